What follows belongs to an exercise in optimizing a design on an open flow for a short achievable clock period; a production flow would make more cautious choices.
Function was checked by simulation only, so behaviour that the tests miss may differ from the original.
Order is by start time. A run may have started before the one above it ended, and the first run may already hold edits.
Some runs may be left out. An edit can pass the tests and still lose a function that they never use.

[flow/config.mk]
export PLATFORM = sky130hd
export DESIGN_NAME = processador
export DESIGN_NICKNAME = processador
export VERILOG_FILES = /design/flow/design.v
export SDC_FILE = /design/flow/constraint.sdc
export NUM_CORES = 8
export LEC_CHECK = 0
export CAP_MARGIN = 40
export CORE_MARGIN = 2
export CORE_UTILIZATION = 30
export SLEW_MARGIN = 20
[flow/constraint.sdc]
create_clock -name core_clock -period 230.0 [get_ports {clk}]
set_input_delay 46.0000 -clock core_clock [delete_from_list [all_inputs] [get_ports {clk}]]
set_output_delay 46.0000 -clock core_clock [all_outputs]
set_load 0.01 [all_outputs]
[flow/design.v]
module ALU (Resultado, slt, zero, codigo_entrada, operador1, operador2, shift);
	output reg [63:0] Resultado;
	output reg slt, zero;
	reg[31:0] HIdiv;
	reg[31:0] LOdiv;
	input [3:0] codigo_entrada;
	input [31:0] operador1;
	input [31:0] operador2;
	input [4:0] shift;
	always @(*)
	begin
		Resultado = 64'b0;
		slt = 0;
		zero = 0;
		HIdiv = 32'b0;
		LOdiv = 32'b0;
		case(codigo_entrada)
			4'b0001: Resultado = operador1 + operador2;
			4'b0010:
				begin
				Resultado= operador1 - operador2;
				if ($signed(Resultado) < 0) slt = 1;
				zero = Resultado == 0 ? 1:0 ;
				end
			4'b0011: Resultado = operador1 * operador2;
			4'b0100: 
				begin
				if (operador2 == 32'b0) begin
					HIdiv = operador1;
					LOdiv = 32'hFFFFFFFF;
				end else begin
					HIdiv = operador1 % operador2;
					LOdiv = operador1 / operador2;
				end
				Resultado = {HIdiv, LOdiv};
				end
			4'b0101: Resultado = operador1 << shift;
			4'b0110: Resultado = operador1 >> shift;
			4'b0111: Resultado = operador1 & operador2;
			4'b1000: Resultado = operador1 | operador2;
			4'b1001: Resultado = operador1 ^ operador2;
			4'b1010: Resultado = ~(operador1 | operador2);
			4'b1011: Resultado = ~operador1;
			default: Resultado = 64'b0;
		endcase
	end
endmodule
module Add_B (entrada_AddPC, entrada_Imediato, saida_addB);
	input [31:0] entrada_AddPC, entrada_Imediato;
	output wire [31:0] saida_addB;
	assign saida_addB = entrada_AddPC + entrada_Imediato;
endmodule 
module Add_PC (entrada_PC, saida_addPC);
	input [31:0] entrada_PC;
	output wire [31:0] saida_addPC;
	assign saida_addPC = entrada_PC + 1;
endmodule 
module Program_counter (breakk, entrada_PC, saida_PC, clk, reset, in, out, switchIO);
	input breakk, clk, reset, in, out;
	input switchIO;
	input [31:0] entrada_PC;
	output reg [31:0] saida_PC;
	reg paradaIO;
	wire paradaIO_prox;
	assign paradaIO_prox = switchIO ? 1'b0 : ((in | out) ? 1'b1 : paradaIO);
	always @(posedge clk)
	begin
		if (reset)
			begin
			saida_PC <= 32'd1;
			paradaIO <= 1'b0;
			end
		else
			begin
			paradaIO <= paradaIO_prox;
			if (paradaIO_prox == 1'b0 && breakk == 1'b0) saida_PC <= entrada_PC;
			end
	end
endmodule 
module banco_Registradores (Reg_leitura1, Reg_leitura2, Reg_escrita, Dados_entrada, Dados_escrita, Dados_leitura1,
Dados_leitura2, RS, EscreveReg, WriteHILO, In, ResultadoHILO, clk, reset, Out);
parameter RA = 5'b11111;
parameter HI = 5'b11110;
parameter LO = 5'b11101;
parameter RE = 5'b11100;
parameter ZERO = 5'b11010;
input [4:0] Reg_leitura1;
input [4:0] Reg_leitura2;
input [31:0] Dados_escrita;
input [31:0] Dados_entrada;
input clk, reset;
input EscreveReg, WriteHILO, Out, In;
input [63:0] ResultadoHILO;
input [4:0] Reg_escrita;
output wire [31:0] Dados_leitura1;
output wire [31:0] Dados_leitura2;
output reg [31:0] RS;
reg [31:0] registradores_banco [31:0];
assign Dados_leitura1 = registradores_banco[Reg_leitura1];  
assign Dados_leitura2 = registradores_banco[Reg_leitura2];
genvar k;
generate
	for (k = 0; k < 32; k = k + 1) begin : g_reg
		always @ (posedge clk)
		begin
			if (reset)
				registradores_banco[k] <= 32'b0;
			else if (In && k == RE)
				registradores_banco[k] <= Dados_entrada;
			else if (EscreveReg && Reg_escrita == k)
				registradores_banco[k] <= Dados_escrita;
			else if (WriteHILO && k == HI)
				registradores_banco[k] <= ResultadoHILO[63:32];
			else if (WriteHILO && k == LO)
				registradores_banco[k] <= ResultadoHILO[31:0];
			else if (k == ZERO)
				registradores_banco[k] <= 32'b0;
		end
	end
endgenerate
always @ (posedge clk)
begin
	if (reset) RS <= 32'b0;
	else if (Out) RS <= Dados_escrita;
end
endmodule 
module binParaBCD(
	input [25:0] bin,
	output reg [3:0] dezmilhao,
	output reg [3:0] milhao,
	output reg [3:0] cemmil,
	output reg [3:0] dezmil,
	output reg [3:0] mil,
	output reg [3:0] cem,
	output reg [3:0] dez,
	output reg [3:0] um
);
	integer i;
	always @(bin)
	begin
			dezmilhao = 4'd0;
			milhao = 4'd0;
			cemmil = 4'd0;
			dezmil = 4'd0;
			mil = 4'd0;
			cem = 4'd0;
			dez = 4'd0;
			um = 4'd0;
			for (i = 25; i >= 0; i = i-1)
			begin
				if (dezmilhao >= 5) dezmilhao = dezmilhao + 3;
				if (milhao >= 5) milhao = milhao + 3;
				if (cemmil >= 5) cemmil = cemmil + 3;
				if (dezmil >= 5) dezmil = dezmil + 3;
				if (mil >= 5) mil = mil+3;
				if (cem >= 5) cem = cem+3;
				if (dez >= 5) dez = dez+3;
				if (um >= 5) um = um+3;
				dezmilhao = dezmilhao << 1;
				dezmilhao[0] = milhao[3];
				milhao = milhao << 1;
				milhao[0] = cemmil[3];
				cemmil = cemmil << 1;
				cemmil[0] = dezmil [3];
				dezmil = dezmil << 1;
				dezmil[0] = mil[3];
				mil = mil << 1;
				mil[0] = cem[3];
				cem = cem << 1;
				cem[0] = dez[3];
				dez = dez << 1;
				dez[0] = um[3];
				um = um << 1;
				um[0] = bin[i];
			end
	end
endmodule 
module branch_logic (Zero_ula, BifNot, Branch, saida_para_muxf);
input Zero_ula, BifNot, Branch;
output reg saida_para_muxf;
	always @(*)
	begin
	saida_para_muxf = (Zero_ula & Branch) | (~Zero_ula & BifNot);
	end
endmodule 
module concatenador (entrada_AddPC, entrada_jump, saida_endJump);
	input [31:0] entrada_AddPC;
	input [25:0] entrada_jump;
	output wire [31:0] saida_endJump;
	assign saida_endJump = { entrada_AddPC [31:26] , entrada_jump };
endmodule 
module decodificadorDisplay (A,B,C,D, a,b,c,d,e,f,g);
	input A, B, C, D;
	output a,b,c,d,e,f,g;
	reg[6:0]segmentos;
	always @(*)
    	if ({A,B,C,D} == 4'b0000)
        	begin
        	segmentos = 7'b0000001;
        	end
    	else if ({A,B,C,D} == 4'b0001)
        	begin
        	segmentos = 7'b1001111;
        	end
    	else if ({A,B,C,D} == 4'b0010)
        	begin
        	segmentos = 7'b0010010;
        	end
    	else if ({A,B,C,D} == 4'b0011)
        	begin
        	segmentos = 7'b0000110;
        	end
    	else if ({A,B,C,D} == 4'b0100)
        	begin
        	segmentos = 7'b1001100;
        	end
    	else if ({A,B,C,D} == 4'b0101)
        	begin
        	segmentos = 7'b0100100;
        	end	 
    	else if ({A,B,C,D} == 4'b0110)
        	begin
        	segmentos = 7'b1100000;
        	end	 
    	else if ({A,B,C,D} == 4'b0111)
        	begin
        	segmentos = 7'b0001111;
        	end	 
    	else if ({A,B,C,D} == 4'b1000)
        	begin
        	segmentos = 7'b0000000;
        	end
    	else if ({A,B,C,D} == 4'b1001)
        	begin
        	segmentos = 7'b0000100;
        	end	 
    	else
        	segmentos = 7'b1111111;
    	assign {a,b,c,d,e,f,g} = segmentos;
endmodule 
module entrada (switches_fpga, In, saida_RE);
input [9:0] switches_fpga;
input In;
output reg [31:0] saida_RE;
always @(*)
begin
saida_RE = 32'b0;
if(In) saida_RE = switches_fpga;
end
endmodule 
module extensor_sinal (sin_entrada, sin_saida);
input [15:0] sin_entrada;
output wire [31:0] sin_saida;
assign sin_saida = sin_entrada[15] == 0 ? {16'b0000000000000000, sin_entrada}: {16'b1111111111111111, sin_entrada};
endmodule 
module filtroSwitchIO (clk, reset, switch, saida);
	input clk, reset, switch;
	output reg saida;
	reg [1:0] controle;
	always @( posedge clk )
	begin
		if (reset)
		begin
			saida <= 1'd0;
			controle <= 2'd0;
		end
		else if(switch == 1'd1 && (controle == 2'd0 || controle == 2'd1)) 
		begin 
			saida <= 1'd1;	
			controle <= controle + 2'd1;
		end
		else if (switch == 1'd1 && controle == 2'd2) 
		begin 
			saida <= 1'd0;	
		end
		else
		begin
			saida <= 1'd0;
			controle<=1'd0;
		end
	end
endmodule
module muxa (Instrucao0_25, Dados_leitura1, JumpR, saida_muxa);
	input [25:0] Instrucao0_25;
	input [31:0] Dados_leitura1;
	input JumpR;
	output reg [25:0] saida_muxa;
	always @ (*)
	begin
		if (JumpR) saida_muxa = Dados_leitura1[25:0];
		else saida_muxa = Instrucao0_25;
	end
endmodule 
module muxb (Instrucao21_25, JumpR, saida_muxb);
	input [4:0] Instrucao21_25;
	parameter ra = 5'b11111;
	input JumpR;
	output reg [4:0] saida_muxb;
	always @ (*)
	begin
		if (JumpR) saida_muxb = ra;
		else saida_muxb = Instrucao21_25;
	end
endmodule 
module muxc (Instrucao16_20, Instrucao11_15, RegDst, saida_muxc);
	parameter ra = 5'b11111;  
	input [4:0] Instrucao16_20;
	input [4:0] Instrucao11_15;
	input [1:0] RegDst;
	output reg [4:0] saida_muxc;
	always @ (*)
	begin
		saida_muxc = 5'b0;
		if (RegDst == 2'b00) saida_muxc = Instrucao16_20;
		if (RegDst == 2'b01) saida_muxc = Instrucao11_15;
		if (RegDst == 2'b10) saida_muxc = ra;
	end
endmodule 
module muxd (PC, Dados_escrita, WriteRa, saida_muxd);
input [31:0] PC;
input [31:0] Dados_escrita;
input WriteRa;
output reg [31:0] saida_muxd;
always @(*)
begin
	if (WriteRa) saida_muxd = PC;
	else saida_muxd = Dados_escrita;
end
endmodule 
module muxe (OrigALU, Dados_leitura2, imediato, saida_muxe);
input OrigALU;
input [31:0] Dados_leitura2;
input [31:0] imediato;
output reg [31:0] saida_muxe;
always @(*)
begin
	if (OrigALU) saida_muxe = imediato;
	else saida_muxe = Dados_leitura2;
end
endmodule
module muxf (entradaOR, PCplus4, PCplusBranch, saida_muxf );
input [31:0] PCplus4;
input [31:0] PCplusBranch;
input entradaOR;
output reg [31:0] saida_muxf;
always @(*)
begin
	if (entradaOR) saida_muxf = PCplusBranch;
	else saida_muxf = PCplus4;
end
endmodule
module muxg (entrada_muxf, entrada_jump, Jump, saida_muxg);
	input [31:0]entrada_muxf;
	input [31:0]entrada_jump;
	input Jump;
	output reg [31:0]saida_muxg;
	always @(*)
	begin
		if (Jump) saida_muxg = entrada_jump;
		else saida_muxg = entrada_muxf;
	end
endmodule 
module muxk (Dados_leitura, Slt_resultado, Resultado_ula, Slt, MemparaReg, saida_muxk);
	input [31:0] Dados_leitura;
	input Slt_resultado, Slt, MemparaReg;
	input [31:0] Resultado_ula;
	output reg [31:0] saida_muxk;
	always @(*)
	begin
		if (Slt) saida_muxk = Slt_resultado;
		else if (MemparaReg) saida_muxk = Dados_leitura;
		else saida_muxk = Resultado_ula;
	end
endmodule 
module unidade_Controle(Opcode, WriteHILO, EscreveReg, OrigALU, LeMem, EscreveMem, MemparaReg,
WriteRa, BifNot, Slt, Jump, JumpR, Out, In, Break, Branch, RegDst, controleALU);
	input [5:0] Opcode;
	output reg WriteHILO, EscreveReg, OrigALU, LeMem, EscreveMem, MemparaReg,
	WriteRa, BifNot, Slt, Jump, JumpR, Out, In, Break, Branch;
	output reg [1:0] RegDst;
	output reg [3:0] controleALU;
	always @(*)
	begin
		WriteHILO = 0;
		EscreveReg = 0;
		OrigALU = 0;
		LeMem = 0;
		EscreveMem = 0;
		MemparaReg = 0;
		WriteRa = 0;
		BifNot = 0;
		Slt = 0;
		Jump = 0;
		JumpR = 0;
		Out = 0;
		In = 0;
		Break = 0;
		Branch = 0;
		RegDst = 2'b00;
		controleALU = 4'b0000;
		case(Opcode)
			6'b000001:
				begin
					WriteHILO = 0;
					EscreveReg = 1;
					OrigALU = 0;
					LeMem = 0;
					EscreveMem = 0;
					MemparaReg = 0;
					WriteRa = 0;
					BifNot = 0;
					Slt = 0;
					Jump = 0;
					JumpR = 0;
					Out = 0;
					In = 0;
					Break = 0;
					Branch = 0;
					RegDst = 2'b01;
					controleALU = 4'b0001;
				end
			6'b000010 :
				begin
					RegDst = 2'b00;
					WriteHILO = 0;
					EscreveReg = 1;
					OrigALU = 1;
					LeMem = 0;
					EscreveMem = 0;
					MemparaReg = 0;
					WriteRa = 0;
					BifNot = 0;
					Slt = 0;
					Jump = 0;
					JumpR = 0;
					Out = 0;
					In = 0;
					Break = 0;
					Branch = 0;
					controleALU = 4'b0001;
				end
				6'b000011 :
				begin
					RegDst = 2'b01;
					WriteHILO = 0;
					EscreveReg = 1;
					OrigALU = 0;
					LeMem = 0;
					EscreveMem = 0;
					MemparaReg = 0;
					WriteRa = 0;
					BifNot = 0;
					Slt = 0;
					Jump = 0;
					JumpR = 0;
					Out = 0;
					In = 0;
					Break = 0;
					Branch = 0;
					controleALU = 4'b0010;
				end
				6'b000100 :
				begin
					RegDst = 2'b00;
					WriteHILO = 0;
					EscreveReg = 1;
					OrigALU = 1;
					LeMem = 0;
					EscreveMem = 0;
					MemparaReg = 0;
					WriteRa = 0;
					BifNot = 0;
					Slt = 0;
					Jump = 0;
					JumpR = 0;
					Out = 0;
					In = 0;
					Break = 0;
					Branch = 0;
					controleALU = 4'b0010;
				end
				6'b000101 :
				begin
					RegDst = 2'b01;
					WriteHILO = 1;
					EscreveReg = 0;
					OrigALU = 0;
					LeMem = 0;
					EscreveMem = 0;
					MemparaReg = 0;
					WriteRa = 0;
					BifNot = 0;
					Slt = 0;
					Jump = 0;
					JumpR = 0;
					Out = 0;
					In = 0;
					Break = 0;
					Branch = 0;	
					controleALU = 4'b0011;
				end
				6'b000111 :
				begin
					RegDst = 2'b01;
					WriteHILO = 1;
					EscreveReg = 0;
					OrigALU = 0;
					LeMem = 0;
					EscreveMem = 0;
					MemparaReg = 0;
					WriteRa = 0;
					BifNot = 0;
					Slt = 0;
					Jump = 0;
					JumpR = 0;
					Out = 0;
					In = 0;
					Break = 0;
					Branch = 0;	
					controleALU = 4'b0100;
				end
				6'b001000 :
				begin
					RegDst = 2'b00;
					WriteHILO = 0;
					EscreveReg = 1;
					OrigALU = 1;
					LeMem = 1;
					EscreveMem = 0;
					MemparaReg = 1;
					WriteRa = 0;
					BifNot = 0;
					Slt = 0;
					Jump = 0;
					JumpR = 0;
					Out = 0;
					In = 0;
					Break = 0;
					Branch = 0;
					controleALU = 4'b0001;	
				end
				6'b001001 :
				begin
					RegDst = 2'b00;
					WriteHILO = 0;
					EscreveReg = 0;
					OrigALU = 1;
					LeMem = 0;
					EscreveMem = 1;
					MemparaReg = 0;
					WriteRa = 0;
					BifNot = 0;
					Slt = 0;
					Jump = 0;
					JumpR = 0;
					Out = 0;
					In = 0;
					Break = 0;
					Branch = 0;
					controleALU = 4'b0001;	
				end
				6'b001011 :
				begin
					RegDst = 2'b01;
					WriteHILO = 0;
					EscreveReg = 1;
					OrigALU = 0;
					LeMem = 0;
					EscreveMem = 0;
					MemparaReg = 0;
					WriteRa = 0;
					BifNot = 0;
					Slt = 0;
					Jump = 0;
					JumpR = 0;
					Out = 0;
					In = 0;
					Break = 0;
					Branch = 0;
					controleALU = 4'b0110;	
				end
				6'b001100 :
				begin
					RegDst = 2'b01;
					WriteHILO = 0;
					EscreveReg = 1;
					OrigALU = 0;
					LeMem = 0;
					EscreveMem = 0;
					MemparaReg = 0;
					WriteRa = 0;
					BifNot = 0;
					Slt = 0;
					Jump = 0;
					JumpR = 0;
					Out = 0;
					In = 0;
					Break = 0;
					Branch = 0;
					controleALU = 4'b0101;	
				end
				6'b001101 :
				begin
					RegDst = 2'b01;
					WriteHILO = 0;
					EscreveReg = 1;
					OrigALU = 0;
					LeMem = 0;
					EscreveMem = 0;
					MemparaReg = 0;
					WriteRa = 0;
					BifNot = 0;
					Slt = 0;
					Jump = 0;
					JumpR = 0;
					Out = 0;
					In = 0;
					Break = 0;
					Branch = 0;
					controleALU = 4'b0111;		
				end
				6'b001110 :
				begin
					RegDst = 2'b00;
					WriteHILO = 0;
					EscreveReg = 1;
					OrigALU = 1;
					LeMem = 0;
					EscreveMem = 0;
					MemparaReg = 0;
					WriteRa = 0;
					BifNot = 0;
					Slt = 0;
					Jump = 0;
					JumpR = 0;
					Out = 0;
					In = 0;
					Break = 0;
					Branch = 0;
					controleALU = 4'b0111;		
				end
				6'b001111 :
				begin
					RegDst = 2'b01;
					WriteHILO = 0;
					EscreveReg = 1;
					OrigALU = 0;
					LeMem = 0;
					EscreveMem = 0;
					MemparaReg = 0;
					WriteRa = 0;
					BifNot = 0;
					Slt = 0;
					Jump = 0;
					JumpR = 0;
					Out = 0;
					In = 0;
					Break = 0;
					Branch = 0;
					controleALU = 4'b1000;		
				end
				6'b010000 :
				begin
					RegDst = 2'b00;
					WriteHILO = 0;
					EscreveReg = 1;
					OrigALU = 1;
					LeMem = 0;
					EscreveMem = 0;
					MemparaReg = 0;
					WriteRa = 0;
					BifNot = 0;
					Slt = 0;
					Jump = 0;
					JumpR = 0;
					Out = 0;
					In = 0;
					Break = 0;
					Branch = 0;
					controleALU = 4'b1000;		
				end
				6'b010001 :
				begin
					RegDst = 2'b01;
					WriteHILO = 0;
					EscreveReg = 1;
					OrigALU = 0;
					LeMem = 0;
					EscreveMem = 0;
					MemparaReg = 0;
					WriteRa = 0;
					BifNot = 0;
					Slt = 0;
					Jump = 0;
					JumpR = 0;
					Out = 0;
					In = 0;
					Break = 0;
					Branch = 0;
					controleALU = 4'b1001;		
				end
				6'b010010 :
				begin
					RegDst = 2'b00;
					WriteHILO = 0;
					EscreveReg = 1;
					OrigALU = 1;
					LeMem = 0;
					EscreveMem = 0;
					MemparaReg = 0;
					WriteRa = 0;
					BifNot = 0;
					Slt = 0;
					Jump = 0;
					JumpR = 0;
					Out = 0;
					In = 0;
					Break = 0;
					Branch = 0;
					controleALU = 4'b1001;		
				end
				6'b010011 :
				begin
					RegDst = 2'b01;
					WriteHILO = 0;
					EscreveReg = 1;
					OrigALU = 0;
					LeMem = 0;
					EscreveMem = 0;
					MemparaReg = 0;
					WriteRa = 0;
					BifNot = 0;
					Slt = 0;
					Jump = 0;
					JumpR = 0;
					Out = 0;
					In = 0;
					Break = 0;
					Branch = 0;
					controleALU = 4'b1010;		
				end
				6'b010100 :
				begin
					RegDst = 2'b01;
					WriteHILO = 0;
					EscreveReg = 1;
					OrigALU = 0;
					LeMem = 0;
					EscreveMem = 0;
					MemparaReg = 0;
					WriteRa = 0;
					BifNot = 0;
					Slt = 1;
					Jump = 0;
					JumpR = 0;
					Out = 0;
					In = 0;
					Break = 0;
					Branch = 0;
					controleALU = 4'b0010;		
				end
				6'b010101 :
				begin
					RegDst = 2'b00;
					WriteHILO = 0;
					EscreveReg = 1;
					OrigALU = 1;
					LeMem = 0;
					EscreveMem = 0;
					MemparaReg = 0;
					WriteRa = 0;
					BifNot = 0;
					Slt = 1;
					Jump = 0;
					JumpR = 0;
					Out = 0;
					In = 0;
					Break = 0;
					Branch = 0;
					controleALU = 4'b0010;		
				end
				6'b010110 :
				begin
					RegDst = 2'b01;
					WriteHILO = 0;
					EscreveReg = 1;
					OrigALU = 0;
					LeMem = 0;
					EscreveMem = 0;
					MemparaReg = 0;
					WriteRa = 0;
					BifNot = 0;
					Slt = 0;
					Jump = 0;
					JumpR = 0;
					Out = 0;
					In = 0;
					Break = 0;
					Branch = 0;
					controleALU = 4'b1011;	
				end
				6'b010111:
				begin
					RegDst = 2'b00;
					WriteHILO = 0;
					EscreveReg = 0;
					OrigALU = 0;
					LeMem = 0;
					EscreveMem = 0;
					MemparaReg = 0;
					WriteRa = 0;
					BifNot = 0;
					Slt = 0;
					Jump = 1;
					JumpR = 0;
					Out = 0;
					In = 0;
					Break = 0;
					Branch = 0;
					controleALU = 4'b0000;	
				end
				6'b011000:
				begin
					RegDst = 2'b00;
					WriteHILO = 0;
					EscreveReg = 0;
					OrigALU = 0;
					LeMem = 0;
					EscreveMem = 0;
					MemparaReg = 0;
					WriteRa = 0;
					BifNot = 0;
					Slt = 0;
					Jump = 1;
					JumpR = 1;
					Out = 0;
					In = 0;
					Break = 0;
					Branch = 0;
					controleALU = 4'b0000;	
				end
				6'b011001:
				begin
					RegDst = 2'b00;
					WriteHILO = 0;
					EscreveReg = 0;
					OrigALU = 0;
					LeMem = 0;
					EscreveMem = 0;
					MemparaReg = 0;
					WriteRa = 0;
					BifNot = 0;
					Slt = 0;
					Jump = 0;
					JumpR = 0;
					Out = 0;
					In = 0;
					Break = 0;
					Branch = 1;
					controleALU = 4'b0010;
				end
				6'b011010:
				begin
					RegDst = 2'b00;
					WriteHILO = 0;
					EscreveReg = 0;
					OrigALU = 0;
					LeMem = 0;
					EscreveMem = 0;
					MemparaReg = 0;
					WriteRa = 0;
					BifNot = 1;
					Slt = 0;
					Jump = 0;
					JumpR = 0;
					Out = 0;
					In = 0;
					Break = 0;
					Branch = 0;
					controleALU = 4'b0010;	
				end
				6'b011011:
				begin
					RegDst = 2'b10;
					WriteHILO = 0;
					EscreveReg = 1;
					OrigALU = 0;
					LeMem = 0;
					EscreveMem = 0;
					MemparaReg = 0;
					WriteRa = 1;
					BifNot = 0;
					Slt = 0;
					Jump = 1;
					JumpR = 0;
					Out = 0;
					In = 0;
					Break = 0;
					Branch = 0;
					controleALU = 4'b0000;	
				end
				6'b011100:
				begin
					RegDst = 2'b00;
					WriteHILO = 0;
					EscreveReg = 0;
					OrigALU = 0;
					LeMem = 0;
					EscreveMem = 0;
					MemparaReg = 0;
					WriteRa = 0;
					BifNot = 0;
					Slt = 0;
					Jump = 0;
					JumpR = 0;
					Out = 0;
					In = 0;
					Break = 1;
					Branch = 0;
					controleALU = 4'b0000;	
				end
				6'b011101:
				begin
					RegDst = 2'b01;
					WriteHILO = 0;
					EscreveReg = 0;
					OrigALU = 0;
					LeMem = 0;
					EscreveMem = 0;
					MemparaReg = 0;
					WriteRa = 0;
					BifNot = 0;
					Slt = 0;
					Jump = 0;
					JumpR = 0;
					Out = 1;
					In = 0;
					Break = 0;
					Branch = 0;
					controleALU = 4'b0001;	
				end
				6'b011110:
				begin
					RegDst = 2'b00;
					WriteHILO = 0;
					EscreveReg = 0;
					OrigALU = 0;
					LeMem = 0;
					EscreveMem = 0;
					MemparaReg = 0;
					WriteRa = 0;
					BifNot = 0;
					Slt = 0;
					Jump = 0;
					JumpR = 0;
					Out = 0;
					In = 1;
					Break = 0;
					Branch = 0;
					controleALU = 4'b0000;	
				end	
				default:
				begin
					WriteHILO = 0;
					EscreveReg = 0;
					OrigALU = 0;
					LeMem = 0;
					EscreveMem = 0;
					MemparaReg = 0;
					WriteRa = 0;
					BifNot = 0;
					Slt = 0;
					Jump = 0;
					JumpR = 0;
					Out = 0;
					In = 0;
					Break = 0;
					Branch = 0;
					controleALU = 4'b0000;
					RegDst = 2'b10;			
				end
		endcase
	end
endmodule 
module processador (clk, Reset, Chaves, switch, display1, display2, display3, display4, display5, display6, display7, display8, saida_Display, 
saidaPC, Instrucao, EscreveMem, Dados_escrita_mem, Dados_leitura_mem, Resultado_ULA);
	input clk, Reset, switch;
	input [9:0] Chaves;
	output wire [31:0] saida_Display, saidaPC;
	input [31:0] Instrucao;
	output wire EscreveMem;
	output wire [31:0] Dados_escrita_mem;
	input [31:0] Dados_leitura_mem;
	output wire [6:0] display1, display2, display3, display4, display5, display6, display7, display8;
	wire WriteHILOwire, EscreveRegwire, OrigALUwire,
	LeMemwire, EscreveMemwire, MemparaRegwire, WriteRawire, BifNotwire, Sltwire,
	Jumpwire, JumpRwire, Outwire, Inwire, Breakwire, Branchwire;
	wire [1:0] RegDstwire;
	wire[3:0] controleALU;
	output wire [63:0] Resultado_ULA;
	wire [31:0] Saida_addPC, saida_moduloEntrada, saida_leitura2, saida_leitura1,
	saida_Concatenador, saida_AddB, saida_MemData, saida_Muxg, saida_Muxf,
	saida_Extensor, saida_Muxe, saida_Muxk, saida_Muxd;
	wire [4:0] saida_Muxc;
	wire [25:0] saida_Muxa;
	wire [4:0] saida_Muxb;
	wire [3:0] display1b, display2b, display3b, display4b, display5b, display6b, display7b, display8b;
	wire slt_ula, zero_ula, saida_branch_logic, switchIO;
	unidade_Controle UndControle(
			.Opcode(Instrucao[31:26]),
			.WriteHILO(WriteHILOwire),
			.EscreveReg(EscreveRegwire),
			.OrigALU(OrigALUwire),
			.LeMem(LeMemwire),
			.EscreveMem(EscreveMemwire),
			.MemparaReg(MemparaRegwire),
			.WriteRa(WriteRawire),
			.BifNot(BifNotwire),
			.Slt(Sltwire),
			.Jump(Jumpwire),
			.JumpR(JumpRwire),
			.Out(Outwire),
			.In(Inwire),
			.Break(Breakwire),
			.Branch(Branchwire),
			.RegDst(RegDstwire),
			.controleALU(controleALU)
	);
	Program_counter pc(
			.breakk(Breakwire),
			.entrada_PC(saida_Muxg),
			.saida_PC(saidaPC),
			.clk(clk),
			.reset(Reset),
			.in(Inwire),
			.out(Outwire),
			.switchIO(switchIO)
	);
	filtroSwitchIO filtro(
		.clk(clk),
		.reset(Reset),
		.switch(switch),
		.saida(switchIO)
	);
	Add_PC addPC (
		.entrada_PC(saidaPC),
		.saida_addPC(Saida_addPC)
	);
	muxa MuxA(
		.Instrucao0_25(Instrucao[25:0]),
		.Dados_leitura1(saida_leitura1),
		.JumpR(JumpRwire),
		.saida_muxa(saida_Muxa)
	);
	muxb MuxB(
		.Instrucao21_25(Instrucao[25:21]),
		.JumpR(JumpRwire),
		.saida_muxb(saida_Muxb)
	);
	muxc MuxC (
		.Instrucao16_20(Instrucao[20:16]),
		.Instrucao11_15(Instrucao[15:11]),
		.RegDst(RegDstwire),
		.saida_muxc(saida_Muxc)
	);
	muxd MuxD(
		.PC(saidaPC),
		.Dados_escrita(saida_Muxk),
		.WriteRa(WriteRawire),
		.saida_muxd(saida_Muxd)
	);
	banco_Registradores bancoR(
		.Reg_leitura1(saida_Muxb),
		.Reg_leitura2(Instrucao[20:16]),
		.Reg_escrita(saida_Muxc),
		.Dados_entrada(saida_moduloEntrada),
		.Dados_escrita(saida_Muxd),
		.Dados_leitura1(saida_leitura1),
		.Dados_leitura2(saida_leitura2),
		.RS(saida_Display),
		.EscreveReg(EscreveRegwire),  
		.WriteHILO(WriteHILOwire),
		.In(Inwire),
		.ResultadoHILO(Resultado_ULA),
		.clk(clk),
		.reset(Reset),
		.Out(Outwire)
	);
	binParaBCD decod(
		.bin(saida_Display[25:0]),
		.dezmilhao(display8b),
		.milhao(display7b),
		.cemmil(display6b),
		.dezmil(display5b),
		.mil(display4b),
		.cem(display3b),
		.dez(display2b),
		.um(display1b)
	);
	decodificadorDisplay decodSaida8(
		.A(display8b[3]),
		.B(display8b[2]),
		.C(display8b[1]),
		.D(display8b[0]),
		.a(display8[6]),
		.b(display8[5]),
		.c(display8[4]),
		.d(display8[3]),
		.e(display8[2]),
		.f(display8[1]),
		.g(display8[0])
	);
	decodificadorDisplay decodSaida7(
		.A(display7b[3]),
		.B(display7b[2]),
		.C(display7b[1]),
		.D(display7b[0]),
		.a(display7[6]),
		.b(display7[5]),
		.c(display7[4]),
		.d(display7[3]),
		.e(display7[2]),
		.f(display7[1]),
		.g(display7[0])
	);
	decodificadorDisplay decodSaida6(
		.A(display6b[3]),
		.B(display6b[2]),
		.C(display6b[1]),
		.D(display6b[0]),
		.a(display6[6]),
		.b(display6[5]),
		.c(display6[4]),
		.d(display6[3]),
		.e(display6[2]),
		.f(display6[1]),
		.g(display6[0])
	);
	decodificadorDisplay decodSaida5(
		.A(display5b[3]),
		.B(display5b[2]),
		.C(display5b[1]),
		.D(display5b[0]),
		.a(display5[6]),
		.b(display5[5]),
		.c(display5[4]),
		.d(display5[3]),
		.e(display5[2]),
		.f(display5[1]),
		.g(display5[0])
	);
	decodificadorDisplay decodSaida4(
		.A(display4b[3]),
		.B(display4b[2]),
		.C(display4b[1]),
		.D(display4b[0]),
		.a(display4[6]),
		.b(display4[5]),
		.c(display4[4]),
		.d(display4[3]),
		.e(display4[2]),
		.f(display4[1]),
		.g(display4[0])
	);
	decodificadorDisplay decodSaida3(
		.A(display3b[3]),
		.B(display3b[2]),
		.C(display3b[1]),
		.D(display3b[0]),
		.a(display3[6]),
		.b(display3[5]),
		.c(display3[4]),
		.d(display3[3]),
		.e(display3[2]),
		.f(display3[1]),
		.g(display3[0])
	);
	decodificadorDisplay decodSaida2(
		.A(display2b[3]),
		.B(display2b[2]),
		.C(display2b[1]),
		.D(display2b[0]),
		.a(display2[6]),
		.b(display2[5]),
		.c(display2[4]),
		.d(display2[3]),
		.e(display2[2]),
		.f(display2[1]),
		.g(display2[0])
	);
	decodificadorDisplay decodSaida1(
		.A(display1b[3]),
		.B(display1b[2]),
		.C(display1b[1]),
		.D(display1b[0]),
		.a(display1[6]),
		.b(display1[5]),
		.c(display1[4]),
		.d(display1[3]),
		.e(display1[2]),
		.f(display1[1]),
		.g(display1[0])
	);
	entrada Entrada (
		.switches_fpga(Chaves),
		.In(Inwire),
		.saida_RE(saida_moduloEntrada)
	);
	extensor_sinal Extensor(
		.sin_entrada(Instrucao[15:0]),
		.sin_saida(saida_Extensor)
	);
	concatenador Concat(
		.entrada_AddPC(Saida_addPC),
		.entrada_jump(saida_Muxa),
		.saida_endJump(saida_Concatenador)
	);
	muxe Muxe ( 
		.OrigALU(OrigALUwire),
		.Dados_leitura2(saida_leitura2),
		.imediato(saida_Extensor),
		.saida_muxe(saida_Muxe)
	);
	ALU Alu ( 
		.Resultado(Resultado_ULA),
		.slt(slt_ula),
		.zero(zero_ula),
		.codigo_entrada(controleALU),
		.operador1(saida_leitura1),
		.operador2(saida_Muxe),
		.shift(Instrucao[10:6])
	);
	Add_B Add_b(
		.entrada_AddPC(Saida_addPC),
		.entrada_Imediato(saida_Extensor),
		.saida_addB(saida_AddB)
	);
	assign EscreveMem = EscreveMemwire;
	assign Dados_escrita_mem = saida_leitura2;
	assign saida_MemData = Dados_leitura_mem;
	muxk Muxk(
		.Dados_leitura(saida_MemData),
		.Slt_resultado(slt_ula),
		.Resultado_ula(Resultado_ULA[31:0]),
		.Slt(Sltwire),
		.MemparaReg(MemparaRegwire),
		.saida_muxk(saida_Muxk)
	);
	branch_logic Branch(
		.Zero_ula(zero_ula),
		.BifNot(BifNotwire),
		.Branch(Branchwire),
		.saida_para_muxf(saida_branch_logic)
	);
	muxf Muxf(
		.entradaOR(saida_branch_logic),
		.PCplus4(Saida_addPC),
		.PCplusBranch(saida_AddB),
		.saida_muxf(saida_Muxf)
	);
	muxg Muxg(
		.entrada_muxf(saida_Muxf),
		.entrada_jump(saida_Concatenador),
		.Jump(Jumpwire),
		.saida_muxg(saida_Muxg)
	);
endmodule 
[flow/run.sh]
#!/bin/bash
# synth_recipe.tcl (not shown) runs the flow's synth.tcl, then flattens the netlist and writes it again
# the make line also repeats each setting of config.mk as NAME=value (left out here)
make -C /OpenROAD-flow-scripts/flow DESIGN_CONFIG=/design/flow/config.mk WORK_HOME=/design/flow/orfs CLKGATE_MAP_FILE= SYNTH_SCRIPT=/design/flow/synth_recipe.tcl finish
==> metrics.md, run 1 <==
| Metric | Value |
|---|---|
| Prevailing post-synth register cell | dfxtp_1 |
| Wire length of the first global-routing pass | around 1100000 um |
| # DRC | 0 |
| Critical path's top delay family | compound AO/OA/AOI/OAI gates |
| CTS Hold Bufs | 0 |
| Worst skew pair latency | 0.85 ns |
| CP endpoint | Resultado_ULA[45] |
| Area of the multi-input gates | 103000 um2 |
| CP most frequent cell | o21a_1 |
| Syn_area_per_cell | approximately 7.8 um2 |
| Status | no timing/DRC/antenna violations |
| Clock Sinks | 1092 |
| Synth async-reset ratio | 0% |
| Final setup margin | 9.54 ns |
| Clk slew on worst S/H paths | around 0.070 ns |
| Vias | 144000 |
| Sequential cell area | 21900 um2 |
| Fin nets | 19200 |
| CTS tree | done |
| Fin crit share | 95.9% |
| Crit path launch | Instrucao[16] |
| Slew headroom | 26.9% |
| Tmin final | 220.46 ns |
| Worst slew pin tran | ~1.1 ns |
| Worst path slowest cell | nor2_1 |
| Mapped cell area | approximately 130000 um2 |
| Antenna-violating nets left | 0 |
| Post-synthesis sequential area ratio | 16.4% |
| EDFF count, synth | 0 |
| Crit path depth | approximately 630 |
| Hold Violations, Final | 0 |
| Die Area | 449000 um2 |
| Post-route cell area | roughly 150000 um2 |
| Overflow after GRT | 0 |
| CTS root buf | clkbuf_16 |
| Vias in the first global route | 133000 |
| Clock Skew | 0.103 ns |
| Max Clk Rate | between 0.004 and 0.005 GHz |
| # H-tree levels | 3 |
| Netlist cell types | 137 |
| Critical path type | input port to primary output |
| Share of layout cells above drive strength 1 | about a tenth |
| Slew Viols, Final | 0 |
| Worst hold start | filtro.controle[0] |
| Crit path DAT | 174.46 ns |
| Critical path fanouts, max | 47 |
| Core Footprint | about 440000 um2 |
| Worst Path Buf+Inv | 31 |
| Worst setup EP type | primary output |
| Post-DR wirelength/cell | around 33 um |
| Fill cells | 46500 |
| Wirelength, routed | 768000 um |
| Vias per std cell | 6.23 |
| Worst Path Required | approximately 180 ns |
| Maximum number of pins on one net before global-route repair | 200 |
| Initial antenna violation count | between 90 and 100 |
| Post-synthesis instance total | 17100 |
| Most common cell in the netlist | nor2_1 |
| Hold Slack | around 0.50 ns |
| Worst Hold Class | flip-flop to flip-flop |
| Cells taking the most area after synthesis | dfxtp_1 16%, fa_1 14%, ha_1 11% |
| Commonest cells post-synth | 2433 x nor2_1, 1541 x inv_1, 1337 x nand2_1 |
| Worst r2r dst | bancoR.registradores_banco[11][0] |
| Final setup fails | 0 |
| Ports | 294 |
| Area Growth Syn to Fin | 13.0% |
| Critical path launch point type | input port |
| Placed Area | 146000 um2 |
| End of the worst hold path | filtro.controle[0] |
| Placer congestion estimate | 1.12 |
| Area leader, netlist | dfxtp_1 |
| Setup slack, reg-to-reg | 101.53 ns |
| Max-Cap Viols | 0 |
| Final HPWL DP | 566000 um |
| TritonCTS buffer count | 110 |
| Die Y | 670 um |
| Worst Reg-to-Reg Cells | 635 |
| DR iter-0 viols | between 20000 and 25000 |
| Hold path cells | 2 |
| PortBufs | 293 |
| CP peak stage delay | 0.78 ns |
| Clk buf depth | 3 |
| Yosys warning count | 18 |
| # rows | about 240 |
| Starting density of the core | 30.2% |
| FF-to-FF Start | bancoR.registradores_banco[30][28] |
| GRT Total Usage | between 30 and 40% |
| Yosys top cell area share | 16.4% |
| Iteration count of the initial detailed-routing pass | 30 |
| DP Worst Slack | 6.07 ns |
| Yosys reg bits | 1092 |
| Chip width | between 600 and 700 um |
==> kinds of logic after synthesis <==
family | Yosys count | share of synthesized area (%)
AOI/OAI and AO/OA | 4794 | 25.9
adders and majority gates | 2040 | 24.2
xor gates and xnor gates | 279 | 1.90
buffers and inverters | 2760 | 7.95
and+or+nand+nor | 5572 | 18.6
muxes | 609 | 5.02
DFF | 1092 | 16.4
==> state kept, by name, summed over array words and instances, names as in the netlist <==
register / flops
bancoR.RS: 32
pc.saida_PC: 32
filtro.saida: 1
filtro.controle: 2
pc.paradaIO: 1
bancoR.registradores_banco: 1024
==> through the flow <==
stage                     util [%]  setup TNS [ns]  std cells
after floorplan                  -               0      17100
after global placement        32.7               0      22700
after detailed placement      32.9               0      22800
after CTS                     33.8               0      23000
after global routing          34.0          -0.149      23000
final                         34.1               0      23100
==> placed cells by master (no fill, tap or decap), types with 540 or more instances in the layout <==
cell,synthesis,routed
a211oi_1,1066,1058
a21oi_1,626,591
a22oi_1,595,595
buf_4,57,556
dfxtp_1,1092,1092
fa_1,900,900
ha_1,1140,1140
inv_1,1541,1524
nand2_1,1337,1331
nor2_1,2433,2333
o21ai_0,567,540
==> what timing repair did <==
item                                    in CTS  in global routing
setup buffers                                0                 32
endpoints found under the setup margin       0                 34
resized for setup                            0                 84
endpoints found under the hold margin        0                  0
==> layout make-up <==
cell class                      count  area share (%)
Inverter                         1583            3.95
Sequential cell                  1092            14.5
Clock buffer                      147            2.08
Antenna cell                      100           0.166
Multi-Input combinational cell  13300            68.3
Timing Repair Buffer              950            5.66
Clock inverter                     56           0.462
Tap cell                         5904            4.91
==> per-layer routing <==
| metal | wire length (um) | up-vias | track usage (%) |
|---|---|---|---|
| met4 | 78900 | 54 | 25.7 |
| met3 | 107000 | 3251 | 13.8 |
| met5 | 713 | - | 0.840 |
| met1 | 287000 | 69200 | 39.8 |
| met2 | 295000 | 10700 | 45.6 |
| li1 | - | 60800 | - |
Power of run 1 is not shown: the default activity estimate is doubtful for this run.
## Run 2: large edit since run 1, in outline
flow/design.v: 1267 -> 8904 lines; modules unchanged: 3
  datapath: new, 4522 lines, shown in part
  sel: new, 6 lines
  addw: new, 6 lines
  subw: new, 6 lines
  carryw: new, 7 lines
  recip: new, 3472 lines, not shown
  recip_seed: new, 18 lines
  booth16: new, 12 lines
  booth8: new, 12 lines
  processador: edited, 283 -> 133 lines
  removed: ALU, Add_B, Add_PC, Program_counter, banco_Registradores, branch_logic, concatenador, entrada, extensor_sinal, filtroSwitchIO, muxa, muxb, muxc, muxd, muxe, muxf, muxg, muxk
==> module datapath as of run 2, first 62 of 4522 lines <==
module datapath (rs, rt, sh, imm, OrigALU, ctl, R, MS1, MS3,
	pvA, paA, pvB, rA1, rA3, rB1, rB3, res, b, zero, slt);
	input [4:0] rs, rt, sh;
	input [31:0] imm;
	input OrigALU;
	input [3:0] ctl;
	input [32*32-1:0] R;
	input [32*68-1:0] MS1;
	input [32*70-1:0] MS3;
	input pvA, pvB;
	input [4:0] paA;
	input [67:0] rA1, rB1;
	input [69:0] rA3, rB3;
	output reg [63:0] res;
	output [31:0] b;
	output zero, slt;
	integer k;
	genvar g, h;
	wire [32*11-1:0] dsg;
	wire [32*44-1:0] dmg;
	generate
		for (g = 0; g < 32; g = g + 1) begin : g_dig
			wire [33:0] ext = {1'b0, R[32*g +: 32], 1'b0};
			for (h = 0; h < 11; h = h + 1) begin : g_d
				booth8 bd (.v(ext[3*h +: 4]), .s(dsg[11*g+h]), .mg(dmg[44*g+4*h +: 4]));
			end
		end
	endgenerate
	wire [31:0] drs = 32'b1 << rs;
	wire hitA = pvA && (paA == rt);
	wire hitB = pvB && (rt == 5'd30);
	wire [31:0] drt = 32'b1 << rt;
	wire [33:0] drm = {hitB, hitA, drt & {32{~(hitA | hitB)}}};
	wire [31:0] a;
	wire [10:0] asg;
	wire [43:0] amg;
	wire [70:0] M1, M3;
	generate
		for (g = 0; g < 32; g = g + 1) begin : g_sa
			wire [31:0] xa, xb;
			for (h = 0; h < 32; h = h + 1) begin : g_r
				assign xa[h] = R[32*h + g];
			end
			sel #(.N(32)) sa (.d(drs), .x(xa), .y(a[g]));
			sel #(.N(32)) sb (.d(drt), .x(xa), .y(b[g]));
		end
		for (g = 0; g < 11; g = g + 1) begin : g_ss
			wire [31:0] xs;
			for (h = 0; h < 32; h = h + 1) begin : g_r
				assign xs[h] = dsg[11*h + g];
			end
			sel #(.N(32)) ss (.d(drs), .x(xs), .y(asg[g]));
		end
		for (g = 0; g < 44; g = g + 1) begin : g_sm
			wire [31:0] xm;
			for (h = 0; h < 32; h = h + 1) begin : g_r
				assign xm[h] = dmg[44*h + g];
			end
			sel #(.N(32)) sm (.d(drs), .x(xm), .y(amg[g]));
		end
		for (g = 0; g < 71; g = g + 1) begin : g_sM
			wire [33:0] x1, x3;
==> module sel as of run 2 <==
module sel (d, x, y);
  parameter N = 32;
  input [N-1:0] d, x;
  output y;
  assign y = |(d & x);
endmodule
==> module addw as of run 2 <==
module addw (a, b, s);
  parameter W = 32;
  input [W-1:0] a, b;
  output [W-1:0] s;
  assign s = a + b;
endmodule
==> module subw as of run 2 <==
module subw (a, b, s);
  parameter W = 32;
  input [W-1:0] a, b;
  output [W-1:0] s;
  assign s = a - b;
endmodule
==> module carryw as of run 2 <==
module carryw (a, b, c);
  parameter W = 32;
  input [W-1:0] a, b;
  output c;
  wire [W:0] t = {1'b0, a} + {1'b0, b};
  assign c = t[W];
endmodule
==> module recip_seed as of run 2 <==
module recip_seed (idx, y0);
  input [9:0] idx;
  output [12:0] y0;
  wire [1023:0] oh = 1024'b1 << idx;
  assign y0[0] = |(oh & 1024'hfffffe0001ffc01fe03f03e0f83c3c3c3871c71c718c7319cce6666666cc993649b6db6d25a5a5294ad4ab552aaaaaaaaaa955ab56b5ad2da49649364c999998ce738e38f1f0f81fc003ffffc007f03e1e3c738ce6666cdb25b4b5a955aaaa954ad692d936666738e1e0fe00000fe0f1c7333364b4a55aa954a4b264671c3f00);
  assign y0[1] = |(oh & 1024'h555554aaaaaa95554aaa554aad56a956ad5a95a95ad6a5ad694b4b4b4b692da492db6db64936c9b26c9932664cccccccccce663398c631ce38e78e3870e1e1e0f07c0fc0fe00ffe00003ffffc0000ffe01fc0f83e1e1e3c71c738c67339999b3264db64b6d2d2d6a54aa555555554aa56a5a5a4926c9933198c73c78781fc000);
  assign y0[2] = |(oh & 1024'h3333326666664cccd999332664cd9b3264c9b364c9b26c9b24d926d926db649249b6db6d24925b6925b496d2da5a5a5a5a5ad296b5ad6b5a95ad5a952a54ab55aad55aaa5555aaaaaaa955556aaaaaab5556aad54ab54a95a95ad6b5a52d2d25b496db6db649b64c99336666666673398c639c71c70e1c3e1f07c07f801fffff);
  assign y0[3] = |(oh & 1024'hf0f0e1e1e1e3c3c3878f0e1e3c3870e1c3870e3c78e1c78e3c71e38e1c71c71c78e38e31c71c718e38c71ce39c639c639c6318e739ce7398c63398ce63398cc66333999cccc66666667333326666666cccd99b3266cd9b364c9b26c93649b6c924db6db6d2492da4b692d2d2d2d296b5ad6b52b52a54a954aad552aaab55555);
  assign y0[4] = |(oh & 1024'hff01fe01fe03fc07f80fe01fc07f01fc07f01fc07e03f81fc0fe07e03f03f03f81f81f03f03f07e07c0fc1f83e07c1f83e0f81f07c1f0783e0f87c1e0f87c3e1f0f8783c3c1e1e1e1f0f0f1e1e1e1e3c3c7870e1e3c78f1c3871e38f1c78e38e3c71c71ce38e39c718e31ce31ce718c6318ce7319cc673399ccce666733333);
  assign y0[5] = |(oh & 1024'hfffe0001fffc0007ffe0003fff0003fff0003ffe0007ffc001ffe000fff0007ff800fff000ffe003ffc007fe003ff801ff800ffc00ff801ff803fe007fc01ff007f803fc01fe01ff00ff01fe01fe03fc07f01fe03f80fc07f01f80fc07e07e03f03f03e07e07c0f81f03e0fc1f07c1f07c1f0f83c1f0f87c3c1e1e0f0f0f);
  assign y0[6] = |(oh & 1024'h1fffffffc0000001fffffff0000000ffffffe0000003fffffe000000ffffff800000fffffe000003ffffe000007ffff800003ffff800007fffe00003ffff00007fffc0001ffff0000fffe0001fffc000fffe0007ffc000fff8003ffe001fff000ffe001ffc007ff001ffc00ffc00ffc00ff803ff007fc03fe01ff00ff);
  assign y0[7] = |(oh & 1024'h3ffffffffffffff00000000000001ffffffffffffe0000000000007ffffffffffe00000000001ffffffffff80000000007ffffffffe000000000ffffffffc00000000fffffffe00000003ffffffe0000003ffffff8000001ffffff000001fffffc00000fffffc00003ffffc00007ffff00003fffe0000ffff);
  assign y0[8] = |(oh & 1024'hffffffffffffffffffffffffffe000000000000000000000001fffffffffffffffffffff80000000000000000001fffffffffffffffffc0000000000000001ffffffffffffffe00000000000007ffffffffffff000000000003ffffffffffc0000000003fffffffff000000001ffffffff);
  assign y0[9] = |(oh & 1024'h1fffffffffffffffffffffffffffffffffffffffffffff80000000000000000000000000000000000003ffffffffffffffffffffffffffffffe00000000000000000000000000ffffffffffffffffffffffc0000000000000000000fffffffffffffffff);
  assign y0[10] = |(oh & 1024'h7fffffffffffffffffffffffffffffffffffffffffffffffffffffffffffffffffffe0000000000000000000000000000000000000000000000003ffffffffffffffffffffffffffffffffffff);
  assign y0[11] = |(oh & 1024'h1fffffffffffffffffffffffffffffffffffffffffffffffffffffffffffffffffffffffffffffffffffff);
  assign y0[12] = |(oh & 1024'hffffffffffffffffffffffffffffffffffffffffffffffffffffffffffffffffffffffffffffffffffffffffffffffffffffffffffffffffffffffffffffffffffffffffffffffffffffffffffffffffffffffffffffffffffffffffffffffffffffffffffffffffffffffffffffffffffffffffffffffffffffffffffffffff);
endmodule
==> module booth16 as of run 2 <==
module booth16 (v, s, mg);
  input [4:0] v;
  output s;
  output [7:0] mg;
  wire [3:0] u = {1'b0, v[3:1]} + {3'b0, v[0]};       
  wire [3:0] mag = v[4] ? 4'd8 - u : u;
  assign s = v[4] & (u != 4'd8);
  genvar k;
  for (k = 1; k <= 8; k = k + 1) begin : g_m
    assign mg[k-1] = (mag == k);
  end
endmodule
==> module booth8 as of run 2 <==
module booth8 (v, s, mg);
  input [3:0] v;
  output s;
  output [3:0] mg;
  wire [2:0] u = {1'b0, v[2:1]} + {2'b0, v[0]};       
  wire [2:0] mag = v[3] ? 3'd4 - u : u;
  assign s = v[3] & (u != 3'd4);
  genvar k;
  for (k = 1; k <= 4; k = k + 1) begin : g_m
    assign mg[k-1] = (mag == k);
  end
endmodule
==> module processador as of run 2 <==
module processador (clk, Reset, Chaves, switch, display1, display2, display3, display4, display5, display6, display7, display8, saida_Display,
saidaPC, Instrucao, EscreveMem, Dados_escrita_mem, Dados_leitura_mem, Resultado_ULA);
	input clk, Reset, switch;
	input [9:0] Chaves;
	output wire [31:0] saida_Display, saidaPC;
	input [31:0] Instrucao;
	output wire EscreveMem;
	output wire [31:0] Dados_escrita_mem;
	input [31:0] Dados_leitura_mem;
	output wire [6:0] display1, display2, display3, display4, display5, display6, display7, display8;
	output wire [63:0] Resultado_ULA;
	integer k;
	wire WriteHILO, EscreveReg, OrigALU, LeMem, EscreveMemC, MemparaReg, WriteRa, BifNot, Slt,
	     Jump, JumpR, Out, In, Break, Branch;
	wire [1:0] RegDst;
	wire [3:0] controleALU;
	unidade_Controle UndControle(
		.Opcode(Instrucao[31:26]), .WriteHILO(WriteHILO), .EscreveReg(EscreveReg),
		.OrigALU(OrigALU), .LeMem(LeMem), .EscreveMem(EscreveMemC), .MemparaReg(MemparaReg),
		.WriteRa(WriteRa), .BifNot(BifNot), .Slt(Slt), .Jump(Jump), .JumpR(JumpR),
		.Out(Out), .In(In), .Break(Break), .Branch(Branch), .RegDst(RegDst),
		.controleALU(controleALU));
	wire [4:0] rs = Instrucao[25:21];
	wire [4:0] rt = Instrucao[20:16];
	wire [4:0] rd = Instrucao[15:11];
	wire [4:0] sh = Instrucao[10:6];
	wire [31:0] imm = {{16{Instrucao[15]}}, Instrucao[15:0]};
	reg [32*32-1:0] R;             
	reg [32*68-1:0] MS1;           
	reg [32*70-1:0] MS3;           
	reg pvA, pvB;                  
	reg [4:0] paA;                 
	reg [31:0] pxA, pxB;           
	reg [31:0] PC;
	reg paradaIO;
	reg [31:0] RS;
	wire [67:0] rA1, rB1;
	wire [69:0] rA3, rB3;
	recip recA (.x(pxA), .M1(rA1), .M3(rA3));
	recip recB (.x(pxB), .M1(rB1), .M3(rB3));
	wire [31:0] b;
	wire zero, slt;
	datapath dp (.rs(rs), .rt(rt), .sh(sh), .imm(imm), .OrigALU(OrigALU), .ctl(controleALU),
		.R(R), .MS1(MS1), .MS3(MS3),
		.pvA(pvA), .paA(paA), .pvB(pvB),
		.rA1(rA1), .rA3(rA3), .rB1(rB1), .rB3(rB3),
		.res(Resultado_ULA), .b(b), .zero(zero), .slt(slt));
	wire [31:0] wd = WriteRa ? PC : Slt ? {31'b0, slt} : MemparaReg ? Dados_leitura_mem : Resultado_ULA[31:0];
	wire [4:0] regdst = (RegDst == 2'b00) ? rt : (RegDst == 2'b01) ? rd : (RegDst == 2'b10) ? 5'd31 : 5'd0;
	wire weA = In | EscreveReg | WriteHILO;
	wire [4:0] waA = In ? 5'd28 : EscreveReg ? regdst : 5'd29;
	wire [31:0] wdA = In ? {22'b0, Chaves} : EscreveReg ? wd : Resultado_ULA[31:0];
	wire weB = WriteHILO & ~In & ~EscreveReg;
	wire [31:0] wdB = Resultado_ULA[63:32];
	always @(posedge clk) begin
		for (k = 0; k < 32; k = k + 1) begin
			if (Reset) R[32*k +: 32] <= 32'b0;
			else if (weA && waA == k) R[32*k +: 32] <= wdA;
			else if (weB && k == 30) R[32*k +: 32] <= wdB;
			else if (k == 26) R[32*k +: 32] <= 32'b0;
			if (Reset) begin
				MS1[68*k +: 68] <= 68'b0; MS3[70*k +: 70] <= 70'b0;
			end else if (pvA && paA == k) begin
				MS1[68*k +: 68] <= rA1; MS3[70*k +: 70] <= rA3;
			end else if (pvB && k == 30) begin
				MS1[68*k +: 68] <= rB1; MS3[70*k +: 70] <= rB3;
			end
		end
		if (Reset) begin
			pvA <= 1'b0; pvB <= 1'b0; paA <= 5'b0; pxA <= 32'b0; pxB <= 32'b0;
		end else begin
			pvA <= weA; paA <= waA; pxA <= wdA;
			pvB <= weB; pxB <= wdB;
		end
	end
	always @(posedge clk) begin
		if (Reset) RS <= 32'b0;
		else if (Out) RS <= wd;
	end
	assign saida_Display = RS;
	reg switchIO;
	reg [1:0] controle;
	always @(posedge clk) begin
		if (Reset) begin
			switchIO <= 1'b0;
			controle <= 2'd0;
		end else if (switch && (controle == 2'd0 || controle == 2'd1)) begin
			switchIO <= 1'b1;
			controle <= controle + 2'd1;
		end else if (switch && controle == 2'd2) begin
			switchIO <= 1'b0;
		end else begin
			switchIO <= 1'b0;
			controle <= 2'd0;
		end
	end
	wire [31:0] pc1 = PC + 32'd1;
	wire taken = (Branch & zero) | (BifNot & ~zero);
	wire [25:0] jtgt = JumpR ? R[32*31 +: 26] : Instrucao[25:0];
	wire [31:0] pcn = Jump ? {pc1[31:26], jtgt} : taken ? pc1 + imm : pc1;
	wire paradaIO_prox = switchIO ? 1'b0 : ((In | Out) ? 1'b1 : paradaIO);
	always @(posedge clk) begin
		if (Reset) begin
			PC <= 32'd1;
			paradaIO <= 1'b0;
		end else begin
			paradaIO <= paradaIO_prox;
			if (!paradaIO_prox && !Break) PC <= pcn;
		end
	end
	assign saidaPC = PC;
	assign EscreveMem = EscreveMemC;
	assign Dados_escrita_mem = b;
	wire [3:0] display1b, display2b, display3b, display4b, display5b, display6b, display7b, display8b;
	binParaBCD decod (.bin(RS[25:0]), .dezmilhao(display8b), .milhao(display7b), .cemmil(display6b),
		.dezmil(display5b), .mil(display4b), .cem(display3b), .dez(display2b), .um(display1b));
	decodificadorDisplay d8 (.A(display8b[3]), .B(display8b[2]), .C(display8b[1]), .D(display8b[0]),
		.a(display8[6]), .b(display8[5]), .c(display8[4]), .d(display8[3]), .e(display8[2]), .f(display8[1]), .g(display8[0]));
	decodificadorDisplay d7 (.A(display7b[3]), .B(display7b[2]), .C(display7b[1]), .D(display7b[0]),
		.a(display7[6]), .b(display7[5]), .c(display7[4]), .d(display7[3]), .e(display7[2]), .f(display7[1]), .g(display7[0]));
	decodificadorDisplay d6 (.A(display6b[3]), .B(display6b[2]), .C(display6b[1]), .D(display6b[0]),
		.a(display6[6]), .b(display6[5]), .c(display6[4]), .d(display6[3]), .e(display6[2]), .f(display6[1]), .g(display6[0]));
	decodificadorDisplay d5 (.A(display5b[3]), .B(display5b[2]), .C(display5b[1]), .D(display5b[0]),
		.a(display5[6]), .b(display5[5]), .c(display5[4]), .d(display5[3]), .e(display5[2]), .f(display5[1]), .g(display5[0]));
	decodificadorDisplay d4 (.A(display4b[3]), .B(display4b[2]), .C(display4b[1]), .D(display4b[0]),
		.a(display4[6]), .b(display4[5]), .c(display4[4]), .d(display4[3]), .e(display4[2]), .f(display4[1]), .g(display4[0]));
	decodificadorDisplay d3 (.A(display3b[3]), .B(display3b[2]), .C(display3b[1]), .D(display3b[0]),
		.a(display3[6]), .b(display3[5]), .c(display3[4]), .d(display3[3]), .e(display3[2]), .f(display3[1]), .g(display3[0]));
	decodificadorDisplay d2 (.A(display2b[3]), .B(display2b[2]), .C(display2b[1]), .D(display2b[0]),
		.a(display2[6]), .b(display2[5]), .c(display2[4]), .d(display2[3]), .e(display2[2]), .f(display2[1]), .g(display2[0]));
	decodificadorDisplay d1 (.A(display1b[3]), .B(display1b[2]), .C(display1b[1]), .D(display1b[0]),
		.a(display1[6]), .b(display1[5]), .c(display1[4]), .d(display1[3]), .e(display1[2]), .f(display1[1]), .g(display1[0]));
endmodule
removed: flow/run.sh
==> flow/flow/run.sh (new file) <==
#!/bin/bash
set -euo pipefail
bash standard.sh synth > synth.log 2>&1
bash standard.sh SETUP_SLACK_MARGIN=130 finish > layout.log 2>&1
==> flow/standard.sh (new file) <==
#!/bin/bash
# synth_recipe.tcl (not shown) runs the flow's synth.tcl, then flattens the netlist and writes it again
# the make line also repeats each setting of config.mk as NAME=value (left out here)
make -C /OpenROAD-flow-scripts/flow DESIGN_CONFIG=/design/flow/config.mk WORK_HOME=/design/flow/orfs CLKGATE_MAP_FILE= SYNTH_SCRIPT=/design/flow/synth_recipe.tcl "${@:-finish}"
--- a/flow/config.mk
+++ b/flow/config.mk
@@ -5,7 +5,11 @@
 export SDC_FILE = /design/flow/constraint.sdc
 export NUM_CORES = 8
 export LEC_CHECK = 0
+export ABC_CLOCK_PERIOD_IN_PS = 1000
 export CAP_MARGIN = 40
 export CORE_MARGIN = 2
 export CORE_UTILIZATION = 30
+export PLACE_DENSITY = 0.38
 export SLEW_MARGIN = 20
+export SYNTH_HIERARCHICAL = 1
+export SYNTH_MINIMUM_KEEP_SIZE = 0
==> run 2 against run 1 <==
  * Synthesized cell count increased to 4.6 times the previous value
  * Area after synthesis grew to 4.5 times the previous value
  * First-iteration DRC count rose to 4.2 times the previous value
  * Non-clock buffer count up 4006
  * Routed wire length grew to 5.5 times the previous value
  * Design area grew to 4.6 times the previous value
  * Utilization is 0.84 points higher
  * Now fails the layout checks on max-slew violations
  * Worst setup slack better by 110 ns
  * Count of clock-buffer cells in the layout grew 889
  * Cell count grew to 4.6 times the previous value
  * Via count rose to 4.6 times the previous value
==> metrics.md, run 2 <==
| Metric | Value |
|---|---|
| Status | failed layout checks |
| Layout Check Failures | max-slew violations |
| Overflow after GRT | 0 |
| Ports | 294 |
| Commonest non-fill, non-tap cell in the layout | nand2_1 |
| Worst path slowest cell | or4_4 |
| # DRC | 0 |
| Max-Cap Viols | 0 |
| Fin util | 34.9% |
| CTS root buf | clkbuf_16 |
| GRT Total Usage | roughly 40% |
| Starting density of the core | 30.1% |
| Worst Path Required | 184.00 ns |
| Mapped cell area | 595000 um2 |
| Antenna-violating nets left | 0 |
| Post-DR wirelength/cell | 39.8 um |
| Worst slew pin tran | roughly 1.7 ns |
| Fill cells | 209000 |
| Clock Sinks | 5579 |
| Clk slew on worst S/H paths | ~0.050 ns |
| Final setup fails | 0 |
| GR Util met2 | between 50% and 60% |
| Hold Violations, Final | 0 |
| Final setup margin | 123.64 ns |
| Initial antenna violation count | between 500 and 600 |
| Area of the multi-input gates | 454000 um2 |
| Wire length of the first global-routing pass | 5580000 um |
| Met1 GRT Util | 48.7% |
| Fin crit share | 46.2% |
| Chip width | 1410 um |
| Sequential cell area | roughly 110000 um2 |
| Worst skew pair latency | about 1.4 ns |
| # H-tree levels | 6 |
| Post-synthesis instance total | 78700 |
| Syn_area_per_cell | 7.57 um2 |
| Die Area | around 2000000 um2 |
| Critical path type | input port to primary output |
| Core Footprint | 1980000 um2 |
| Slew Viols, Final | between 40 and 50 |
| Clk buf depth | 5 |
| Maximum number of pins on one net before global-route repair | roughly 190 |
| Crit path DAT | 60.36 ns |
| Max Clk Rate | 0.00940 GHz |
| Vias in the first global route | between 600k and 700k |
| CTS tree | done |
| TritonCTS buffer count | slightly above 700 |
| CP most frequent cell | fa_1 |
| Area Growth Syn to Fin | 16.1% |
| CP peak stage delay | 0.89 ns |
| GR peak layer | met2 |
| Final HPWL DP | around 2900000 um |
| Commonest non-fill, non-tap cells in the layout | 13500 x nand2_1, 8134 x a21oi_1, 6193 x a22oi_1 |
| Top Registers | MS3: 2240 flops, MS1: 2176 flops, R: 1024 flops |
| Yosys warning count | 12 |
| Met3 Track Usage GR | 12.4% |
| Vias per std cell | approximately 6.3 |
| Worst Hold Class | flip-flop to flip-flop |
| Critical path fanouts, max | 51 |
| Max FFs per register | around 2200 |
| Largest register by flop count | MS3 |
| Vias | 660000 |
| Wirelength, routed | 4200000 um |
| Placer congestion estimate | approximately 1.1 |
| PortBufs | 293 |
| RSZ-0062 raised after global routing | yes |
| Fin nets | 83000 |
| Critical path launch point type | input port |
| DR iter-0 viols | a little over 90000 |
| Tmin final | between 100 and 150 ns |
| Clock Skew | 0.216 ns |
| Worst setup EP type | primary output |
| CTS Hold Bufs | 0 |
| Setup slack, reg-to-reg | around 170 ns |
| DP Worst Slack | 119.93 ns |
| Die Y | 1410 um |
| Iteration count of the initial detailed-routing pass | 15 |
| Slew headroom | -10.1% |
| Share of layout cells above drive strength 1 | 14.4% |
| Sum Neg Setup Slack | 0 ns |
| # rows | roughly 520 |
| Hold Slack | 0.452 ns |
[run 2: final timing paths]
check | from | to | depth (start not counted)
max | Instrucao[21] | Resultado_ULA[62] | 47
min | MS3[2034] | MS3[2034] | 2
max reg2reg | pxA[24] | R[985] | 169
min reg2reg | MS3[2034] | MS3[2034] | 2
[run 2: through the flow]
| stage | area [um2] | std cells |
|---|---|---|
| finish | 691000 | 106000 |
| detailed placement | 639000 | 102000 |
| global route | 690000 | 105000 |
| global placement | 632000 | 101000 |
| floorplan | 599000 | 78800 |
| CTS | 682000 | 104000 |
[run 2: cell type report]
class / count / area share (%)
diodes: 1284 / 0.465
clock buffers: 1036 / 2.96
clock inverters: 211 / 0.442
inverters: 3797 / 2.08
multi-input cells: 62200 / 65.7
flip-flops and latches: 5579 / 16.2
well taps: 26500 / 4.79
repair buffers: 4956 / 7.39
[run 2: timing repair]
item / in CTS / in global routing
setup endpoints to repair: 64 / 64
resized for setup: 2095 / 575
gates cloned: 121 / 22
pin swaps: 583 / 368
setup buffers: 807 / 188
[run 2: layer usage]
layer / share of wire [%] / routed length, um
met4: 9.0 / 379000
met1: 39 / 1630000
met3: 10 / 427000
met5: 0.071 / 2980
met2: 42 / 1760000
[run 2: worst max-delay path, delay by kind of cell]
| family | cells | cell delay [ns] |
|---|---|---|
| fa+ha+maj | 12 | 5.57 |
| buf+inv | 15 | 2.82 |
| simple gates | 7 | 2.37 |
| compound gates | 10 | 2.37 |
| xor+xnor | 3 | 0.65 |
Power of run 2 is not shown: default switching activity piles up to over one toggle a cycle in this logic, so the estimate is an artifact.
==> inputs of run 3 (changes only) <==
--- a/flow/config.mk
+++ b/flow/config.mk
@@ -7,9 +7,10 @@
 export LEC_CHECK = 0
 export ABC_CLOCK_PERIOD_IN_PS = 1000
 export CAP_MARGIN = 40
+export CELL_PAD_IN_SITES_DETAIL_PLACEMENT = 1
 export CORE_MARGIN = 2
-export CORE_UTILIZATION = 30
-export PLACE_DENSITY = 0.38
+export CORE_UTILIZATION = 25
+export PLACE_DENSITY = 0.34
 export SLEW_MARGIN = 20
 export SYNTH_HIERARCHICAL = 1
 export SYNTH_MINIMUM_KEEP_SIZE = 0
==> run 3 against run 2 <==
  * Cell count is 4.2% higher
  * Critical endpoint is now Resultado_ULA[57]
  * Synthesized cell count stayed put
  * Non-clock buffer count is 52 lower
  * Design area is 0.55% higher
  * Clock skew is 0.012 ns lower
  * The layout fails its checks (antenna violations, max-slew violations)
  * Maximum frequency is 0.34% lower
==> metrics.md, run 3 <==
| Metric | Value |
|---|---|
| Status | failed layout checks |
| Layout Check Failures | antenna violations, max-slew violations |
| Worst skew pair latency | 1.43 ns |
| Area Growth Syn to Fin | 16.8% |
| Clk slew on worst S/H paths | 0.06 ns |
| Worst Path Required | 184.00 ns |
| Vias in the first global route | 643000 |
| Die Area | between 2000000 and 2500000 um2 |
| Area of the multi-input gates | 454000 um2 |
| Maximum number of pins on one net before global-route repair | 211 |
| Post-synthesis instance total | 78700 |
| Critical path type | input port to primary output |
| Critical path launch point type | input port |
| Met1 GRT Util | 45.4% |
| Slew Viols, Final | between 40 and 50 |
| Worst Hold Class | flip-flop to flip-flop |
| Slew headroom | -26.5% |
| Number of cells after detailed placement | around 110k |
| Mapped cell area | slightly below 600000 um2 |
| # H-tree levels | 6 |
| Final HPWL DP | 3080000 um |
| Clk buf depth | 6 |
| Initial antenna violation count | roughly 670 |
| CTS Hold Bufs | 0 |
| Yosys warning count | 12 |
| Final setup fails | 0 |
| Clock Sinks | ~5600 |
| Chip width | 1550 um |
| DR iter-0 viols | about 85000 |
| Hold Violations, Final | 0 |
| GRT Total Usage | 35.2% |
| # rows | roughly 570 |
| Crit path DAT | between 60 and 70 ns |
| GR Util met2 | 51.8% |
| Ports | 294 |
| Wire length of the first global-routing pass | roughly 6000000 um |
| PortBufs | 293 |
| Syn_area_per_cell | 7.57 um2 |
| Commonest non-fill, non-tap cells in the layout | 13500 x nand2_1, 8116 x a21oi_1, 6208 x a22oi_1 |
| Worst slew pin tran | 1.90 ns |
| Sequential cell area | 112000 um2 |
| CP peak stage delay | roughly 0.70 ns |
| Hold Slack | 0.454 ns |
| Worst path slowest cell | fa_2 |
| RSZ-0062 raised after global routing | yes |
| Post-DR wirelength/cell | 40.4 um |
| Overflow after GRT | 0 |
| Met3 Track Usage GR | 10.5% |
| Max FFs per register | 2240 |
| Tmin final | 106.72 ns |
| Starting density of the core | 25.0% |
| Critical path fanouts, max | 60 |
| GR peak layer | met2 |
| Fill cells | 282000 |
| Top Registers | MS3: 2240 flops, MS1: 2176 flops, R: 1024 flops |
| Antenna-violating nets left | 1 |
| Sum Neg Setup Slack | 0 ns |
| Vias per std cell | 6.10 |
| TritonCTS buffer count | 739 |
| CTS root buf | clkbuf_16 |
| Share of layout cells above drive strength 1 | 14.3% |
| Core Footprint | 2380000 um2 |
| Wirelength, routed | 4440000 um |
| Worst setup EP type | primary output |
| Fin nets | 82900 |
| Iteration count of the initial detailed-routing pass | 12 |
| # DRC | 0 |
| Vias | about 670k |
| Max Clk Rate | 0.00937 GHz |
| CTS tree | done |
| Max-Cap Viols | 0 |
| Fin crit share | about 46% |
| Fin cells | 110000 |
| Clock Skew | just over 0.2 ns |
| Placer congestion estimate | 1.09 |
| Die Y | 1550 um |
| Commonest non-fill, non-tap cell in the layout | nand2_1 |
| Largest register by flop count | MS3 |
## run 3: worst paths after layout
kind	from	end	slack [ns]	cells after the start
hold / removal	MS3[1798]	MS3[1798]	0.45	2
setup / recovery	Instrucao[19]	Resultado_ULA[57]	123.28	60
setup reg to reg	pxA[26]	pxA[20]	171.26	191
hold reg to reg	MS3[1798]	MS3[1798]	0.45	2
## run 3: through the flow
step / utilization [%] / instance area (um2) / worst slack [ns]
after floorplan: - / 599000 / 117.35
after global placement: 26.9 / 639000 / 118.44
after detailed placement: 27.1 / 646000 / 119.13
after CTS: 28.9 / 688000 / 123.56
after global routing: 29.2 / 694000 / 123.27
final: 29.2 / 695000 / 123.28
## run 3: layout make-up
cell class	instances	share of cell area, %
repair buffers	4904	7.24
flip-flops and latches	5579	16.1
well taps	31600	5.68
clock buffers	1068	3.07
clock inverters	203	0.344
inverters	3797	2.06
multi-input cells	62200	65.3
diodes	636	0.229
## run 3: critical path, delay by kind of cell
family | cells | cell delay [ns]
AOI/OAI and AO/OA | 12 | 2.95
xor gates and xnor gates | 3 | 0.59
adders and majority gates | 11 | 5.42
buffers and inverters | 19 | 3.18
and+or+nand+nor | 15 | 2.12
## run 3: layer usage
layer  part of all wire, %  vias up
li1                      -   278000
met1                    42   347000
met2                    42    35600
met3                   9.7     9504
met4                   7.1      258
met5                  0.10        -
## run 3: what timing repair did
action,4_1_cts,5_1_grt
gates cloned,108,16
setup endpoints to repair,64,64
hold endpoints to repair,0,0
buffers inserted,712,146
pin swaps,584,332
gates resized for setup,2138,513
Power of run 3 is left out for the same reason.
==> inputs of run 4 (changes only) <==
==> flow/flow/run.sh (replaced) <==
#!/bin/bash
set -euo pipefail
bash standard.sh synth > synth.log 2>&1
bash standard.sh SETUP_SLACK_MARGIN=130 POST_GLOBAL_ROUTE_TCL="$PWD/flow/post_grt.tcl" finish > layout.log 2>&1
==> flow/flow/post_grt.tcl (new file) <==
# After global routing's timing repair (which may upsize loads behind a weak
# driver), repair max slew and capacitance again, re-route the nets that
# changed, and rewrite the route guides for detailed routing.
puts "post_grt: repair_design after timing repair"
estimate_parasitics -global_routing
report_check_types -max_slew -max_capacitance -violators
repair_design -verbose -cap_margin $::env(CAP_MARGIN) -slew_margin $::env(SLEW_MARGIN)
global_route -start_incremental
detailed_placement
global_route -end_incremental
estimate_parasitics -global_routing
report_check_types -max_slew -max_capacitance -violators
report_worst_slack -max
write_guides $::env(RESULTS_DIR)/route.guide
--- a/flow/config.mk
+++ b/flow/config.mk
@@ -7,10 +7,9 @@
 export LEC_CHECK = 0
 export ABC_CLOCK_PERIOD_IN_PS = 1000
 export CAP_MARGIN = 40
-export CELL_PAD_IN_SITES_DETAIL_PLACEMENT = 1
 export CORE_MARGIN = 2
-export CORE_UTILIZATION = 25
-export PLACE_DENSITY = 0.34
+export CORE_UTILIZATION = 30
+export PLACE_DENSITY = 0.38
 export SLEW_MARGIN = 20
 export SYNTH_HIERARCHICAL = 1
 export SYNTH_MINIMUM_KEEP_SIZE = 0
==> run 4 against run 3 <==
  * Fails layout checks on max-slew violations
  * Critical path depth fell by 12
  * Design area fell by 0.54%
  * Clock skew fell by 0.0028 ns
  * Maximum frequency rose by 0.34%
  * Register-to-register slack improved by 0.58 ns
  * Largest cell class unchanged
==> metrics.md, run 4 <==
| Metric | Value |
|---|---|
| # rows | 517 |
| Worst Hold Class | flip-flop to flip-flop |
| Fin crit share | 46.2% |
| Placed Area | 639000 um2 |
| Yosys warning count | 12 |
| Fin nets | 83000 |
| Hold Slack | 0.452 ns |
| Core Footprint | 1980000 um2 |
| Final HPWL DP | roughly 2900000 um |
| Clock Sinks | 5579 |
| CP peak stage delay | 0.85 ns |
| Overflow after GRT | 0 |
| Resized Gates After CTS | 2095 |
| Wire length of the first global-routing pass | about 5600000 um |
| Vias | 660000 |
| Clock Skew | 0.202 ns |
| Critical path fanouts, max | between 50 and 60 |
| Die Y | 1410 um |
| Final setup fails | 0 |
| CTS Hold Bufs | 0 |
| Chip width | 1410 um |
| GRT Total Usage | approximately two fifths |
| Slew Viols, Final | 48 |
| Commonest non-fill, non-tap cells in the layout | 13500 x nand2_1, 8134 x a21oi_1, 6193 x a22oi_1 |
| TritonCTS buffer count | 706 |
| Vias in the first global route | 609000 |
| Tmin final | 106.36 ns |
| Worst skew pair latency | 1.36 ns |
| Sum Neg Setup Slack | 0 ns |
| Ports | 294 |
| Top Registers | MS3: 2240 flops, MS1: 2176 flops, R: 1024 flops |
| # DRC | 0 |
| Post-route cell area | 691000 um2 |
| Commonest non-fill, non-tap cell in the layout | nand2_1 |
| Hold Violations, Final | 0 |
| CTS tree | done |
| Clk slew on worst S/H paths | 0.06 ns |
| Wirelength, routed | about 4200000 um |
| CTS root buf | clkbuf_16 |
| Post-synthesis instance total | 78700 |
| Layout Check Failures | max-slew violations |
| Syn_area_per_cell | roughly 7.6 um2 |
| Initial antenna violation count | 566 |
| Maximum number of pins on one net before global-route repair | 186 |
| Post-DR wirelength/cell | 39.8 um |
| Area Growth Syn to Fin | 16.1% |
| Iteration count of the initial detailed-routing pass | 17 |
| Worst path slowest cell | or4_4 |
| Post-CTS setup buffers | 807 |
| Vias per std cell | 6.25 |
| Share of layout cells above drive strength 1 | 14.4% |
| PortBufs | 293 |
| Largest register by flop count | MS3 |
| Critical path launch point type | input port |
| Max Clk Rate | around 0.0094 GHz |
| Placer congestion estimate | about 1.1 |
| Die Area | 2000000 um2 |
| DR iter-0 viols | roughly 92000 |
| Starting density of the core | 30.1% |
| Status | failed layout checks |
| CP most frequent cell | fa_1 |
| Worst setup EP type | primary output |
| Max FFs per register | roughly 2200 |
| Critical path type | input port to primary output |
| Worst slew pin tran | 1.64 ns |
| Max-Cap Viols | 0 |
| Mapped cell area | 595000 um2 |
| # H-tree levels | 6 |
| Crit path DAT | 60.36 ns |
| Clk buf depth | 5 |
| Slew headroom | -9.09% |
| Antenna-violating nets left | 0 |
| Worst Path Required | 184.00 ns |
[run 4: changes by cell type in the layout (fill, tap and decap cells not counted), moves of 20 or more]
cell and delta:
nand2_2 +21, clkbuf_16 -28, buf_12 -27, o21ai_1 +24, diode_2 +667, nor4_4 +20, buf_8 +42, inv_2 +20
a221oi_2 -22, inv_1 -22
[run 4: cell type report]
| type | instances | area (um2) |
|---|---|---|
| clock buffer | 1036 | 20500 |
| multi-input combinational | 62200 | 454000 |
| antenna | 1303 | 3260 |
| fill | 209000 | 1290000 |
| inverter | 3797 | 14400 |
| sequential | 5579 | 112000 |
| tap | 26500 | 33100 |
| clock inverter | 211 | 3050 |
| timing repair buffer | 4958 | 51100 |
[run 4: routing by layer]
| metal | GRT usage (%) | routed length [um] | vias up |
|---|---|---|---|
| met4 | 30.0 | 382000 | 210 |
| met1 | 48.7 | 1630000 | 331000 |
| met3 | 12.4 | 428000 | 10300 |
| li1 | - | - | 279000 |
| met2 | 59.0 | 1760000 | 38800 |
| met5 | 0.452 | 3100 | - |
[run 4: path summary, 6_finish.rpt]
kind	slack, ns	start	end	depth (start not counted)
setup reg to reg	171.84	pxA[24]	R[985]	169
setup / recovery	123.64	Instrucao[21]	Resultado_ULA[62]	48
hold / removal	0.45	MS3[1725]	MS3[1725]	2
hold reg to reg	0.45	MS3[1725]	MS3[1725]	2
[run 4: worst max-delay path, delay by kind of cell]
| family | cells | cell delay (ns) |
|---|---|---|
| adder cells (fa/ha/maj) | 12 | 5.57 |
| XOR/XNOR | 3 | 0.66 |
| AO/OA/AOI/OAI | 10 | 2.49 |
| AND/OR/NAND/NOR | 7 | 2.19 |
| buffers and inverters | 16 | 2.95 |
[run 4: per-stage QoR]
step           utilization [%]  worst slack [ns]  std cells
3_5_place_dp              32.3            119.93     102000
3_3_place_gp              31.9            118.77     101000
6_report                  34.9            123.64     106000
2_1_floorplan                -            117.35      78800
4_1_cts                   34.5            123.76     104000
Power of run 4 is left out for the same reason.
==> inputs of run 5 (changes only) <==
--- a/flow/config.mk
+++ b/flow/config.mk
@@ -8,8 +8,8 @@
 export ABC_CLOCK_PERIOD_IN_PS = 1000
 export CAP_MARGIN = 40
 export CORE_MARGIN = 2
-export CORE_UTILIZATION = 30
-export PLACE_DENSITY = 0.38
+export CORE_UTILIZATION = 35
+export PLACE_DENSITY = 0.45
 export SLEW_MARGIN = 20
 export SYNTH_HIERARCHICAL = 1
 export SYNTH_MINIMUM_KEEP_SIZE = 0
==> run 5 against run 4 <==
  * Global-route usage is 2.8 points higher
  * Design area is 1.7% lower
  * Routed wire length is 7.9% lower
  * Non-clock buffer count is 316 lower
  * The layout still fails its checks (max-slew violations)
  * Register-to-register slack better by 0.51 ns
  * Area after synthesis stayed put
  * Clock skew is 0.053 ns lower
  * Utilization is 5.1 points higher
  * Critical path depth is 13 higher
  * Synthesized cell count stayed put
==> metrics.md, run 5 <==
| Metric | Value |
|---|---|
| Max-Cap Viols | 0 |
| Ports | 294 |
| PortBufs | 293 |
| Worst path slowest cell | a222oi_1 |
| Area Growth Syn to Fin | 14.2% |
| Chip width | 1310 um |
| Wire length of the first global-routing pass | 5210000 um |
| Fin nets | slightly above 80000 |
| Vias in the first global route | 603000 |
| CTS tree | done |
| Resized Gates After CTS | around 1500 |
| Starting density of the core | 35.1% |
| Clock Sinks | about 5600 |
| Critical path fanouts, max | 24 |
| Syn_area_per_cell | 7.57 um2 |
| Status | failed layout checks |
| Final setup margin | 123.77 ns |
| Final HPWL DP | 2670000 um |
| Tmin final | roughly 110 ns |
| Post-synthesis instance total | 78700 |
| Initial antenna violation count | around 480 |
| CTS Hold Bufs | 0 |
| Max FFs per register | ~2200 |
| Overflow after GRT | 0 |
| Setup slack, reg-to-reg | ~170 ns |
| CTS root buf | clkbuf_16 |
| Core Footprint | 1700000 um2 |
| Antenna-violating nets left | 0 |
| TritonCTS buffer count | 676 |
| Worst skew pair latency | 1.30 ns |
| Worst slew pin tran | approximately 1.7 ns |
| Fin util | 40.0% |
| Largest register by flop count | MS3 |
| Wirelength, routed | 3870000 um |
| Clock Skew | 0.149 ns |
| Die Y | about 1300 um |
| Post-route cell area | between 600000 and 700000 um2 |
| # H-tree levels | 6 |
| Critical path type | input port to primary output |
| CP peak stage delay | 0.57 ns |
| DR iter-0 viols | approximately 99000 |
| Worst Hold Class | flip-flop to flip-flop |
| Maximum number of pins on one net before global-route repair | 211 |
| Die Area | 1710000 um2 |
| # DRC | 0 |
| Post-CTS setup buffers | 567 |
| Clk slew on worst S/H paths | ~0.060 ns |
| Layout Check Failures | max-slew violations |
| Slew headroom | -16.3% |
| Clk buf depth | 5 |
| Top Registers | MS3: 2240 flops, MS1: 2176 flops, R: 1024 flops |
| Worst setup EP type | primary output |
| Hold Violations, Final | 0 |
| Share of layout cells above drive strength 1 | 14.0% |
| Yosys warning count | 12 |
| Placer congestion estimate | roughly 1.1 |
| Critical path launch point type | input port |
| Max Clk Rate | 0.00941 GHz |
| GRT Total Usage | 42.8% |
| Sum Neg Setup Slack | 0 ns |
| Vias per std cell | approximately 6.6 |
| Fin crit share | 46.2% |
| Final setup fails | 0 |
| Iteration count of the initial detailed-routing pass | 17 |
| Post-DR wirelength/cell | slightly below 40 um |
| # rows | roughly 480 |
| Placed Area | 632000 um2 |
| Slew Viols, Final | 48 |
| Commonest non-fill, non-tap cells in the layout | 13500 x nand2_1, 8104 x a21oi_1, 6209 x a22oi_1 |
| Worst Path Required | 184.00 ns |
| Commonest non-fill, non-tap cell in the layout | nand2_1 |
| Vias | 662000 |
| DP Worst Slack | ~120 ns |
| Crit path DAT | 60.23 ns |
| Mapped cell area | 595000 um2 |
==> run 5: path summary, 6_finish.rpt <==
check,startpoint,to,cells after the start
max,Instrucao[18],Resultado_ULA[59],61
min,MS3[1964],MS3[1964],2
max reg2reg,pxB[8],R[979],172
min reg2reg,MS3[1964],MS3[1964],2
==> run 5: routing by layer <==
| layer | part of all wire (%) | global-route usage (%) |
|---|---|---|
| met5 | 0.085 | 1.02 |
| met4 | 9.5 | 32.8 |
| met3 | 12 | 15.8 |
| met2 | 41 | 61.9 |
| met1 | 37 | 51.2 |
==> run 5: through the flow <==
stage / cells / hold slack, ns
6_report: 101000 / 0.453
3_3_place_gp: 97200 / 0.441
4_1_cts: 99500 / 0.454
3_5_place_dp: 97700 / 0.446
2_1_floorplan: 78800 / 0.422
==> run 5: worst max-delay path: cells and delay by family <==
kind | cells | cell delay, ns
AO/OA/AOI/OAI | 13 | 2.31
XOR/XNOR | 2 | 0.62
adder cells (fa/ha/maj) | 11 | 4.88
buffers and inverters | 24 | 4.24
AND/OR/NAND/NOR | 11 | 1.95
==> run 5: cell type report <==
class | count | area (um2)
diodes | 616 | 1540
flip-flops and latches | 5579 | 112000
multi-input cells | 62200 | 454000
fillers | 176000 | 1020000
repair buffers | 4642 | 46500
well taps | 22600 | 28300
clock buffers | 953 | 19400
clock inverters | 248 | 3540
inverters | 3797 | 14400
Power of run 5 is left out for the same reason.
==> inputs of run 6 (changes only) <==
==> flow/flow/run.sh (replaced) <==
#!/bin/bash
set -euo pipefail
bash standard.sh synth > synth.log 2>&1
bash standard.sh SETUP_SLACK_MARGIN=130 POST_GLOBAL_ROUTE_TCL="$PWD/flow/post_grt.tcl" "BUFFER_PORTS_ARGS=-buffer_cell sky130_fd_sc_hd__buf_4" finish > layout.log 2>&1
==> flow/flow/post_grt.tcl (replaced) <==
# After global routing's timing repair (which may upsize loads behind a weak
# driver): give adder cells that drive many loads their strongest size (the
# parasitic estimate has missed the wire of some such nets), repair max slew
# and capacitance again, re-route the nets that changed, and rewrite the
# route guides for detailed routing.
puts "post_grt: repair after timing repair"
set block [ord::get_db_block]
set n 0
foreach inst [$block getInsts] {
  set mname [[$inst getMaster] getName]
  if {![regexp {^sky130_fd_sc_hd__(ha|fa)_(1|2)$} $mname -> kind drv]} { continue }
  set big 0
  foreach it [$inst getITerms] {
    if {[$it isOutputSignal]} {
      set net [$it getNet]
      if {$net ne "NULL" && [llength [$net getITerms]] > 13} { set big 1 }
    }
  }
  if {$big} {
    replace_cell [$inst getName] sky130_fd_sc_hd__${kind}_4
    incr n
  }
}
puts "post_grt: upsized $n adder cells driving more than 12 loads"
estimate_parasitics -global_routing
report_check_types -max_slew -max_capacitance -violators
repair_design -verbose -cap_margin $::env(CAP_MARGIN) -slew_margin $::env(SLEW_MARGIN)
global_route -start_incremental
detailed_placement
global_route -end_incremental
estimate_parasitics -global_routing
report_check_types -max_slew -max_capacitance -violators
report_worst_slack -max
write_guides $::env(RESULTS_DIR)/route.guide
--- a/flow/config.mk
+++ b/flow/config.mk
@@ -8,8 +8,8 @@
 export ABC_CLOCK_PERIOD_IN_PS = 1000
 export CAP_MARGIN = 40
 export CORE_MARGIN = 2
-export CORE_UTILIZATION = 35
-export PLACE_DENSITY = 0.45
+export CORE_UTILIZATION = 30
+export PLACE_DENSITY = 0.38
 export SLEW_MARGIN = 20
 export SYNTH_HIERARCHICAL = 1
 export SYNTH_MINIMUM_KEEP_SIZE = 0
==> run 6 against run 5 <==
  * The run now fails in global routing (5_1_grt)
  * Synthesized cell count unchanged
  * Area after synthesis unchanged
==> metrics.md, run 6 <==
| Metric | Value |
|---|---|
| CTS root buf | clkbuf_16 |
| Chip width | 1410 um |
| # H-tree levels | 6 |
| Syn_area_per_cell | 7.57 um2 |
| Fail Step | global routing (5_1_grt) |
| Yosys warning count | 12 |
| Placer congestion estimate | 1.06 |
| Post-synthesis instance total | 78700 |
| Clk buf depth | 5 |
| PortBufs | a little under 300 |
| First error | [ERROR EST-0104] inconsistent parasitics state |
| Maximum number of pins on one net before global-route repair | approximately 200 |
| Status | did not finish |
| Die Y | 1410 um |
| Worst endpoint type | top-level output |
| Starting density of the core | 30.1% |
| Mapped cell area | 595000 um2 |
| GR repair worst EP | Resultado_ULA[63] |
| TritonCTS buffer count | about 680 |
| Ports | 294 |
| Final HPWL DP | 2880000 um |
| # rows | 517 |
==> run 6: repair_timing <==
action                                  in CTS
pin swaps                                  332
buffers inserted                           434
resized for setup                         1111
endpoints found under the setup margin      64
hold buffers                                 0
gates cloned                                58
==> run 6: per-stage QoR <==
step	cells	hold slack, ns	instance area (um2)	util (%)	setup slack [ns]
after floorplan	78800	0.422	599000	-	117.35
after global placement	101000	0.440	631000	31.9	119.59
after detailed placement	102000	0.445	637000	32.2	119.79
after CTS	103000	0.454	671000	33.9	123.89
==> run 6: worst max-delay path by stage <==
stage / from / end / slack [ns] / depth (start not counted)
after detailed placement: Instrucao[17] / Resultado_ULA[59] / 119.79 / 57
after CTS: Instrucao[17] / Resultado_ULA[63] / 123.89 / 53
after global placement: Instrucao[17] / Resultado_ULA[61] / 119.59 / 60
after floorplan: Instrucao[18] / Resultado_ULA[63] / 117.35 / 47
==> inputs of run 7 (changes only) <==
--- a/flow/config.mk
+++ b/flow/config.mk
@@ -8,8 +8,8 @@
 export ABC_CLOCK_PERIOD_IN_PS = 1000
 export CAP_MARGIN = 40
 export CORE_MARGIN = 2
-export CORE_UTILIZATION = 30
-export PLACE_DENSITY = 0.38
+export CORE_UTILIZATION = 35
+export PLACE_DENSITY = 0.45
 export SLEW_MARGIN = 20
 export SYNTH_HIERARCHICAL = 1
 export SYNTH_MINIMUM_KEEP_SIZE = 0
==> run 7 against run 6 <==
  * The run again fails in global routing (5_1_grt)
  * Area after synthesis did not move
  * Synthesized cell count did not move
==> metrics.md, run 7 <==
| Metric | Value |
|---|---|
| GR repair worst EP | Resultado_ULA[61] |
| Maximum number of pins on one net before global-route repair | 219 |
| Mapped cell area | 595000 um2 |
| Status | did not finish |
| Post-synthesis instance total | 78700 |
| Worst endpoint type | top-level output |
| Die Y | 1310 um |
| # H-tree levels | 6 |
| Final HPWL DP | 2670000 um |
| Starting density of the core | 35.1% |
| PortBufs | 293 |
| First error | [ERROR EST-0104] inconsistent parasitics state |
| Number of cells after detailed placement | just under 100k |
| Clk buf depth | 5 |
| Ports | a little under 300 |
| Fail Step | global routing (5_1_grt) |
| Placer congestion estimate | 1.09 |
| CTS root buf | clkbuf_16 |
| Syn_area_per_cell | 7.57 um2 |
| TritonCTS buffer count | 700 |
| # rows | 479 |
| Yosys warning count | 12 |
| Chip width | 1310 um |
==> run 7: per-stage QoR <==
step / hold WS, ns / area (um2) / worst slack (ns)
after CTS: 0.454 / 669000 / 124.32
after detailed placement: 0.446 / 631000 / 120.58
after global placement: 0.441 / 625000 / 120.20
after floorplan: 0.422 / 599000 / 117.35
==> run 7: worst min-delay path by stage <==
| stage | endpoint | from | slack [ns] | cells after the start |
|---|---|---|---|---|
| CTS | MS3[1499] | MS3[1499] | 0.45 | 2 |
| detailed placement | MS1[1362] | MS1[1362] | 0.45 | 2 |
| global placement | MS3[2205] | MS3[2205] | 0.44 | 2 |
| floorplan | paradaIO | switchIO | 0.42 | 1 |
==> run 7: repair_timing <==
action | 4_1_cts
pin swaps | 372
cloned | 95
hold buffers | 0
buffers inserted | 468
endpoints found under the setup margin | 64
resized for setup | 1313
==> inputs of run 8 (changes only) <==
==> flow/flow/run.sh (replaced) <==
#!/bin/bash
set -euo pipefail
bash standard.sh synth > synth.log 2>&1
bash standard.sh SETUP_SLACK_MARGIN=130 \
  POST_RESIZE_TCL="$PWD/flow/upsize.tcl" \
  POST_GLOBAL_ROUTE_TCL="$PWD/flow/post_grt.tcl" \
  "BUFFER_PORTS_ARGS=-buffer_cell sky130_fd_sc_hd__buf_4" \
  finish > layout.log 2>&1
==> flow/flow/post_grt.tcl (replaced) <==
# After global routing's timing repair (which may upsize loads behind a weak
# driver), repair max slew and capacitance again, re-route the nets that
# changed, and rewrite the route guides for detailed routing.
puts "post_grt: repair_design after timing repair"
estimate_parasitics -global_routing
report_check_types -max_slew -max_capacitance -violators
repair_design -verbose -cap_margin $::env(CAP_MARGIN) -slew_margin $::env(SLEW_MARGIN)
global_route -start_incremental
detailed_placement
global_route -end_incremental
estimate_parasitics -global_routing
report_check_types -max_slew -max_capacitance -violators
report_worst_slack -max
write_guides $::env(RESULTS_DIR)/route.guide
==> flow/flow/upsize.tcl (new file) <==
# After placement's repair_design: give full and half adder cells that drive
# many loads their strongest size.  The resizer leaves the nets these cells
# drive alone, and after routing a few of them exceed the max slew.
set block [ord::get_db_block]
set n 0
foreach inst [$block getInsts] {
  set mname [[$inst getMaster] getName]
  if {![regexp {^sky130_fd_sc_hd__(ha|fa)_(1|2)$} $mname -> kind drv]} { continue }
  set big 0
  foreach it [$inst getITerms] {
    if {[$it isOutputSignal]} {
      set net [$it getNet]
      if {$net ne "NULL" && [llength [$net getITerms]] > 16} { set big 1 }
    }
  }
  if {$big} {
    replace_cell [$inst getName] sky130_fd_sc_hd__${kind}_4
    incr n
  }
}
puts "upsize: $n adder cells driving more than 15 loads set to size 4"
==> run 8 against run 7 <==
  * Now clean on timing, DRC and antenna
  * Area after synthesis unchanged
  * Synthesized cell count unchanged
==> metrics.md, run 8 <==
| Metric | Value |
|---|---|
| Fin crit share | a little under half |
| Worst Path Buf+Inv | 20 |
| Clk slew on worst S/H paths | around 0.060 ns |
| Antenna-violating nets left | 0 |
| Share of layout cells above drive strength 1 | 14.0% |
| Worst Hold Class | flip-flop to flip-flop |
| CP peak stage delay | 0.99 ns |
| Starting density of the core | 35.1% |
| Die Area | 1710000 um2 |
| Sequential cell area | 112000 um2 |
| # H-tree levels | 6 |
| Tmin final | 106.13 ns |
| Sum Neg Setup Slack | 0 ns |
| Yosys warning count | 12 |
| Placer congestion estimate | 1.09 |
| Commonest non-fill, non-tap cells in the layout | 13500 x nand2_1, 8128 x a21oi_1, 6221 x a22oi_1 |
| Area of the multi-input gates | 454000 um2 |
| Max FFs per register | 2240 |
| Clock Skew | 0.233 ns |
| Top Registers | MS3: 2240 flops, MS1: 2176 flops, R: 1024 flops |
| Critical path's top delay family | adder cells |
| Fill cells | ~180k |
| Worst path slowest cell | nor4_4 |
| Slew headroom | 4.25% |
| Commonest non-fill, non-tap cell in the layout | nand2_1 |
| Vias per std cell | around 6.6 |
| Post-DR wirelength/cell | 38.7 um |
| Worst skew pair latency | 1.34 ns |
| FF-to-FF Start | pxB[18] |
| Syn_area_per_cell | 7.57 um2 |
| CTS Hold Bufs | 0 |
| Max-Cap Viols | 0 |
| Hold Slack | 0.452 ns |
| Area Growth Syn to Fin | 13.7% |
| Critical path type | input port to primary output |
| Crit path DAT | 60.13 ns |
| Iteration count of the initial detailed-routing pass | 14 |
| Final setup fails | 0 |
| Resized Gates After CTS | 1402 |
| Crit path depth | 56 |
| CTS tree | done |
| Mapped cell area | 595000 um2 |
| Critical path launch point type | input port |
| Status | no timing/DRC/antenna violations |
| Ports | 294 |
| Worst hold start | MS3[888] |
| Initial antenna violation count | between 400 and 500 |
| GRT Total Usage | ~43% |
| Worst slew pin tran | ~1.4 ns |
| Post-CTS setup buffers | 471 |
| Overflow after GRT | 0 |
| # DRC | 0 |
| Wirelength, routed | approximately 3900000 um |
| TritonCTS buffer count | 710 |
| Worst Path Required | 184.00 ns |
| Maximum number of pins on one net before global-route repair | about 220 |
| End of the worst hold path | MS3[888] |
| Clk buf depth | 5 |
| Max Clk Rate | 0.00942 GHz |
| Post-synthesis instance total | between 70000 and 80000 |
| Largest register by flop count | MS3 |
| Wire length of the first global-routing pass | 5240000 um |
| Fin nets | 82500 |
| CTS root buf | clkbuf_16 |
| Setup slack, reg-to-reg | 171.39 ns |
| Chip width | 1310 um |
| Slew Viols, Final | 0 |
| Hold Violations, Final | 0 |
| # rows | roughly 480 |
| Worst setup EP type | primary output |
| Vias | ~660k |
| Core Footprint | ~1700000 um2 |
| PortBufs | 293 |
| Worst r2r dst | R[988] |
| Worst Reg-to-Reg Cells | 174 |
| DR iter-0 viols | 96600 |
| Vias in the first global route | 605000 |
| Critical path fanouts, max | 27 |
| Hold path cells | 2 |
| Final HPWL DP | approximately 2700000 um |
| Clock Sinks | about 5600 |
| Die Y | 1310 um |
run 8: worst register-to-register path, delay by kind of cell, from the launching register on:
family / cells / cell delay (ns)
simple gates: 37 / 11.18
buf+inv: 43 / 10.98
xor+xnor: 11 / 3.92
compound gates: 38 / 11.96
flops: 1 / 0.46
mux: 7 / 1.95
fa+ha+maj: 38 / 18.06
run 8: per-stage QoR:
stage	cells	instance area (um2)	utilization (%)	worst slack [ns]
final	100000	677000	39.9	123.87
after CTS	99600	670000	39.4	124.34
after detailed placement	97800	632000	37.2	120.59
after floorplan	78800	599000	-	117.35
after global placement	97300	625000	36.8	120.20
run 8: cell type report:
cell class	instances	area share, %
Clock inverter	248	0.494
Antenna cell	342	0.126
Timing Repair Buffer	4512	6.56
Sequential cell	5579	16.5
Tap cell	22600	4.18
Clock buffer	1031	3.06
Multi-Input combinational cell	62200	67.0
Inverter	3797	2.12
run 8: worst max path at each step:
stage	startpoint	end
2_1_floorplan	Instrucao[18]	Resultado_ULA[63]
3_3_place_gp	Instrucao[20]	Resultado_ULA[57]
3_5_place_dp	Instrucao[20]	Resultado_ULA[63]
4_1_cts	Instrucao[17]	Resultado_ULA[63]
6_report	Instrucao[20]	Resultado_ULA[63]
run 8: per-layer routing:
metal	vias to the layer above	routed length (um)	GRT usage, %
li1	277000	-	-
met1	327000	1520000	53.8
met2	42900	1570000	61.3
met3	11700	452000	14.8
met4	242	338000	30.5
met5	-	3370	0.901
Power of run 8 is left out for the same reason.
==> run 9: too many edits to list; what changed since run 8 <==
flow/design.v: 8904 -> 9096 lines; modules unchanged: 12
  recip: edited, 3472 -> 3664 lines, shown in part
==> module recip as of run 9, first 41 of 3664 lines <==
module recip (x, M1, M3);
  input [31:0] x;
  output [67:0] M1;
  output [69:0] M3;
  wire [4:0] lz;
  assign lz[4] = ~|x[31:16];
  wire [31:0] n4 = lz[4] ? {x[15:0], 16'b0} : x;
  assign lz[3] = ~|n4[31:24];
  wire [31:0] n3 = lz[3] ? {n4[23:0], 8'b0} : n4;
  assign lz[2] = ~|n3[31:28];
  wire [31:0] n2 = lz[2] ? {n3[27:0], 4'b0} : n3;
  assign lz[1] = ~|n2[31:30];
  wire [31:0] n1 = lz[1] ? {n2[29:0], 2'b0} : n2;
  assign lz[0] = ~n1[31];
  wire [31:0] xn = lz[0] ? {n1[30:0], 1'b0} : n1;
  wire [12:0] y0;
  recip_seed seed (.idx(xn[30:21]), .y0(y0));
  wire e0bs1 = (~y0[1] & (y0[0] | 1'b0));
  wire e0bm2 = (y0[0] ^ 1'b0);
  wire e0bm3 = ((y0[0] & 1'b0 & ~y0[1]) | (~y0[0] & ~1'b0 & y0[1]));
  wire e0bs4 = (~y0[3] & (y0[2] | y0[1]));
  wire e0bm5 = (y0[2] ^ y0[1]);
  wire e0bm6 = ((y0[2] & y0[1] & ~y0[3]) | (~y0[2] & ~y0[1] & y0[3]));
  wire e0bs7 = (~y0[5] & (y0[4] | y0[3]));
  wire e0bm8 = (y0[4] ^ y0[3]);
  wire e0bm9 = ((y0[4] & y0[3] & ~y0[5]) | (~y0[4] & ~y0[3] & y0[5]));
  wire e0bs10 = (~y0[7] & (y0[6] | y0[5]));
  wire e0bm11 = (y0[6] ^ y0[5]);
  wire e0bm12 = ((y0[6] & y0[5] & ~y0[7]) | (~y0[6] & ~y0[5] & y0[7]));
  wire e0bs13 = (~y0[9] & (y0[8] | y0[7]));
  wire e0bm14 = (y0[8] ^ y0[7]);
  wire e0bm15 = ((y0[8] & y0[7] & ~y0[9]) | (~y0[8] & ~y0[7] & y0[9]));
  wire e0bs16 = (~y0[11] & (y0[10] | y0[9]));
  wire e0bm17 = (y0[10] ^ y0[9]);
  wire e0bm18 = ((y0[10] & y0[9] & ~y0[11]) | (~y0[10] & ~y0[9] & y0[11]));
  wire e0p19 = ((e0bm2 & xn[0])) ^ e0bs1;
  wire e0p20 = ((e0bm2 & xn[1]) | (e0bm3 & xn[0])) ^ e0bs1;
  wire e0p21 = ((e0bm2 & xn[2]) | (e0bm3 & xn[1])) ^ e0bs1;
  wire e0p22 = ((e0bm2 & xn[3]) | (e0bm3 & xn[2])) ^ e0bs1;
  wire e0p23 = ((e0bm2 & xn[4]) | (e0bm3 & xn[3])) ^ e0bs1;
  wire e0p24 = ((e0bm2 & xn[5]) | (e0bm3 & xn[4])) ^ e0bs1;
removed: flow/flow/run.sh
removed: flow/flow/post_grt.tcl
removed: flow/flow/upsize.tcl
removed: flow/standard.sh
==> flow/run.sh (new file) <==
#!/bin/bash
# synth_recipe.tcl (not shown) runs the flow's synth.tcl, then flattens the netlist and writes it again
# the make line also repeats each setting of config.mk as NAME=value (left out here)
make -C /OpenROAD-flow-scripts/flow DESIGN_CONFIG=/design/flow/config.mk WORK_HOME=/design/flow/orfs CLKGATE_MAP_FILE= SYNTH_SCRIPT=/design/flow/synth_recipe.tcl finish
--- a/flow/config.mk
+++ b/flow/config.mk
@@ -8,8 +8,8 @@
 export ABC_CLOCK_PERIOD_IN_PS = 1000
 export CAP_MARGIN = 40
 export CORE_MARGIN = 2
-export CORE_UTILIZATION = 35
-export PLACE_DENSITY = 0.45
+export CORE_UTILIZATION = 30
+export PLACE_DENSITY = 0.38
 export SLEW_MARGIN = 20
 export SYNTH_HIERARCHICAL = 1
 export SYNTH_MINIMUM_KEEP_SIZE = 0
==> run 9 against run 8 <==
  * Synthesized cell count rose by 0.49%
  * Sequential share of layout area increased by 0.26 points
  * Design area fell by 1.5%
  * Critical endpoint is now Resultado_ULA[59]
  * Largest cell class unchanged
==> metrics.md, run 9 <==
| Metric | Value |
|---|---|
| Share of layout cells above drive strength 1 | a little under an eighth |
| Sum Neg Setup Slack | 0 ns |
| Worst r2r dst | pxB[27] |
| Mapped cell area | 598000 um2 |
| Wire length of the first global-routing pass | 5350000 um |
| Initial antenna violation count | 490 |
| Overflow after GRT | 0 |
| PortBufs | roughly 300 |
| Critical path type | input port to primary output |
| Crit path DAT | 65.68 ns |
| Vias | 648000 |
| Hold Violations, Final | 0 |
| Clk buf depth | 6 |
| Core Footprint | 1990000 um2 |
| DR iter-0 viols | 92000 |
| Worst Reg-to-Reg Cells | around 170 |
| Commonest non-fill, non-tap cells in the layout | 13900 x nand2_1, 8190 x a21oi_1, 6151 x a22oi_1 |
| CTS root buf | clkbuf_16 |
| Die Area | 2000000 um2 |
| Status | no timing/DRC/antenna violations |
| Placer congestion estimate | approximately 1.1 |
| End of the worst hold path | MS1[1143] |
| Area Growth Syn to Fin | 11.5% |
| Syn_area_per_cell | 7.56 um2 |
| # rows | 518 |
| RSZ-0062 raised after global routing | no |
| Vias in the first global route | 598000 |
| Post-route cell area | 667000 um2 |
| Largest register by flop count | MS3 |
| Fin util | 33.5% |
| GRT Total Usage | 37.7% |
| Worst hold start | MS1[1143] |
| Hold path cells | 2 |
| Critical path fanouts, max | 36 |
| # DRC | 0 |
| Post-synthesis instance total | 79000 |
| Final setup fails | 0 |
| Clock Sinks | 5579 |
| Post-DR wirelength/cell | ~38 um |
| Worst Hold Class | flip-flop to flip-flop |
| Critical path launch point type | input port |
| # H-tree levels | 6 |
| Iteration count of the initial detailed-routing pass | 30 |
| Slew headroom | 11.8% |
| Max FFs per register | about 2200 |
| Vias per std cell | 6.22 |
| Max-Cap Viols | 0 |
| Worst slew pin tran | 1.32 ns |
| Worst setup EP type | primary output |
| Resized Gates After CTS | 0 |
| Tmin final | 111.68 ns |
| CTS Hold Bufs | 0 |
| Final HPWL DP | around 2900000 um |
| Starting density of the core | 30.1% |
| Wirelength, routed | 3980000 um |
| CP peak stage delay | roughly 0.99 ns |
| Post-CTS setup buffers | 0 |
| Hold Slack | between 0.4 and 0.5 ns |
| Worst path slowest cell | fa_1 |
| CTS tree | done |
| Top Registers | MS3: 2240 flops, MS1: 2176 flops, R: 1024 flops |
| Worst Path Required | 184.00 ns |
| Maximum number of pins on one net before global-route repair | 187 |
| Setup slack, reg-to-reg | between 150 and 200 ns |
| Fin crit share | 48.6% |
| Clk slew on worst S/H paths | 0.05 ns |
| Ports | 294 |
| Commonest non-fill, non-tap cell in the layout | nand2_1 |
| Yosys warning count | 12 |
| FF-to-FF Start | pxB[31] |
| Worst skew pair latency | 1.46 ns |
| Max Clk Rate | 0.00895 GHz |
| Antenna-violating nets left | 0 |
| TritonCTS buffer count | 741 |
| Placed Area | 640000 um2 |
| Fin nets | 82300 |
| Slew Viols, Final | 0 |
| Chip width | around 1400 um |
| Clock Skew | approximately 0.23 ns |
| Die Y | approximately 1400 um |
| CP most frequent cell | fa_1 |
## run 9: area by class of cell
type                            instances  area [um2]
Sequential cell                      5579      112000
Antenna cell                          520        1300
Fill cell                          212000     1320000
Clock buffer                         1064       21700
Inverter                             3766       14100
Timing Repair Buffer                 3872       34200
Tap cell                            26500       33200
Clock inverter                        213        2450
Multi-Input combinational cell      62600      448000
## run 9: critical path, delay by kind of cell
kind	cells	cell delay, ns
compound gates	13	4.04
buf+inv	16	4.31
xor+xnor	2	0.65
simple gates	13	4.25
fa+ha+maj	12	6.08
## run 9: how the worst max path moves through the flow
stage,from,end,slack [ns],depth (start not counted)
5_1_grt,Instrucao[18],Resultado_ULA[59],117.97,56
6_report,Instrucao[18],Resultado_ULA[59],118.32,56
4_1_cts,Instrucao[18],Resultado_ULA[59],118.87,56
3_3_place_gp,Instrucao[18],Resultado_ULA[59],118.34,55
2_1_floorplan,Instrucao[19],Resultado_ULA[63],103.52,50
3_5_place_dp,Instrucao[18],Resultado_ULA[59],118.89,56
## run 9: per-layer routing
layer | up-vias | share of wire, % | global-route usage (%)
met4 | 219 | 6.3 | 19.9
met1 | 326000 | 43 | 50.8
met3 | 7761 | 10 | 10.7
li1 | 277000 | - | -
met2 | 36400 | 41 | 54.2
met5 | - | 0.046 | 0.280
## run 9: per-stage QoR
stage,instances,setup WS (ns)
after floorplan,79200,103.52
after global placement,102000,118.34
after detailed placement,102000,118.89
after CTS,103000,118.87
after global routing,104000,117.97
final,104000,118.32
Power of run 9 is left out for the same reason.

==> afterwards: timing with drivers on the ports <==
Ports are ideal in the flow. The routed layouts listed here were re-timed in OpenROAD.
Step 1 assumes that a clkbuf_16 drives the clock port and a buf_2 every other input.
Step 2 adds t to the input delays and takes it off the output delays; t is the mean of the earliest and latest rising clock arrival at the registers after step 1. Input paths then give back, and output paths get back, about the clock's delay inside the block.
a / b / c = ideal / step 1 / step 2; a / b = the first two.
run | t (ns) | slack for setup (ns) | latest minus earliest clock arrival (ns) | worst register clock-pin slew, ns
run 1 | 0.914 | 9.541 / 9.516 / 9.516 | 0.103 / 0.103 | 0.09 / 0.09
run 2 | 1.489 | 123.636 / 123.074 / 123.074 | 0.216 / 0.216 | 0.09 / 0.09
run 3 | 1.529 | 123.277 / 122.796 / 122.796 | 0.205 / 0.204 | 0.08 / 0.08
run 4 | 1.486 | 123.639 / 123.073 / 123.073 | 0.202 / 0.202 | 0.09 / 0.09
run 5 | 1.425 | 123.767 / 123.727 / 123.727 | 0.149 / 0.149 | 0.07 / 0.07
run 8 | 1.440 | 123.869 / 123.700 / 123.700 | 0.235 / 0.235 | 0.08 / 0.08
run 9 | 1.573 | 118.320 / 118.008 / 118.008 | 0.233 / 0.234 | 0.09 / 0.09
For run 4, which loses most, drivers alone change the setup slack by -0.566 ns; drivers and shift together by -0.566 ns.
